From an optimization exercise on the open Yosys and OpenROAD flow, aimed at a short achievable clock period and few clock cycles; shortcuts taken in it are not production practice.
The RTL was checked by simulation tests, not by an equivalence proof against the original design.
Runs are listed by start time; runs that overlapped did not see each other's results, and the first one shown may already differ from the original design.
Not every run is shown, and edits may drop behaviour that the tests do not exercise.
Power and IR drop assume default switching activity.

[constraint.sdc]
create_clock -name core_clock -period 17.0 [get_ports {clk}]
set_input_delay 3.4000 -clock core_clock [delete_from_list [all_inputs] [get_ports {clk}]]
set_output_delay 3.4000 -clock core_clock [all_outputs]
set_load 0.01 [all_outputs]
[run.sh]
#!/bin/bash
# synth_recipe.tcl (not shown) runs the flow's synth.tcl, then flattens the netlist and writes it again
# the make line also repeats each setting of config.mk as NAME=value (left out here)
make -C /OpenROAD-flow-scripts/flow DESIGN_CONFIG=/design/flow/config.mk WORK_HOME=/design/flow/orfs CLKGATE_MAP_FILE= SYNTH_SCRIPT=/design/flow/synth_recipe.tcl finish
[design.v]
module dff(q, d, wen, clk, rst);
    output         q;  
    input          d;  
    input 	   wen;  
    input          clk;  
    input          rst;  
    reg            state;
    assign q = state;
    always @(posedge clk) begin
      state <= rst ? 1'b0 : (wen ? d : state);
    end
endmodule
module BitCell(clk, rst, D, WriteEnable, ReadEnable1, ReadEnable2, Bitline1, Bitline2);
	input clk;
	input rst;
	input D;
	input WriteEnable;
	input ReadEnable1;
	input ReadEnable2;
	output Bitline1;
	output Bitline2;
	wire q;
	dff flipflop(.q(q), .d(D), .wen(WriteEnable), .clk(clk), .rst(rst));
	assign Bitline1 = ReadEnable1 ? 1'b0 : q;
	assign Bitline2 = ReadEnable2 ? 1'b0 : q;
endmodule
module Register(clk, rst, D, WriteReg, ReadEnable1, ReadEnable2, Bitline1, Bitline2);
	input clk;
	input rst;
	input [15:0] D;
	input WriteReg;
	input ReadEnable1;
	input ReadEnable2;
	output [15:0] Bitline1;
	output [15:0] Bitline2;
	BitCell bitcells[15:0] (.clk(clk), .rst(rst), .D(D), .WriteEnable(WriteReg),
		.ReadEnable1(ReadEnable1), .ReadEnable2(ReadEnable2), .Bitline1(Bitline1), .Bitline2(Bitline2));
endmodule
module Shifter (Shift_Out, Shift_In, Shift_Val, Mode);
	input[15:0] Shift_In;
	input[3:0] Shift_Val;
	input Mode;  
	output[15:0] Shift_Out;
		wire [15:0] shift8 = Shift_In >> 8;
	wire [15:0] bit3 = Shift_Val[3] ? (Mode ? {{8{shift8[7]}}, shift8[7:0]} : (Shift_In << 8)) : Shift_In;
		wire [15:0] shift4 = bit3 >> 4;
	wire [15:0] bit2 = Shift_Val[2] ? (Mode ? {{4{shift4[11]}}, shift4[11:0]} : (bit3 << 4)) : bit3;
		wire [15:0] shift2 = bit2 >> 2;
	wire [15:0] bit1 = Shift_Val[1] ? (Mode ? {{2{shift2[13]}}, shift2[13:0]} : (bit2 << 2)) : bit2;
		wire [15:0] shift1 = bit1 >> 1;
	wire [15:0] bit0 = Shift_Val[0] ? (Mode ? {shift1[14], shift1[14:0]} : (bit1 << 1)) : bit1;
	assign Shift_Out = bit0;
endmodule
module ReadDecoder_4_16(RegId, Wordline);
	input [3:0] RegId;
	output [15:0] Wordline;
	wire [15:0] shiftOut;
	Shifter shifter(.Shift_Out(shiftOut), .Shift_Val(RegId), .Shift_In(16'b1), .Mode(1'b0));
	assign Wordline = ~shiftOut;
endmodule
module WriteDecoder_4_16(RegId, WriteReg, Wordline);
	input [3:0] RegId;
	input WriteReg;
	output [15:0] Wordline;
	wire [15:0] shiftOut;
	Shifter shifter(.Shift_Out(shiftOut), .Shift_Val(RegId), .Shift_In(16'b1), .Mode(1'b0));
	assign Wordline = WriteReg ? shiftOut : 0;
endmodule
module RegisterFile(clk, rst, SrcReg1,  SrcReg2, DstReg, WriteReg, DstData, SrcData1, SrcData2);
	input clk;
	input rst;
	input [3:0] SrcReg1;
	input [3:0] SrcReg2;
	input [3:0] DstReg;
	input WriteReg;
	input [15:0] DstData;
	output [15:0] SrcData1;
	output [15:0] SrcData2;
	wire [15:0] rdecoded1, rdecoded2, wdecoded;
	wire [255:0] rout1, rout2;
	ReadDecoder_4_16 rdecoder1(.RegId(SrcReg1), .Wordline(rdecoded1));
	ReadDecoder_4_16 rdecoder2(.RegId(SrcReg2), .Wordline(rdecoded2));
	WriteDecoder_4_16 wdecoder(.RegId(DstReg), .WriteReg(WriteReg), .Wordline(wdecoded));
	Register registers[15:0] (.clk(clk), .rst(rst), .D(DstData), .WriteReg(wdecoded),
		.ReadEnable1(rdecoded1), .ReadEnable2(rdecoded2), .Bitline1(rout1), .Bitline2(rout2));
	assign SrcData1 = rout1[15:0] | rout1[31:16] | rout1[47:32] | rout1[63:48] |
		rout1[79:64] | rout1[95:80] | rout1[111:96] | rout1[127:112] |
		rout1[143:128] | rout1[159:144] | rout1[175:160] | rout1[191:176] |
		rout1[207:192] | rout1[223:208] | rout1[239:224] | rout1[255:240];
	assign SrcData2 = rout2[15:0] | rout2[31:16] | rout2[47:32] | rout2[63:48] |
		rout2[79:64] | rout2[95:80] | rout2[111:96] | rout2[127:112] |
		rout2[143:128] | rout2[159:144] | rout2[175:160] | rout2[191:176] |
		rout2[207:192] | rout2[223:208] | rout2[239:224] | rout2[255:240];
endmodule
module cla_4bit(
    input [3:0] a,
    input [3:0] b,
    input cin,
    input sub,
    input sat,
    output signed [3:0] sum,
    output cout
);
    wire [3:0] g, p, b_xor_sub;
    wire [4:0] c;
    wire [3:0] result;
    assign b_xor_sub = sub ? ~b : b;
    assign g = a & b_xor_sub;
    assign p = a ^ b_xor_sub;
    assign c[0] = cin | sub;
    assign c[1] = g[0] | (p[0] & c[0]);
    assign c[2] = g[1] | (p[1] & c[1]);
    assign c[3] = g[2] | (p[2] & c[2]);
    assign c[4] = g[3] | (p[3] & c[3]);
    assign result = p ^ c[3:0];
    assign cout = c[4];
    assign  sum = (sat) ? ((result[3]) ?  ((~a[3] & ~b[3]) ? 4'b0111 : result) : ((a[3] & b[3]) ? 4'b1000 : result)) : result;
endmodule
module cla_16bit(
    input [15:0] a,
    input [15:0] b,
    input sub,
    output signed [15:0] sum,
    output cout,
    output N,
    output Z,
    output V
);
    wire [15:0] g, p, b_xor_sub;
    wire [16:0] c;
    wire [15:0] result; 
    assign b_xor_sub = sub ? ~b : b;
    assign g = a & b_xor_sub;
    assign p = a ^ b_xor_sub;
    assign c[0] = sub;
    assign c[1] = g[0] | (p[0] & c[0]);
    assign c[2] = g[1] | (p[1] & c[1]);
    assign c[3] = g[2] | (p[2] & c[2]);
    assign c[4] = g[3] | (p[3] & c[3]);
    assign c[5] = g[4] | (p[4] & c[4]);
    assign c[6] = g[5] | (p[5] & c[5]);
    assign c[7] = g[6] | (p[6] & c[6]);
    assign c[8] = g[7] | (p[7] & c[7]);
    assign c[9] = g[8] | (p[8] & c[8]);
    assign c[10] = g[9] | (p[9] & c[9]);
    assign c[11] = g[10] | (p[10] & c[10]);
    assign c[12] = g[11] | (p[11] & c[11]);
    assign c[13] = g[12] | (p[12] & c[12]);
    assign c[14] = g[13] | (p[13] & c[13]);
    assign c[15] = g[14] | (p[14] & c[14]);
    assign c[16] = g[15] | (p[15] & c[15]);
    assign result = p ^ c[15:0];
    assign cout = c[16];
    assign sum = result[15] ? ((~a[15] & ~b_xor_sub[15]) ? 16'h7FFF : result)
        : ((a[15] & b_xor_sub[15]) ? 16'h8000 : result);
    assign V = result[15] ? (~a[15] & ~b_xor_sub[15]) : (a[15] & b_xor_sub[15]);
    assign N = sum[15];
    assign Z = (sum == 0);
    assign cout = c[16];
endmodule
module RED(
    input [15:0] A,
    input [15:0] B,
    output [15:0] Out
);
wire [8:0] upper, lower;
wire [11:0] upper_ext, lower_ext;
wire [12:0] final_out;
wire u0_cout, l0_cout, f0_cout, f1_cout;
cla_4bit cla_u0(.a(A[11:8]), .b(B[11:8]), .cin(1'b0), .sub(1'b0), .sat(1'b0), .sum(upper[3:0]), .cout(u0_cout));
cla_4bit cla_u1(.a(A[15:12]), .b(B[15:12]), .cin(u0_cout), .sub(1'b0), .sat(1'b0), .sum(upper[7:4]), .cout(upper[8]));
cla_4bit cla_l0(.a(A[3:0]), .b(B[3:0]), .cin(1'b0), .sub(1'b0), .sat(1'b0), .sum(lower[3:0]), .cout(l0_cout));
cla_4bit cla_l1(.a(A[7:4]), .b(B[7:4]), .cin(l0_cout), .sub(1'b0), .sat(1'b0), .sum(lower[7:4]), .cout(lower[8]));
assign upper_ext = {{3{upper[8]}}, upper};
assign lower_ext = {{3{lower[8]}}, lower};
cla_4bit cla_f0(.a(upper_ext[3:0]), .b(lower_ext[3:0]), .cin(1'b0), .sub(1'b0), .sat(1'b0), .sum(final_out[3:0]), .cout(f0_cout));
cla_4bit cla_f1(.a(upper_ext[7:4]), .b(lower_ext[7:4]), .cin(f0_cout), .sub(1'b0), .sat(1'b0), .sum(final_out[7:4]), .cout(f1_cout));
cla_4bit cla_f2(.a(upper_ext[11:8]), .b(lower_ext[11:8]), .cin(f1_cout), .sub(1'b0), .sat(1'b0), .sum(final_out[11:8]), .cout(final_out[12]));
assign Out = {{3{final_out[12]}}, final_out};
endmodule
module PADDSB(
    input [15:0] regT,
    input [15:0] regS,
    output [15:0] regD
);
wire [3:0] first, second, third, fourth;
wire ovfl1, ovfl2, ovfl3, ovfl4;
cla_4bit cla1(.a(regT[15:12]), .b(regS[15:12]), .sum(first), .cin(1'b0), .sub(1'b0), .cout(ovfl1), .sat(1'b1));
cla_4bit cla2(.a(regT[11:8]), .b(regS[11:8]), .sum(second), .cin(1'b0), .sub(1'b0), .cout(ovfl2), .sat(1'b1));
cla_4bit cla3(.a(regT[7:4]), .b(regS[7:4]), .sum(third), .cin(1'b0), .sub(1'b0), .cout(ovfl3), .sat(1'b1));
cla_4bit cla4(.a(regT[3:0]), .b(regS[3:0]), .sum(fourth), .cin(1'b0), .sub(1'b0), .cout(ovfl4), .sat(1'b1));
assign regD = {first, second, third, fourth};
endmodule
module RightRot(
    input [15:0] RR_In, 
    input [3:0] RR_Amt,
    output [15:0] RR_Out
);
wire [15:0] RR_1 = RR_Amt[0] ? {RR_In[0], RR_In[15:1]} : RR_In;
wire [15:0] RR_2 = RR_Amt[1] ? {RR_1[1:0], RR_1[15:2]} : RR_1;
wire [15:0] RR_3 = RR_Amt[2] ? {RR_2[3:0], RR_2[15:4]} : RR_2;
wire [15:0] RR_4 = RR_Amt[3] ? {RR_3[7:0], RR_3[15:8]} : RR_3;
assign RR_Out = RR_4;
endmodule
module Mem_Instr(
    input [15:0] baseReg, 
    input signed [3:0] offset,
    output [15:0] addr_out
);
    wire [15:0] regHold = baseReg & 16'hFFFE;
    wire [15:0] signExtended = ({{12{offset[3]}}, offset} << 1);
    cla_16bit cla(
        .a(regHold), 
        .b(signExtended), 
        .sub(1'b0), 
        .sum(addr_out), 
        .cout(), 
        .N(),
        .Z(),
        .V()
    );
endmodule
module ALU (clk, rst, ALU_Out, ALU_In1, ALU_In2, Opcode, N_Flag, Z_Flag, V_Flag);
    input [15:0] ALU_In1, ALU_In2;
    input [3:0] Opcode;
    input clk, rst;
    output reg [15:0] ALU_Out;
    output N_Flag, Z_Flag, V_Flag;
    wire [15:0] sum;
    wire ovfl;
    wire [15:0] shift_output;
    wire N_In, Z_In, V_In, Z_Out;
    reg Z;
    reg [2:0] NZV_wen;
    wire [15:0] RR_output;
    wire [15:0] Mem_output;
    wire [15:0] pas_output;
    wire [15:0] RED_output;
    RED reduction(.A(ALU_In1),.B(ALU_In2),.Out(RED_output));
    cla_16bit cla(.a(ALU_In1), .b(ALU_In2), .sub(Opcode[0]), .sum(sum), .cout(), .N(N_In), .Z(Z_Out), .V(V_In));
    Shifter shift(.Shift_In(ALU_In1), .Shift_Val(ALU_In2[3:0]), .Shift_Out(shift_output), .Mode(Opcode[0]));
    RightRot rr(.RR_In(ALU_In1), .RR_Amt(ALU_In2[3:0]), .RR_Out(RR_output));
    PADDSB pas(.regT(ALU_In1), .regS(ALU_In2), .regD(pas_output));
    dff N_dff(.q(N_Flag), .d(N_In), .wen(NZV_wen[2]), .clk(clk), .rst(rst));
    dff Z_dff(.q(Z_Flag), .d(Z_In), .wen(NZV_wen[1]), .clk(clk), .rst(rst));
    dff V_dff(.q(V_Flag), .d(V_In), .wen(NZV_wen[0]), .clk(clk), .rst(rst));
    Mem_Instr mem(.baseReg(ALU_In1), .offset(ALU_In2[3:0]), .addr_out(Mem_output));
    assign Z_In = (Opcode[3:1] == 3'b000) ? Z_Out : Z;
    always @* case (Opcode)
        4'b0000: begin  
            ALU_Out = sum;
            NZV_wen = 3'b111;
        end
        4'b0001: begin  
            ALU_Out = sum;
            NZV_wen = 3'b111;
        end
        4'b0010: begin  
            ALU_Out = ALU_In1 ^ ALU_In2;
            NZV_wen = 3'b010;
        end
        4'b0011: begin  
            ALU_Out = RED_output;
            NZV_wen = 3'b000;
        end
        4'b0100: begin  
            ALU_Out = shift_output;
            NZV_wen = 3'b010;
        end
        4'b0101: begin  
            ALU_Out = shift_output;
            NZV_wen = 3'b010;
        end
        4'b0110: begin  
            ALU_Out = RR_output;
            NZV_wen = 3'b010;
        end
        4'b0111: begin  
            ALU_Out = pas_output;
            NZV_wen = 3'b000;
        end
        4'b1000: begin  
            ALU_Out = Mem_output;
            NZV_wen = 3'b000;
        end
        4'b1001: begin  
            ALU_Out = Mem_output;
            NZV_wen = 3'b000;
        end
        4'b1010: begin  
            ALU_Out = ((ALU_In1 & 16'hFF00) | {8'd0, ALU_In2[7:0]});
            NZV_wen = 3'b000;
        end
        4'b1011: begin  
            ALU_Out = ((ALU_In1 & 16'h00FF) | {ALU_In2[7:0], 8'd0});
            NZV_wen = 3'b000;
        end
        4'b1100: begin  
            ALU_Out = 16'h0000;
            NZV_wen = 3'b000;
        end
        4'b1101: begin  
            ALU_Out = 16'h0000;
            NZV_wen = 3'b000;
        end
        4'b1110: begin  
            ALU_Out = 16'h0000;
            NZV_wen = 3'b000;
        end
        4'b1111: begin  
            ALU_Out = 16'h0000;
            NZV_wen = 3'b000;
        end
        default: begin
            ALU_Out = 16'h0000;
            NZV_wen = 3'b000;
        end
    endcase
    always @* Z = (ALU_Out == 16'd0) ? 1'b1 : 1'b0;
endmodule
module Control(Instruction, RegWrite, ALUSrc, 
    MemWrite, MemtoReg, MemRead, Branch, PCStore, LxB, Br, hlt, sw);
    input [3:0] Instruction;
    output RegWrite, MemWrite, MemtoReg, MemRead, Branch, ALUSrc, LxB, PCStore, Br, hlt, sw;  
    assign RegWrite = (~Instruction[3] | 
        (Instruction[3] & ~Instruction[2] & ~Instruction[1] & ~Instruction[0]) | 
        (Instruction[3] & ~Instruction[2] & Instruction[1] & ~Instruction[0]) |
        (Instruction[3] & ~Instruction[2] & Instruction[1] & Instruction[0]) | 
        (Instruction[3] & Instruction[2] & Instruction[1] & ~Instruction[0]));
    assign MemWrite = (Instruction[3] & ~Instruction[2] & ~Instruction[1] & Instruction[0]);
    assign sw = (Instruction[3] & ~Instruction[2] & ~Instruction[1] & Instruction[0]);
    assign MemRead = (Instruction[3] & ~Instruction[2] & ~Instruction[1] & ~Instruction[0]);
    assign MemtoReg = (Instruction[3] & ~Instruction[2] & ~Instruction[1] & ~Instruction[0]);
    assign Branch = (Instruction[3] & Instruction[2] & ~Instruction[1]);
    assign ALUSrc = ((~Instruction[3] & Instruction[2] & ~Instruction[1])|
        (~Instruction[3] & Instruction[2] & Instruction[1] & ~Instruction[0])|
        (Instruction[3]));
    assign LxB = (Instruction[3] & ~Instruction[2] & Instruction[1]);
    assign PCStore = (Instruction[3] & Instruction[2]);
    assign Br = Instruction[0];
    assign hlt = &Instruction;
endmodule
module PC_Updater(clk, rst, AddrSrc, InAddrReg, InAddrImm, branch, cond, Z, N, V, hlt, OutAddr, PCSOut);
	input clk, rst, branch, Z, N, V, AddrSrc, hlt;  
	input [2:0] cond;
	input [15:0] InAddrImm, InAddrReg;
	output [15:0] OutAddr, PCSOut;
	wire [15:0] pcOut, pcPlus2, shiftOut, pcBranchImm, newPc;
	reg isBranching;
	Register pc(.clk(clk), .rst(rst), .D(newPc), .WriteReg(1'b1), .ReadEnable1(1'b0), .ReadEnable2(1'b1), .Bitline1(pcOut), .Bitline2());
	cla_16bit plus2(.a(pcOut), .b(16'd2), .sub(1'b0), .sum(pcPlus2), .cout(), .N(), .Z(), .V());
	cla_16bit branchAdd(.a(pcPlus2), .b(shiftOut), .sub(1'b0), .sum(pcBranchImm), .cout(), .N(), .Z(), .V());
	Shifter ls1(.Shift_Out(shiftOut), .Shift_In(InAddrImm), .Shift_Val(4'd1), .Mode(1'b0));
	assign newPc = hlt ? pcOut : (isBranching ? (AddrSrc ? InAddrReg : pcBranchImm) : pcPlus2);
	assign OutAddr = pcOut;
	assign PCSOut = pcPlus2;
	always @* case(cond)
		3'b000: begin  
			isBranching = ~Z ? branch : 1'b0;
		end
		3'b001: begin  
			isBranching = Z ? branch : 1'b0;
		end
		3'b010: begin  
			isBranching = (Z == 1'b0 && N == 1'b0) ? branch : 1'b0;
		end
		3'b011: begin  
			isBranching = N ? branch : 1'b0;
		end
		3'b100: begin  
			isBranching = (Z | (~Z & ~N)) ? branch : 1'b0;
		end
		3'b101: begin  
			isBranching = (N | Z) ? branch : 1'b0;
		end
		3'b110: begin  
			isBranching = V ? branch : 1'b0;
		end
		3'b111: begin  
			isBranching = branch;
		end
		default: begin
			isBranching = 1'b0;
		end
	endcase
endmodule
module cpu(clk, rst_n, hlt, pc, instr, dmem_addr, dmem_wdata, dmem_re, dmem_we, dmem_rdata);
	input clk, rst_n;
	output hlt;
	output [15:0] pc;
	input [15:0] instr;           
	output [15:0] dmem_addr;      
	output [15:0] dmem_wdata;     
	output dmem_re;               
	output dmem_we;               
	input [15:0] dmem_rdata;      
	wire [15:0] pcAddr, PCSOut, wb, dstData, srcData1, srcData2, signExtImm, ALU_In2, ALU_Out, memOut;
	wire [3:0] srcReg1, srcReg2;
	wire RegWrite, ALUSrc, MemWrite, MemtoReg, MemRead, Branch, PCStore, LxB, Br, N, Z, V, hlt, enable, sw;
	PC_Updater PCU(.clk(clk), .rst(~rst_n), .AddrSrc(Br), .InAddrReg(srcData1), .InAddrImm(signExtImm), .branch(Branch), .cond(instr[11:9]), .Z(Z), .N(N), .V(V), .hlt(hlt), .OutAddr(pcAddr), .PCSOut(PCSOut));
	assign pc = pcAddr;
	assign srcReg1 = LxB ? instr[11:8] : instr[7:4];
	assign dstData = PCStore ? PCSOut : wb;
	assign srcReg2 = sw ? instr[11:8] : instr[3:0];
	RegisterFile registerFile(.clk(clk), .rst(~rst_n), .SrcReg1(srcReg1), .SrcReg2(srcReg2), .DstReg(instr[11:8]), .WriteReg(RegWrite), .DstData(dstData), .SrcData1(srcData1), .SrcData2(srcData2));
	Control control(.Instruction(instr[15:12]), .RegWrite(RegWrite), .ALUSrc(ALUSrc), .MemWrite(MemWrite), .MemtoReg(MemtoReg), .MemRead(MemRead), .Branch(Branch), .PCStore(PCStore), .LxB(LxB), .Br(Br), .hlt(hlt), .sw(sw));
	assign signExtImm = {{7{instr[8]}}, instr[8:0]};
	assign ALU_In2 = ALUSrc ? signExtImm: srcData2;
	ALU alu(.clk(clk), .rst(~rst_n), .ALU_Out(ALU_Out), .ALU_In1(srcData1), .ALU_In2(ALU_In2), .Opcode(instr[15:12]), .N_Flag(N), .Z_Flag(Z), .V_Flag(V));
	assign enable = MemRead | MemWrite;
	assign dmem_addr = ALU_Out;
	assign dmem_wdata = srcData2;
	assign dmem_re = enable & ~MemWrite;
	assign dmem_we = MemWrite & rst_n;
	assign memOut = dmem_rdata;
	assign wb = MemtoReg ? memOut : ALU_Out;
endmodule
[config.mk]
export PLATFORM = sky130hd
export DESIGN_NAME = cpu
export DESIGN_NICKNAME = cpu
export VERILOG_FILES = /design/flow/design.v
export SDC_FILE = /design/flow/constraint.sdc
export NUM_CORES = 4
export LEC_CHECK = 0
export CAP_MARGIN = 20
export CORE_MARGIN = 2
export CORE_UTILIZATION = 40
export PLACE_DENSITY = 0.6
export SETUP_SLACK_MARGIN = 0.3
export SLEW_MARGIN = 20
==> results.py, run 1 <==
metrics = {
    "finish": {
        "areaGrowthSynthToFinish_pct": 18.2,
        "fill_cells": 5610,
        "layout.nets": 3146,
        "final_core_util": 0.478,
        "drive_gt1_frac": 0.168,
        "final_cells": 3778,
    },
    "floorplan": {
        "die_y_um": 242,
        "die_w_um": 242,
        "io_pins": 85,
        "row_count": 87,
        "die_area_mm2": 0.0588,
        "initial_core_util": 0.404,
        "core_mm2": 0.0563,
    },
    "worst_setup_path": {
        "required_ns": 13.60,
        "regToRegEndpoint": "PCU.pc.bitcells[11].flipflop.state",
        "cp-start-kind": "input port",
        "crit_top_cell": "fa_1",
        "critical_path_class": "input port to primary output",
        "worstSetupEndpointType": "primary output",
        "cp_slowest_cell": "fa_1",
        "rrSetupSlack_ns": 6.31,
        "max_stage_delay_ns": 0.51,
        "rr_worst_depth": 42,
        "reg2reg_from": "PCU.pc.bitcells[1].flipflop.state",
        "critical_path_peak_fanout": 8,
        "cp_data_arrival_time_ns": 13.18,
    },
    "job": {
        "maxCapViolations": 0,
    },
    "timing": {
        "worst_pin_slew_ns": 1.21,
        "post-route-min-period_ns": 16.58,
        "hold_ws_ns": 0.497,
        "finalHoldViolations": 0,
        "fmax_mhz": 60.3,
        "finalCritPeriodShare": 0.976,
        "slew_violations": 0,
        "fin_skew_ns": 0.0234,
        "finalSetupViolations": 0,
        "grt_setup_unrepaired": "yes",
        "max_slew_margin": 0.193,
    },
    "cts": {
        "clk_path_buf_depth": 3,
        "clkTransAtPathRegs_ns": 0.06,
        "cts_buffers": 31,
        "h-tree-depth": 1,
        "cts_tree": "done",
        "cts.sinks": 275,
        "clkLatencyLatePin_ns": 0.62,
        "clockRootBuffer": "clkbuf_16",
    },
    "grt": {
        "antenna_found_initial": 2,
        "grt_pass1_wl_um": 189000,
        "grt_pass1_vias": 24873,
        "grt_start_max_net_pins": 98,
        "grt_overflow_total": 0,
        "grt_usage": 0.444,
    },
    "yosys": {
        "synth_cells": 2913,
        "netlist_area_mm2": 0.0227,
        "async_flop_share": 0,
        "syn-num-nets": 3062,
        "synth.area.top_cells": "dfxtp_1 (24%), fa_1 (6.3%), o21ai_0 (5.1%)",
        "synth-warning-count": 3,
        "synth_top_cell_by_area": "dfxtp_1",
        "yosysUniqueCellTypes": 94,
        "synth_seq_cells": 275,
        "synth_top_area_share": 0.242,
        "syn_area_per_cell_um2": 7.81,
        "yosysSeqAreaShare": 0.242,
        "synth_edf_count": 0,
        "ys.flop_type": "dfxtp_1",
    },
    "placed_design": {
        "hpwlAfterDp_um": 102000,
        "gp_congestion": 1.07,
        "portBuffers": 84,
        "place_inst": 3707,
    },
    "power_and_ir_drop": {
        "p_leak_nw": 10.3,
        "ir_worst_vdd_v": 0.0000895,
        "cellPowerDensity_mw_per_mm2": 77.3,
    },
    "hold_path": {
        "holdPathStages": 2,
        "hold_path.class": "flop to flop",
    },
    "route": {
        "drt_wl_total_um": 136000,
        "drc_errors": 0,
        "wl_per_cell_um": 36.1,
        "num_vias": 26795,
        "drtAntennaViolNets": 0,
        "dr.pass1.iters": 7,
        "drtIter0Drc": 4225,
        "drt-vias-per-instance": 7.09,
    },
    "run_status": {
        "status": "timing/DRC/antenna clean",
    },
}
==> flip-flops by register name (all words and copies together), names as in the netlist <==
signal,count
alu.N_dff.state,1
registerFile.registers.bitcells.flipflop.state,256
alu.Z_dff.state,1
alu.V_dff.state,1
PCU.pc.bitcells.flipflop.state,16
==> where the power goes <==
group	switching [mW]	internal [mW]	total [mW]
sequential	0.0260	0.664	0.690
clock	0.300	0.408	0.708
combinational	0.449	0.230	0.680
total	0.775	1.30	2.08
==> metal layers <==
metal  GRT usage  part of all wire
met3       0.132              0.13
met2       0.669              0.42
met1       0.557              0.37
met5           0                 0
met4       0.273             0.080
==> final cells by class <==
cell class              count  area, µm²  share of cell area
well taps                 756        946              0.0352
clock buffers              40        840              0.0312
inverters                  91        347              0.0129
multi-input cells        2248      16000               0.595
diodes                      2       5.00            0.000186
clock inverters            16        199             0.00740
flip-flops and latches    275       5510               0.205
repair buffers            350       3050               0.114
==> per-stage QoR <==
step / setup TNS, ns / total power, mW / setup WS, ns / area, µm²
finish: 0 / 2.08 / 0.416 / 26900
global route: 0 / 2.13 / 0.188 / 26900
CTS: 0 / 2.04 / 0.265 / 26500
detailed placement: -0.564 / 1.34 / -0.427 / 25300
global placement: -0.372 / 1.34 / -0.372 / 25300
floorplan: 0 / 1.04 / 1.08 / 22700
==> logic make-up (layout without fill, tap and decap cells) <==
logic type	count (synthesis)	in the layout	share of synthesized area
buffers and inverters	390	497	0.0765
AND/OR/NAND/NOR	949	949	0.212
AO/OA/AOI/OAI	1000	1000	0.300
adder cells (fa/ha/maj)	115	115	0.0870
XOR/XNOR	19	19	0.00732
multiplexers	165	165	0.0755
flip-flops	275	275	0.242
other	0	2	0
==> how the worst max path moves through the flow <==
| stage | start | end | depth (start not counted) | slack [ns] |
|---|---|---|---|---|
| after floorplan | instr[13] | dmem_addr[15] | 38 | 1.08 |
| after global placement | instr[14] | dmem_addr[6] | 37 | -0.37 |
| after detailed placement | instr[14] | dmem_addr[6] | 37 | -0.43 |
| after CTS | instr[14] | dmem_addr[6] | 38 | 0.26 |
| after global routing | instr[14] | dmem_addr[11] | 35 | 0.19 |
| final | instr[14] | dmem_addr[11] | 35 | 0.42 |
==> timing repair <==
action | CTS | global route
hold buffers | 0 | 0
pin swaps | 6 | 17
setup buffers | 1 | 11
resized for setup | 35 | 67
hold endpoints to repair | 0 | 0
gates cloned | 1 | 0
setup endpoints to repair | 16 | 16
==> placed cells by master (no fill, tap or decap), drive strengths merged, types with 72 or more instances in the layout <==
cell / n
inv: 92
nand3: 126
a22oi: 81
dfxtp: 275
nand2: 232
a21oi: 202
buf: 272
fa: 72
mux2i: 115
nor2: 270
o21ai: 237
a211oi: 85
==> cell usage after synthesis, types with 66 or more instances <==
cell type / number
inv_1: 85
clkbuf_1: 183
o21ai_0: 233
fa_1: 72
a211oi_1: 83
a22oi_1: 79
buf_2: 66
nand2_1: 232
a21oi_1: 202
nand3_1: 126
nor2_1: 270
mux2i_1: 115
dfxtp_1: 275
==> worst max-delay path, delay by kind of cell <==
| kind | cells | cell delay, ns |
|---|---|---|
| and+or+nand+nor | 4 | 0.76 |
| adders and majority gates | 13 | 5.24 |
| buffers and inverters | 9 | 1.63 |
| muxes | 1 | 0.37 |
| AOI/OAI and AO/OA | 8 | 1.76 |
Testbench counts, summed over its fixed seeds: cycles 75,954.
==> run 2, diff against run 1 <==
==> design.v (replaced) <==
module cpu(clk, rst_n, hlt, pc, instr, dmem_addr, dmem_wdata, dmem_re, dmem_we, dmem_rdata);
	input clk, rst_n;
	output hlt;
	output [15:0] pc;
	input [15:0] instr;
	output [15:0] dmem_addr;
	output [15:0] dmem_wdata;
	output dmem_re;
	output dmem_we;
	input [15:0] dmem_rdata;
	reg [15:0] ir;         
	reg        irv;        
	reg [15:0] pci;        
	reg [15:0] seq;        
	reg [15:0] opa, opb;   
	reg        fn, fz, fv;
	reg        hlt_q, we_q, re_q;
	wire [3:0] op = ir[15:12];
	wire [15:0] bx = op[0] ? ~opb : opb;
	wire [15:0] as_r = opa + bx + {15'd0, op[0]};
	wire as_pos = ~opa[15] & ~bx[15] & as_r[15];
	wire as_neg = opa[15] & bx[15] & ~as_r[15];
	wire [15:0] as_sum = as_pos ? 16'h7FFF : (as_neg ? 16'h8000 : as_r);
	wire [8:0] red_u = {1'b0, opa[15:8]} + {1'b0, opb[15:8]};
	wire [8:0] red_l = {1'b0, opa[7:0]} + {1'b0, opb[7:0]};
	wire [12:0] red_s = {1'b0, {3{red_u[8]}}, red_u} + {1'b0, {3{red_l[8]}}, red_l};
	wire [15:0] red_o = {{3{red_s[12]}}, red_s};
	wire [3:0] sh = ir[3:0];
	wire [15:0] sll_o = opa << sh;
	wire [31:0] sra_w = {{16{opa[15]}}, opa} >> sh;
	wire [15:0] sra_o = sra_w[15:0];
	wire [31:0] ror_w = {opa, opa} >> sh;
	wire [15:0] ror_o = ror_w[15:0];
	wire [15:0] pad_o;
	genvar gi;
	generate for (gi = 0; gi < 4; gi = gi + 1) begin : g_pad
		wire [3:0] a4 = opa[4*gi+3:4*gi];
		wire [3:0] b4 = opb[4*gi+3:4*gi];
		wire [3:0] r4 = a4 + b4;
		assign pad_o[4*gi+3:4*gi] = (~a4[3] & ~b4[3] & r4[3]) ? 4'b0111 :
		                            ((a4[3] & b4[3] & ~r4[3]) ? 4'b1000 : r4);
	end endgenerate
	wire [15:0] ma = {opa[15:1], 1'b0};
	wire [15:0] mo = {{11{ir[3]}}, ir[3:0], 1'b0};
	wire [15:0] ma_r = ma + mo;
	wire [15:0] maddr = (~ma[15] & ~mo[15] & ma_r[15]) ? 16'h7FFF :
	                    ((ma[15] & mo[15] & ~ma_r[15]) ? 16'h8000 : ma_r);
	reg [15:0] alu;
	always @* begin
		case (op)
			4'h0, 4'h1: alu = as_sum;
			4'h2: alu = opa ^ opb;
			4'h3: alu = red_o;
			4'h4: alu = sll_o;
			4'h5: alu = sra_o;
			4'h6: alu = ror_o;
			4'h7: alu = pad_o;
			4'hA: alu = {opa[15:8], ir[7:0]};
			4'hB: alu = {ir[7:0], opa[7:0]};
			default: alu = maddr;
		endcase
	end
	wire x_we = irv & (~op[3] | (op == 4'h8) | (op == 4'hA) | (op == 4'hB) | (op == 4'hE));
	wire [3:0] x_rd = ir[11:8];
	wire [15:0] x_wd = (op == 4'h8) ? dmem_rdata : ((op == 4'hE) ? seq : alu);
	reg cond;
	always @* begin
		case (ir[11:9])
			3'b000: cond = ~fz;
			3'b001: cond = fz;
			3'b010: cond = ~fz & ~fn;
			3'b011: cond = fn;
			3'b100: cond = fz | ~fn;
			3'b101: cond = fn | fz;
			3'b110: cond = fv;
			default: cond = 1'b1;
		endcase
	end
	wire [15:0] bo = {{6{ir[8]}}, ir[8:0], 1'b0};
	wire [15:0] bt_r = seq + bo;
	wire [15:0] btgt = (~seq[15] & ~bo[15] & bt_r[15]) ? 16'h7FFF :
	                   ((seq[15] & bo[15] & ~bt_r[15]) ? 16'h8000 : bt_r);
	wire taken = (op[3:1] == 3'b110) & cond;
	wire [15:0] npc = (op == 4'hF) ? pci : (taken ? (op[0] ? opa : btgt) : seq);
	wire [15:0] fpc = irv ? npc : 16'h0000;
	assign pc = fpc;
	assign hlt = hlt_q;
	assign dmem_addr = maddr;
	assign dmem_wdata = opb;
	assign dmem_re = re_q;
	assign dmem_we = we_q & rst_n;
	wire [15:0] rfq [0:15];
	generate for (gi = 0; gi < 16; gi = gi + 1) begin : g_rf
		reg [15:0] q;
		always @(posedge clk)
			if (!rst_n) q <= 16'h0000;
			else if (x_we && x_rd == gi) q <= x_wd;
		assign rfq[gi] = q;
	end endgenerate
	wire [3:0] fop = instr[15:12];
	wire [3:0] fs1 = (fop[3:1] == 3'b101) ? instr[11:8] : instr[7:4];
	wire [3:0] fs2 = (fop == 4'h9) ? instr[11:8] : instr[3:0];
	wire [15:0] opa_n = (x_we && x_rd == fs1) ? x_wd : rfq[fs1];
	wire [15:0] opb_n = (x_we && x_rd == fs2) ? x_wd : rfq[fs2];
	wire [15:0] fpc_r = fpc + 16'd2;
	wire [15:0] fseq = (~fpc[15] & fpc_r[15]) ? 16'h7FFF : fpc_r;
	always @(posedge clk) begin
		ir <= instr;
		pci <= fpc;
		seq <= fseq;
		opa <= opa_n;
		opb <= opb_n;
		re_q <= (fop == 4'h8);
		if (!rst_n) begin
			irv <= 1'b0;
			hlt_q <= 1'b0;
			we_q <= 1'b0;
			fn <= 1'b0;
			fz <= 1'b0;
			fv <= 1'b0;
		end else begin
			irv <= 1'b1;
			hlt_q <= (fop == 4'hF);
			we_q <= (fop == 4'h9);
			if (irv && op[3:1] == 3'b000) begin
				fn <= as_sum[15];
				fz <= (as_sum == 16'h0000);
				fv <= as_pos | as_neg;
			end else if (irv && (op == 4'h2 || op == 4'h4 || op == 4'h5 || op == 4'h6)) begin
				fz <= (alu == 16'h0000);
			end
		end
	end
endmodule
==> results.py, run 2 <==
metrics = {
    "run_status": {
        "status": "timing/DRC/antenna clean",
    },
    "job": {
        "maxCapViolations": 0,
    },
    "floorplan": {
        "core_mm2": 0.0564,
        "die_y_um": 243,
        "initial_core_util": 0.405,
        "row_count": 87,
        "io_pins": 85,
        "die_w_um": 243,
        "die_area_mm2": 0.0590,
    },
    "finish": {
        "final_core_util": 0.458,
        "fill_cells": 5657,
        "drive_gt1_frac": 0.0921,
        "layout_common_cells": "nand2_1 (417), dfxtp_1 (339), nor2_1 (219)",
        "areaGrowthSynthToFinish_pct": 13.1,
        "layout.nets": 3033,
        "final_area_mm2": 0.0258,
        "largest_register_ffs": 256,
        "regMostFlops": "g_rf.q",
        "mostFrequentLayoutCell": "nand2_1",
    },
    "worst_setup_path": {
        "critical_path_class": "flop to primary output",
        "reg2reg_from": "ir[1]",
        "startpoint": "ir[1]",
        "critPathBufInv": 3,
        "max_stage_delay_ns": 0.60,
        "worstSetupEndpointType": "primary output",
        "critical_path.cell_chain": "buf_4 -> inv_2 -> fa_1 -> nand2b_1 -> a21oi_1 -> o2111ai_1 -> a21oi_1 -> o21ai_0 -> a21oi_1 -> or2_2 -> fa_1 -> nor2b_1 -> nor3b_1 -> or2_2 -> clkdlybuf4s50_1",
        "path_delay_family": "simple AND/OR/NAND/NOR gates",
        "cp-start-kind": "flop",
        "cp_data_arrival_time_ns": 5.74,
        "rr_worst_depth": 18,
        "rrSetupSlack_ns": 10.29,
        "regToRegEndpoint": "opb[5]",
        "crit_end": "dmem_addr[12]",
        "crit_cells": 15,
        "crit_top_cell": "a21oi_1",
        "critical_path_peak_fanout": 41,
        "cp_slowest_cell": "nor2b_1",
        "required_ns": 13.60,
    },
    "yosys": {
        "synth_top_area_share": 0.301,
        "synth_cells": 2905,
        "syn_area_per_cell_um2": 7.86,
        "syn-num-nets": 3027,
        "synth-warning-count": 1,
        "yosysSeqAreaShare": 0.301,
        "async_flop_share": 0,
        "synth_seq_cells": 343,
        "synth_edf_count": 0,
        "yosysUniqueCellTypes": 108,
        "netlist_area_mm2": 0.0228,
        "ys.flop_type": "dfxtp_1",
        "synth_top_cells_by_count": "nand2_1 (417), dfxtp_1 (343), nor2_1 (220)",
        "synth.area.top_cells": "dfxtp_1 (30%), nand2_1 (6.9%), a21oi_1 (4.6%)",
        "yosysMostFrequentCell": "nand2_1",
        "synth_top_cell_by_area": "dfxtp_1",
    },
    "timing": {
        "finalSetupViolations": 0,
        "fmax_mhz": 109,
        "finalSetupTns_ns": 0,
        "slew_violations": 0,
        "finalHoldViolations": 0,
        "finalCritPeriodShare": 0.538,
        "fin_skew_ns": 0.0303,
        "max_slew_margin": 0.188,
        "grt_setup_unrepaired": "no",
        "hold_ws_ns": 0.473,
        "post-route-min-period_ns": 9.14,
        "worst_pin_slew_ns": 1.21,
    },
    "placed_design": {
        "gp_congestion": 1.02,
        "placed_area_mm2": 0.0244,
        "hpwlAfterDp_um": 74900,
        "portBuffers": 84,
    },
    "cts": {
        "cts_tree": "done",
        "cts_hold_buf": 0,
        "cts.sinks": 343,
        "cts_resized": 0,
        "clkTransAtPathRegs_ns": 0.06,
        "clockRootBuffer": "clkbuf_16",
        "h-tree-depth": 2,
        "clkLatencyLatePin_ns": 0.60,
        "cts_buffers": 40,
        "clk_path_buf_depth": 3,
        "post_cts_buffers": 0,
    },
    "route": {
        "drtIter0Drc": 3274,
        "num_vias": 25169,
        "wl_per_cell_um": 29.8,
        "dr.pass1.iters": 7,
        "drt-vias-per-instance": 6.81,
        "drtAntennaViolNets": 0,
        "drc_errors": 0,
        "drt_wl_total_um": 110000,
    },
    "grt": {
        "use_met1": 0.453,
        "gr-usage-met2": 0.541,
        "grt_start_max_net_pins": 103,
        "top_usage_layer": "met2",
        "grt_pass1_vias": 23492,
        "antenna_found_initial": 3,
        "grt_overflow_total": 0,
        "grt_usage": 0.359,
        "grt_pass1_wl_um": 159000,
        "use_met3": 0.0912,
    },
    "hold_path": {
        "hold_path.class": "flop to flop",
    },
    "power_and_ir_drop": {
        "p_leak_nw": 9.55,
        "cellPowerDensity_mw_per_mm2": 91.9,
        "total_power_mw": 2.37,
        "ir_worst_vdd_v": 0.0000992,
    },
}
==> run 2: changes by cell type in the layout (fill, tap and decap cells not counted), moves of 33 or more <==
cell and change:
nand2_1 +186, buf_4 -155, dfxtp_1 +64, o21ai_0 -53, mux2i_1 -52, fa_1 -51
a221oi_1 +48, nor2_1 -41, o31ai_1 -39, a22o_1 +36, ha_1 +36, mux2_2 -36
a222oi_1 -33
==> run 2: kinds of logic (layout without fill, tap and decap cells) <==
logic type                 Yosys count  after routing  synth area share
adders and majority gates           89             89            0.0516
xor gates and xnor gates            70             70            0.0269
DFF                                343            343             0.301
other                                0              1                 0
AOI/OAI and AO/OA                  989            989             0.303
and+or+nand+nor                   1058           1058             0.215
muxes                               87             87            0.0515
buffers and inverters              269            305            0.0514
==> run 2: cell type report <==
type | count | area (µm²) | area share
clock buffer | 52 | 1140 | 0.0440
antenna | 1 | 2.50 | 0.0000969
tap | 756 | 946 | 0.0366
sequential | 343 | 6870 | 0.266
clock inverter | 20 | 302 | 0.0117
inverter | 60 | 228 | 0.00882
timing repair buffer | 173 | 1510 | 0.0583
multi-input combinational | 2293 | 14800 | 0.574
==> run 2: report_power, final <==
part           leakage, nW  switching (mW)  internal [mW]
clock                0.709           0.384          0.569
combinational         6.06           0.371          0.190
sequential            2.78          0.0328          0.826
==> run 2: how the worst min path moves through the flow <==
stage | startpoint | end | cells after the start
global route | g_rf[5].q[2] | g_rf[5].q[2] | 2
finish | g_rf[14].q[6] | g_rf[14].q[6] | 2
floorplan | g_rf[13].q[1] | g_rf[13].q[1] | 2
CTS | g_rf[12].q[13] | g_rf[12].q[13] | 2
detailed placement | g_rf[12].q[2] | g_rf[12].q[2] | 2
global placement | g_rf[11].q[2] | g_rf[11].q[2] | 2
==> run 2: routing by layer <==
layer | part of all wire | vias to the layer above
li1 | - | 10890
met1 | 0.38 | 11855
met2 | 0.43 | 1855
met3 | 0.12 | 565
met4 | 0.078 | 4
met5 | 0.00034 | -
==> run 2: tightest hold or removal path, stage by stage, from the launching register on <==
cell	delay (ns)
dfxtp_1	0.32
nand2_1	0.05
a21oi_1	0.05
==> run 2: metrics by stage <==
stage	setup WS, ns	cells
2_1_floorplan	9.16	2905
3_3_place_gp	8.51	3625
3_5_place_dp	8.52	3625
4_1_cts	7.89	3697
5_1_grt	7.53	3697
6_report	7.86	3698
Testbench counts for the RTL of run 2, summed over its fixed seeds: cycles 76,082.
==> run 3, diff against run 2 <==
--- a/design.v
+++ b/design.v
@@ -8,9 +8,10 @@
 	output dmem_re;
 	output dmem_we;
 	input [15:0] dmem_rdata;
+	reg        rst_q;      
+	reg [15:0] pcf;        
 	reg [15:0] ir;         
 	reg        irv;        
-	reg [15:0] pci;        
 	reg [15:0] seq;        
 	reg [15:0] opa, opb;   
 	reg        fn, fz, fv;
@@ -63,28 +64,13 @@
 	wire x_we = irv & (~op[3] | (op == 4'h8) | (op == 4'hA) | (op == 4'hB) | (op == 4'hE));
 	wire [3:0] x_rd = ir[11:8];
 	wire [15:0] x_wd = (op == 4'h8) ? dmem_rdata : ((op == 4'hE) ? seq : alu);
-	reg cond;
-	always @* begin
-		case (ir[11:9])
-			3'b000: cond = ~fz;
-			3'b001: cond = fz;
-			3'b010: cond = ~fz & ~fn;
-			3'b011: cond = fn;
-			3'b100: cond = fz | ~fn;
-			3'b101: cond = fn | fz;
-			3'b110: cond = fv;
-			default: cond = 1'b1;
-		endcase
-	end
-	wire [15:0] bo = {{6{ir[8]}}, ir[8:0], 1'b0};
-	wire [15:0] bt_r = seq + bo;
-	wire [15:0] btgt = (~seq[15] & ~bo[15] & bt_r[15]) ? 16'h7FFF :
-	                   ((seq[15] & bo[15] & ~bt_r[15]) ? 16'h8000 : bt_r);
-	wire taken = (op[3:1] == 3'b110) & cond;
-	wire [15:0] npc = (op == 4'hF) ? pci : (taken ? (op[0] ? opa : btgt) : seq);
-	wire [15:0] fpc = irv ? npc : 16'h0000;
-	assign pc = fpc;
-	assign hlt = hlt_q;
+	wire x_nzv = irv & (op[3:1] == 3'b000);
+	wire x_z = irv & ((op == 4'h2) | (op == 4'h4) | (op == 4'h5) | (op == 4'h6));
+	wire nf = x_nzv ? as_sum[15] : fn;
+	wire nz = x_nzv ? (as_sum == 16'h0000) : (x_z ? (alu == 16'h0000) : fz);
+	wire nv = x_nzv ? (as_pos | as_neg) : fv;
+	assign hlt = hlt_q & rst_q;
+	assign pc = pcf;
 	assign dmem_addr = maddr;
 	assign dmem_wdata = opb;
 	assign dmem_re = re_q;
@@ -93,7 +79,7 @@
 	generate for (gi = 0; gi < 16; gi = gi + 1) begin : g_rf
 		reg [15:0] q;
 		always @(posedge clk)
-			if (!rst_n) q <= 16'h0000;
+			if (!rst_q) q <= 16'h0000;
 			else if (x_we && x_rd == gi) q <= x_wd;
 		assign rfq[gi] = q;
 	end endgenerate
@@ -102,33 +88,47 @@
 	wire [3:0] fs2 = (fop == 4'h9) ? instr[11:8] : instr[3:0];
 	wire [15:0] opa_n = (x_we && x_rd == fs1) ? x_wd : rfq[fs1];
 	wire [15:0] opb_n = (x_we && x_rd == fs2) ? x_wd : rfq[fs2];
-	wire [15:0] fpc_r = fpc + 16'd2;
-	wire [15:0] fseq = (~fpc[15] & fpc_r[15]) ? 16'h7FFF : fpc_r;
+	wire [15:0] fpc_r = pcf + 16'd2;
+	wire [15:0] fseq = (~pcf[15] & fpc_r[15]) ? 16'h7FFF : fpc_r;
+	wire [15:0] fbo = {{6{instr[8]}}, instr[8:0], 1'b0};
+	wire [15:0] fbt_r = fseq + fbo;
+	wire [15:0] fbt = (~fseq[15] & ~fbo[15] & fbt_r[15]) ? 16'h7FFF :
+	                  ((fseq[15] & fbo[15] & ~fbt_r[15]) ? 16'h8000 : fbt_r);
+	reg cond;
+	always @* begin
+		case (instr[11:9])
+			3'b000: cond = ~nz;
+			3'b001: cond = nz;
+			3'b010: cond = ~nz & ~nf;
+			3'b011: cond = nf;
+			3'b100: cond = nz | ~nf;
+			3'b101: cond = nf | nz;
+			3'b110: cond = nv;
+			default: cond = 1'b1;
+		endcase
+	end
+	wire ftaken = (fop[3:1] == 3'b110) & cond;
+	wire [15:0] npc = (fop == 4'hF) ? pcf : (ftaken ? (fop[0] ? opa_n : fbt) : fseq);
 	always @(posedge clk) begin
+		rst_q <= rst_n;
 		ir <= instr;
-		pci <= fpc;
 		seq <= fseq;
 		opa <= opa_n;
 		opb <= opb_n;
 		re_q <= (fop == 4'h8);
-		if (!rst_n) begin
-			irv <= 1'b0;
-			hlt_q <= 1'b0;
-			we_q <= 1'b0;
+		hlt_q <= rst_q & (fop == 4'hF);
+		we_q <= rst_n & rst_q & (fop == 4'h9);
+		irv <= rst_q;
+		if (!rst_q) begin
+			pcf <= 16'h0000;
 			fn <= 1'b0;
 			fz <= 1'b0;
 			fv <= 1'b0;
 		end else begin
-			irv <= 1'b1;
-			hlt_q <= (fop == 4'hF);
-			we_q <= (fop == 4'h9);
-			if (irv && op[3:1] == 3'b000) begin
-				fn <= as_sum[15];
-				fz <= (as_sum == 16'h0000);
-				fv <= as_pos | as_neg;
-			end else if (irv && (op == 4'h2 || op == 4'h4 || op == 4'h5 || op == 4'h6)) begin
-				fz <= (alu == 16'h0000);
-			end
+			pcf <= npc;
+			fn <= nf;
+			fz <= nz;
+			fv <= nv;
 		end
 	end
 endmodule
==> flow/run.sh (new file) <==
#!/bin/bash
set -euo pipefail
export SETUP_SLACK_MARGIN=$(cat flow/margin.txt)
bash standard.sh > standard.log 2>&1
==> flow/margin.txt (new file) <==
10
==> standard.sh (new file) <==
#!/bin/bash
# synth_recipe.tcl (not shown) runs the flow's synth.tcl, then flattens the netlist and writes it again
# the make line also repeats each setting of config.mk as NAME=value (left out here)
make -C /OpenROAD-flow-scripts/flow DESIGN_CONFIG=/design/flow/config.mk WORK_HOME=/design/flow/orfs CLKGATE_MAP_FILE= SYNTH_SCRIPT=/design/flow/synth_recipe.tcl "${@:-finish}"
--- a/config.mk
+++ b/config.mk
@@ -9,5 +9,4 @@
 export CORE_MARGIN = 2
 export CORE_UTILIZATION = 40
 export PLACE_DENSITY = 0.6
-export SETUP_SLACK_MARGIN = 0.3
 export SLEW_MARGIN = 20
removed: run.sh
==> results.py, run 3 <==
metrics = {
    "yosys": {
        "synth_top_cells_by_count": "nand2_1 (592), a21oi_1 (381), dfxtp_1 (344)",
        "yosysMostFrequentCell": "nand2_1",
        "syn_area_per_cell_um2": 7.52,
        "synth-warning-count": 1,
        "synth_top_cell_by_area": "dfxtp_1",
        "ys.flop_type": "dfxtp_1",
        "yosysUniqueCellTypes": 98,
        "async_flop_share": 0,
        "synth_edf_count": 0,
        "synthXorXnorAreaFrac": 0.0324,
        "synth_seq_cells": 344,
        "synth_cells": 3011,
        "synth.area.top_cells": "dfxtp_1 (30%), nand2_1 (9.8%), a21oi_1 (8.4%)",
        "syn-num-nets": 3132,
        "synth_top_area_share": 0.304,
        "yosysSeqAreaShare": 0.304,
        "synth-simple-area-share": 0.219,
        "netlist_area_mm2": 0.0227,
        "synthAdderAreaFrac": 0.0518,
        "synthMuxAreaShare": 0.0561,
        "synth_top_family_by_area": "compound AO/OA/AOI/OAI gates",
        "synth_compound_area_frac": 0.287,
    },
    "route": {
        "met1_length_um": 42500,
        "wl_met2_um": 48900,
        "drtIter0Drc": 3658,
        "wl_per_cell_um": 29.9,
        "drt_wl_total_um": 115000,
        "met3_wirelength_um": 13900,
        "dr.pass1.iters": 7,
        "top_layer_used": "met5",
        "drc_errors": 0,
        "num_vias": 25641,
        "drtAntennaViolNets": 0,
        "drt-vias-per-instance": 6.66,
    },
    "worst_setup_path": {
        "cp_slowest_cell": "fa_2",
        "rrSetupSlack_ns": 10.28,
        "path_delay_family": "compound AO/OA/AOI/OAI gates",
        "crit_cells": 17,
        "rr_worst_depth": 24,
        "critical_path_peak_fanout": 5,
        "critPathBufInv": 5,
        "max_stage_delay_ns": 0.58,
        "cp-start-kind": "flop",
        "critical_path_class": "flop to primary output",
        "cp_data_arrival_time_ns": 3.93,
        "crit_end": "dmem_addr[7]",
        "startpoint": "ir[0]",
        "worstSetupEndpointType": "primary output",
        "reg2reg_from": "opb[9]",
        "regToRegEndpoint": "pcf[3]",
        "required_ns": 13.60,
        "critical_path.cell_chain": "buf_12 -> ha_4 -> inv_2 -> fa_2 -> nor2b_2 -> o31a_1 -> o32ai_4 -> o21a_1 -> o21ai_2 -> a21o_1 -> a21o_1 -> fa_2 -> buf_6 -> nor2b_4 -> o31a_1 -> inv_2 -> buf_6",
    },
    "cts": {
        "clkTransAtPathRegs_ns": 0.06,
        "cts.sinks": 344,
        "h-tree-depth": 2,
        "cts_buffers": 40,
        "cts_hold_buf": 0,
        "clkLatencyLatePin_ns": 0.61,
        "cts_tree": "done",
        "clockRootBuffer": "clkbuf_16",
        "clk_path_buf_depth": 3,
    },
    "floorplan": {
        "core_mm2": 0.0562,
        "die_area_mm2": 0.0586,
        "row_count": 87,
        "die_w_um": 242,
        "io_pins": 85,
        "initial_core_util": 0.403,
        "die_y_um": 242,
    },
    "finish": {
        "areaGrowthSynthToFinish_pct": 18.0,
        "largest_register_ffs": 256,
        "layout.nets": 3184,
        "drive_gt1_frac": 0.120,
        "fill_cells": 5627,
        "mostFrequentLayoutCell": "nand2_1",
        "final_core_util": 0.476,
        "layout_common_cells": "nand2_1 (583), a21oi_1 (372), dfxtp_1 (337)",
        "regMostFlops": "g_rf.q",
    },
    "timing": {
        "max_slew_margin": 0.159,
        "finalSetupTns_ns": 0,
        "post-route-min-period_ns": 7.33,
        "fin_skew_ns": 0.0519,
        "slew_violations": 0,
        "fmax_mhz": 136,
        "finalHoldViolations": 0,
        "grt_setup_unrepaired": "yes",
        "finalSetupViolations": 0,
        "worst_pin_slew_ns": 1.26,
        "finalCritPeriodShare": 0.431,
    },
    "power_and_ir_drop": {
        "total_power_mw": 2.45,
        "ir_worst_vdd_v": 0.0000830,
        "p_leak_nw": 9.96,
        "cellPowerDensity_mw_per_mm2": 91.6,
    },
    "grt": {
        "antenna_found_initial": 2,
        "grt_pass1_wl_um": 165000,
        "grt_start_max_net_pins": 102,
        "grt_pass1_vias": 24124,
        "grt_overflow_total": 0,
        "grt_usage": 0.377,
    },
    "placed_design": {
        "portBuffers": 84,
        "hpwlAfterDp_um": 74700,
        "gp_congestion": 0.997,
    },
    "hold_path": {
        "hold_path.class": "flop to flop",
    },
    "run_status": {
        "status": "timing/DRC/antenna clean",
    },
    "job": {
        "maxCapViolations": 0,
    },
}
run 3: cell type report:
| cell class | count | area, µm² | area share |
|---|---|---|---|
| Multi-Input combinational cell | 2389 | 15000 | 0.562 |
| Sequential cell | 344 | 6900 | 0.258 |
| Timing Repair Buffer | 227 | 2200 | 0.0822 |
| Clock buffer | 52 | 1100 | 0.0410 |
| Tap cell | 756 | 946 | 0.0354 |
| Clock inverter | 19 | 314 | 0.0117 |
| Inverter | 61 | 256 | 0.00959 |
| Antenna cell | 1 | 2.50 | 0.0000936 |
run 3: stage by stage:
| stage | hold WS (ns) | instances | worst slack, ns | instance area [µm²] |
|---|---|---|---|---|
| 3_5_place_dp | 0.463 | 3729 | 8.39 | 24300 |
| 2_1_floorplan | 0.329 | 3011 | 9.96 | 22700 |
| 3_3_place_gp | 0.456 | 3728 | 8.43 | 24300 |
| 4_1_cts | 0.471 | 3835 | 9.66 | 26400 |
| 6_report | 0.474 | 3849 | 9.67 | 26700 |
| 5_1_grt | 0.492 | 3848 | 9.58 | 26700 |
run 3: how the worst min path moves through the flow:
stage,from,end,slack (ns),cells past startpoint
after floorplan,rst_q,irv,0.33,0
after global placement,g_rf[0].q[14],g_rf[0].q[14],0.46,2
after detailed placement,g_rf[7].q[13],g_rf[7].q[13],0.46,2
after CTS,g_rf[7].q[13],g_rf[7].q[13],0.47,2
after global routing,g_rf[7].q[13],g_rf[7].q[13],0.49,2
final,g_rf[7].q[13],g_rf[7].q[13],0.47,2
run 3: cell families (layout without fill, tap and decap cells):
| group | Yosys count | count (layout) |
|---|---|---|
| AND/OR/NAND/NOR | 1137 | 1137 |
| AO/OA/AOI/OAI | 986 | 986 |
| flip-flops | 344 | 344 |
| buffers and inverters | 278 | 359 |
| multiplexers | 96 | 96 |
| adder cells (fa/ha/maj) | 88 | 88 |
| XOR/XNOR | 82 | 82 |
| other | 0 | 1 |
run 3: what timing repair did:
item,4_1_cts,5_1_grt
gates resized for setup,151,50
setup endpoints to repair,49,44
buffers inserted,28,12
pin swaps,22,16
gates cloned,7,0
run 3: report_power, final:
| part | switching, mW | internal, mW | total, mW |
|---|---|---|---|
| registers | 0.0287 | 0.828 | 0.857 |
| clock network | 0.386 | 0.552 | 0.939 |
| logic | 0.427 | 0.226 | 0.653 |
run 3: per-layer routing:
metal / global-route usage / vias to the layer above
met1: 0.457 / 12151
met3: 0.107 / 604
met4: 0.251 / 2
met5: 0 / -
met2: 0.584 / 1833
li1: - / 11051
run 3: worst register-to-register path, cell delays in order (launching register included):
cell and delay (ns):
dfxtp_1 0.65, inv_1 0.14, fa_1 0.48, inv_1 0.07, a21oi_1 0.07, o21bai_1 0.31
nand3_1 0.13, nand2_1 0.09, and2_1 0.14, nor2_1 0.08, ha_1 0.35, o21ai_0 0.25
a2bb2oi_1 0.28, a2111oi_0 0.15, a221o_1 0.36, a211oi_1 0.39, o311ai_0 0.33, nor4_1 0.35
o21a_1 0.21, o2111ai_1 0.14, nor3_2 0.26, nor2_1 0.11, a2111o_2 0.64, and2_4 0.32
a311oi_1 0.30
Testbench counts for the RTL of run 3, summed over its fixed seeds: cycles 76,210.
==> run 4, diff against run 3 <==
==> flow/margin.txt (replaced) <==
11
==> results.py, run 4 <==
metrics = {
    "route": {
        "drt-vias-per-instance": 6.74,
        "num_vias": 26158,
        "drt_wl_total_um": 120000,
        "wl_met2_um": 51400,
        "dr.pass1.iters": 7,
        "met1_length_um": 42100,
        "drtIter0Drc": 4027,
        "met3_wirelength_um": 14300,
        "top_layer_used": "met5",
        "wl_per_cell_um": 30.8,
        "drc_errors": 0,
        "drtAntennaViolNets": 0,
    },
    "grt": {
        "grt_pass1_vias": 24738,
        "grt_usage": 0.394,
        "grt_pass1_wl_um": 171000,
        "grt_start_max_net_pins": 117,
        "grt_overflow_total": 0,
        "antenna_found_initial": 2,
    },
    "yosys": {
        "syn_area_per_cell_um2": 7.52,
        "synth_cells": 3011,
        "async_flop_share": 0,
        "synth_seq_cells": 344,
        "ys.flop_type": "dfxtp_1",
        "synth_edf_count": 0,
        "yosysMostFrequentCell": "nand2_1",
        "netlist_area_mm2": 0.0227,
        "synth.area.top_cells": "dfxtp_1 (30%), nand2_1 (9.8%), a21oi_1 (8.4%)",
        "yosysSeqAreaShare": 0.304,
        "syn-num-nets": 3132,
        "synth_top_cells_by_count": "nand2_1 (592), a21oi_1 (381), dfxtp_1 (344)",
        "synth-warning-count": 1,
        "synth_top_area_share": 0.304,
        "synth_top_cell_by_area": "dfxtp_1",
        "yosysUniqueCellTypes": 98,
    },
    "worst_setup_path": {
        "worstSetupEndpointType": "primary output",
        "regToRegEndpoint": "pcf[1]",
        "cp_data_arrival_time_ns": 3.96,
        "reg2reg_from": "opa[12]",
        "critical_path_peak_fanout": 5,
        "critical_path_class": "flop to primary output",
        "rr_worst_depth": 20,
        "rrSetupSlack_ns": 10.84,
        "cp-start-kind": "flop",
        "required_ns": 13.60,
    },
    "power_and_ir_drop": {
        "power.switching_mw": 0.838,
        "ir_worst_vdd_v": 0.0000739,
        "cellPowerDensity_mw_per_mm2": 86.9,
        "p_seq_frac": 0.364,
        "clockPowerShare": 0.343,
        "total_power_mw": 2.39,
        "pwr-share-comb": 0.293,
        "p_leak_nw": 10.2,
        "swShare": 0.351,
        "power.internal_mw": 1.55,
    },
    "timing": {
        "fmax_mhz": 136,
        "grt_setup_unrepaired": "yes",
        "finalSetupViolations": 0,
        "worst_pin_slew_ns": 1.28,
        "hold_ws_ns": 0.473,
        "fin_skew_ns": 0.0162,
        "post-route-min-period_ns": 7.36,
        "finalCritPeriodShare": 0.433,
        "finalHoldViolations": 0,
        "max_slew_margin": 0.147,
        "finalSetupTns_ns": 0,
        "slew_violations": 0,
    },
    "cts": {
        "h-tree-depth": 2,
        "clk_path_buf_depth": 3,
        "clkLatencyLatePin_ns": 0.58,
        "cts_tree": "done",
        "clockRootBuffer": "clkbuf_16",
        "cts_hold_buf": 0,
        "clkTransAtPathRegs_ns": 0.06,
        "cts.sinks": 344,
        "cts_buffers": 37,
    },
    "floorplan": {
        "row_count": 87,
        "die_y_um": 242,
        "die_w_um": 242,
        "io_pins": 85,
        "initial_core_util": 0.403,
        "die_area_mm2": 0.0586,
        "core_mm2": 0.0562,
    },
    "hold_path": {
        "hold_path.class": "flop to flop",
        "holdPathStages": 2,
        "hold_path_end": "g_rf[7].q[13]",
        "min-delay-start": "g_rf[7].q[13]",
    },
    "placed_design": {
        "hpwlAfterDp_um": 78000,
        "place_inst": 3725,
        "portBuffers": 84,
        "gp_congestion": 1.08,
    },
    "finish": {
        "drive_gt1_frac": 0.156,
        "final_core_util": 0.490,
        "layout.nets": 3221,
        "areaGrowthSynthToFinish_pct": 21.4,
        "mostFrequentLayoutCell": "nand2_1",
        "final_cells": 3883,
        "layout_common_cells": "nand2_1 (576), a21oi_1 (365), dfxtp_1 (327)",
        "regMostFlops": "g_rf.q",
        "largest_register_ffs": 256,
    },
    "job": {
        "maxCapViolations": 0,
    },
    "run_status": {
        "status": "timing/DRC/antenna clean",
    },
}
[run 4: cell counts after synthesis]
Identical to the previous run, type by type.
[run 4: cell type report]
cell class | instances | area, µm²
antenna | 2 | 5.00
clock buffer | 53 | 1110
clock inverter | 11 | 93.8
fill | 5491 | 28700
inverter | 61 | 265
multi-input combinational | 2391 | 15500
sequential | 344 | 6940
tap | 756 | 946
timing repair buffer | 265 | 2590
[run 4: critical path, stage by stage, from the launching register on]
cell     delay [ns]
dfxtp_4        0.35
buf_12         0.13
ha_4           0.16
inv_2          0.05
fa_2           0.21
nor2b_2        0.05
o31a_1         0.28
o32ai_2        0.26
o21a_1         0.19
o21ai_2        0.08
a21o_1         0.16
a21o_1         0.18
fa_2           0.63
buf_6          0.13
nor2b_4        0.05
buf_8          0.14
o31ai_4        0.17
buf_2          0.17
[run 4: power by group through the flow]
stage / logic (mW) / clock network [mW] / registers, mW
after floorplan: 0.374 / 0 / 0.864
after global placement: 0.590 / 0 / 0.884
after detailed placement: 0.594 / 0 / 0.884
after CTS: 0.651 / 0.820 / 0.867
after global routing: 0.725 / 0.854 / 0.870
final: 0.700 / 0.821 / 0.870
[run 4: metal layers]
| layer | up-vias | global-route usage |
|---|---|---|
| li1 | 11141 | - |
| met1 | 12272 | 0.463 |
| met2 | 2019 | 0.607 |
| met3 | 722 | 0.112 |
| met4 | 4 | 0.304 |
| met5 | - | 0 |
[run 4: worst max path at each step]
stage,from,slack [ns],endpoint
2_1_floorplan,rst_n,10.08,dmem_we
3_3_place_gp,ir[0],8.73,dmem_addr[7]
3_5_place_dp,ir[0],8.68,dmem_addr[7]
4_1_cts,ir[0],9.57,dmem_addr[7]
5_1_grt,ir[0],9.53,dmem_addr[4]
6_report,ir[0],9.64,dmem_addr[5]
[run 4: what timing repair did]
action	in CTS	in global routing
resized for setup	255	60
endpoints found under the setup margin	113	56
setup buffers	61	20
hold endpoints to repair	0	0
cloned	9	1
pin swaps	45	41
[run 4: metrics by stage]
step	setup slack [ns]	area, µm²
after floorplan	10.08	23000
after global placement	8.73	24500
after detailed placement	8.68	24500
after CTS	9.57	27100
after global routing	9.53	27500
final	9.64	27500
[run 4: kinds of logic (layout without fill, tap and decap cells)]
kind of cell | after synthesis | after routing | synth area share
fa+ha+maj | 88 | 88 | 0.0518
compound gates | 986 | 987 | 0.287
other cells | 0 | 2 | 0
mux | 96 | 96 | 0.0561
flops | 344 | 344 | 0.304
xor+xnor | 82 | 82 | 0.0324
buf+inv | 278 | 390 | 0.0498
simple gates | 1137 | 1138 | 0.219
==> run 5, diff against run 4 <==
--- a/design.v
+++ b/design.v
@@ -16,6 +16,7 @@
 	reg [15:0] opa, opb;   
 	reg        fn, fz, fv;
 	reg        hlt_q, we_q, re_q;
+	reg [15:0] maddr;      
 	wire [3:0] op = ir[15:12];
 	wire [15:0] bx = op[0] ? ~opb : opb;
 	wire [15:0] as_r = opa + bx + {15'd0, op[0]};
@@ -41,11 +42,6 @@
 		assign pad_o[4*gi+3:4*gi] = (~a4[3] & ~b4[3] & r4[3]) ? 4'b0111 :
 		                            ((a4[3] & b4[3] & ~r4[3]) ? 4'b1000 : r4);
 	end endgenerate
-	wire [15:0] ma = {opa[15:1], 1'b0};
-	wire [15:0] mo = {{11{ir[3]}}, ir[3:0], 1'b0};
-	wire [15:0] ma_r = ma + mo;
-	wire [15:0] maddr = (~ma[15] & ~mo[15] & ma_r[15]) ? 16'h7FFF :
-	                    ((ma[15] & mo[15] & ~ma_r[15]) ? 16'h8000 : ma_r);
 	reg [15:0] alu;
 	always @* begin
 		case (op)
@@ -88,6 +84,11 @@
 	wire [3:0] fs2 = (fop == 4'h9) ? instr[11:8] : instr[3:0];
 	wire [15:0] opa_n = (x_we && x_rd == fs1) ? x_wd : rfq[fs1];
 	wire [15:0] opb_n = (x_we && x_rd == fs2) ? x_wd : rfq[fs2];
+	wire [15:0] ma = {opa_n[15:1], 1'b0};
+	wire [15:0] mo = {{11{instr[3]}}, instr[3:0], 1'b0};
+	wire [15:0] ma_r = ma + mo;
+	wire [15:0] maddr_n = (~ma[15] & ~mo[15] & ma_r[15]) ? 16'h7FFF :
+	                      ((ma[15] & mo[15] & ~ma_r[15]) ? 16'h8000 : ma_r);
 	wire [15:0] fpc_r = pcf + 16'd2;
 	wire [15:0] fseq = (~pcf[15] & fpc_r[15]) ? 16'h7FFF : fpc_r;
 	wire [15:0] fbo = {{6{instr[8]}}, instr[8:0], 1'b0};
@@ -115,6 +116,7 @@
 		seq <= fseq;
 		opa <= opa_n;
 		opb <= opb_n;
+		maddr <= maddr_n;
 		re_q <= (fop == 4'h8);
 		hlt_q <= rst_q & (fop == 4'hF);
 		we_q <= rst_n & rst_q & (fop == 4'h9);
==> flow/margin.txt (replaced) <==
10
==> results.py, run 5 <==
metrics = {
    "run_status": {
        "status": "timing/DRC/antenna clean",
    },
    "placed_design": {
        "hpwlAfterDp_um": 81100,
        "dp_slack_ns": 7.35,
        "portBuffers": 84,
        "gp_congestion": 1.02,
    },
    "timing": {
        "grt_setup_unrepaired": "yes",
        "max_slew_margin": 0.205,
        "post-route-min-period_ns": 7.50,
        "finalCritPeriodShare": 0.441,
        "worst_slack_ns": 9.50,
        "worst_pin_slew_ns": 1.19,
        "fin_skew_ns": 0.0168,
        "fmax_mhz": 133,
        "finalHoldViolations": 0,
        "finalSetupViolations": 0,
        "hold_ws_ns": 0.477,
        "slew_violations": 0,
        "finalSetupTns_ns": 0,
    },
    "cts": {
        "clockRootBuffer": "clkbuf_16",
        "cts_tree": "done",
        "cts.sinks": 360,
        "clk_path_buf_depth": 3,
        "clkLatencyLatePin_ns": 0.59,
        "h-tree-depth": 2,
        "clkTransAtPathRegs_ns": 0.06,
        "cts_hold_buf": 0,
        "cts_buffers": 39,
    },
    "floorplan": {
        "core_mm2": 0.0551,
        "die_area_mm2": 0.0577,
        "initial_core_util": 0.405,
        "die_w_um": 240,
        "die_y_um": 240,
        "row_count": 86,
        "io_pins": 85,
    },
    "finish": {
        "regArea_mm2": 0.00721,
        "fill_cells": 5432,
        "layout.nets": 3104,
        "drive_gt1_frac": 0.134,
        "layout_common_cells": "nand2_1 (497), dfxtp_1 (357), a21oi_1 (307)",
        "final_core_util": 0.484,
        "regMostFlops": "g_rf.q",
        "areaGrowthSynthToFinish_pct": 19.6,
        "multi_input_area_mm2": 0.0147,
        "mostFrequentLayoutCell": "nand2_1",
        "largest_register_ffs": 256,
    },
    "yosys": {
        "synthAdderAreaFrac": 0.0527,
        "yosysUniqueCellTypes": 92,
        "netlist_area_mm2": 0.0223,
        "synth_top_area_share": 0.323,
        "synth_top_family_by_area": "compound AO/OA/AOI/OAI gates",
        "async_flop_share": 0,
        "ys.flop_type": "dfxtp_1",
        "synth_top_cell_by_area": "dfxtp_1",
        "synth.area.top_cells": "dfxtp_1 (32%), nand2_1 (8.5%), a21oi_1 (7.1%)",
        "yosysSeqAreaShare": 0.323,
        "syn-num-nets": 3000,
        "synth_cells": 2879,
        "synth-warning-count": 1,
        "synthXorXnorAreaFrac": 0.0338,
        "synth_top_cells_by_count": "nand2_1 (503), dfxtp_1 (360), a21oi_1 (318)",
        "synthMuxAreaShare": 0.0517,
        "synth-simple-area-share": 0.211,
        "synth_edf_count": 0,
        "synth_seq_cells": 360,
        "yosysMostFrequentCell": "nand2_1",
        "synth_compound_area_frac": 0.284,
        "syn_area_per_cell_um2": 7.75,
    },
    "power_and_ir_drop": {
        "p_leak_nw": 9.94,
        "cellPowerDensity_mw_per_mm2": 91.3,
        "ir_worst_vdd_v": 0.0000696,
    },
    "worst_setup_path": {
        "cp-start-kind": "input port",
        "critical_path_class": "input port to flop",
        "required_ns": 17.51,
        "critical_path_peak_fanout": 8,
        "crit_top_cell": "o21ai_2",
        "max_stage_delay_ns": 0.47,
        "worstSetupEndpointType": "flop",
        "cp_data_arrival_time_ns": 8.01,
        "cp_slowest_cell": "or4_1",
    },
    "grt": {
        "grt_usage": 0.397,
        "grt_overflow_total": 0,
        "grt_start_max_net_pins": 114,
        "grt_pass1_wl_um": 165000,
        "antenna_found_initial": 2,
        "grt_pass1_vias": 23656,
    },
    "hold_path": {
        "hold_path.class": "flop to flop",
    },
    "route": {
        "met3_wirelength_um": 9890,
        "wl_met2_um": 53000,
        "drt_wl_total_um": 116000,
        "drtIter0Drc": 3153,
        "drt-vias-per-instance": 6.61,
        "top_layer_used": "met4",
        "num_vias": 24841,
        "drc_errors": 0,
        "wl_per_cell_um": 31.0,
        "drtAntennaViolNets": 0,
        "met1_length_um": 42500,
        "dr.pass1.iters": 8,
    },
    "job": {
        "maxCapViolations": 0,
    },
}
==> run 5: power breakdown <==
group	switching [mW]	total (mW)	internal, mW
clock	0.378	0.899	0.522
sequential	0.0501	0.927	0.876
combinational	0.392	0.609	0.217
==> run 5: cell type report <==
| cell class | instances | area share |
|---|---|---|
| Inverter | 53 | 0.00765 |
| Timing Repair Buffer | 254 | 0.0858 |
| Sequential cell | 360 | 0.270 |
| Tap cell | 748 | 0.0351 |
| Antenna cell | 1 | 0.0000938 |
| Clock buffer | 51 | 0.0413 |
| Clock inverter | 15 | 0.00849 |
| Multi-Input combinational cell | 2275 | 0.551 |
==> run 5: metrics by stage <==
step / instance area [µm²] / std cells / total power [mW]
6_report: 26700 / 3757 / 2.44
3_3_place_gp: 24300 / 3613 / 1.49
3_5_place_dp: 24300 / 3613 / 1.49
4_1_cts: 26400 / 3742 / 2.41
2_1_floorplan: 22600 / 2879 / 1.25
5_1_grt: 26700 / 3756 / 2.51
==> run 5: final timing paths <==
| check | startpoint | endpoint | slack (ns) | cells after the start |
|---|---|---|---|---|
| worst max-delay path | instr[14] | maddr[5] | 9.50 | 28 |
| worst min-delay path | g_rf[4].q[3] | g_rf[4].q[3] | 0.48 | 2 |
| worst max register to register | opa[0] | maddr[5] | 9.80 | 30 |
| worst min register to register | g_rf[4].q[3] | g_rf[4].q[3] | 0.48 | 2 |
==> run 5: kinds of logic (layout without fill, tap and decap cells) <==
group,after synthesis,in the layout
simple gates,1053,1056
compound gates,952,952
mux,92,92
buf+inv,247,373
xor+xnor,86,86
flops,360,360
fa+ha+maj,89,89
other cells,0,1
==> run 5: critical path, delay by kind of cell <==
kind            cells  cell delay [ns]
compound gates     11             1.57
simple gates        8             1.38
buf+inv             6             0.78
mux                 2             0.57
fa+ha+maj           1             0.25
==> run 5: what timing repair did <==
action / in CTS / in global routing
buffers inserted: 61 / 13
cloned: 2 / 1
endpoints found under the setup margin: 48 / 35
pin swaps: 38 / 12
gates resized for setup: 118 / 40
==> run 5: metal layers <==
metal,up-vias,GRT usage
met2,1630,0.649
met3,580,0.0746
met4,0,0.304
met5,-,0
li1,10791,-
met1,11840,0.459
Testbench counts for the RTL of run 5, summed over its fixed seeds: cycles 76,210.
==> run 6, diff against run 5 <==
--- a/design.v
+++ b/design.v
@@ -84,11 +84,13 @@
 	wire [3:0] fs2 = (fop == 4'h9) ? instr[11:8] : instr[3:0];
 	wire [15:0] opa_n = (x_we && x_rd == fs1) ? x_wd : rfq[fs1];
 	wire [15:0] opb_n = (x_we && x_rd == fs2) ? x_wd : rfq[fs2];
-	wire [15:0] ma = {opa_n[15:1], 1'b0};
-	wire [15:0] mo = {{11{instr[3]}}, instr[3:0], 1'b0};
-	wire [15:0] ma_r = ma + mo;
-	wire [15:0] maddr_n = (~ma[15] & ~mo[15] & ma_r[15]) ? 16'h7FFF :
-	                      ((ma[15] & mo[15] & ~ma_r[15]) ? 16'h8000 : ma_r);
+	wire [15:0] ma_rf = rfq[instr[7:4]];
+	wire [15:0] maddr_rf, maddr_fw;
+	wire [4:0] mo = {instr[3:0], 1'b0};
+	wire mneg = instr[3];
+	madd mrf(.a(ma_rf), .o(mo), .neg(mneg), .s(maddr_rf));
+	madd mfw(.a(x_wd), .o(mo), .neg(mneg), .s(maddr_fw));
+	wire [15:0] maddr_n = (x_we && x_rd == instr[7:4]) ? maddr_fw : maddr_rf;
 	wire [15:0] fpc_r = pcf + 16'd2;
 	wire [15:0] fseq = (~pcf[15] & fpc_r[15]) ? 16'h7FFF : fpc_r;
 	wire [15:0] fbo = {{6{instr[8]}}, instr[8:0], 1'b0};
@@ -134,3 +136,18 @@
 		end
 	end
 endmodule
+module madd(a, o, neg, s);
+	input [15:0] a;
+	input [4:0] o;
+	input neg;
+	output [15:0] s;
+	wire [5:0] lo = {1'b0, a[4:1], 1'b0} + {1'b0, o};
+	wire c = lo[5];
+	wire [10:0] hi = a[15:5];
+	wire [10:0] hi_inc = hi + 11'd1;
+	wire [10:0] hi_dec = hi - 11'd1;
+	wire [10:0] hi_r = neg ? (c ? hi : hi_dec) : (c ? hi_inc : hi);
+	wire pos_ovf = ~neg & c & (hi == 11'h3FF);
+	wire neg_ovf = neg & ~c & (hi == 11'h400);
+	assign s = pos_ovf ? 16'h7FFF : (neg_ovf ? 16'h8000 : {hi_r, lo[4:0]});
+endmodule
==> results.py, run 6 <==
metrics = {
    "route": {
        "drc_errors": 0,
        "num_vias": 28377,
        "drt_wl_total_um": 140000,
        "drtAntennaViolNets": 0,
        "dr.pass1.iters": 7,
        "drtIter0Drc": 4038,
        "wl_per_cell_um": 34.3,
        "drt-vias-per-instance": 6.97,
    },
    "worst_setup_path": {
        "rr_worst_depth": 22,
        "cp_slowest_cell": "and2_4",
        "worstSetupEndpointType": "primary output",
        "cp_data_arrival_time_ns": 3.72,
        "critical_path_class": "input port to primary output",
        "required_ns": 13.60,
        "critical_path_peak_fanout": 2,
        "path_delay_family": "buffers and inverters",
        "crit_cells": 3,
        "reg2reg_from": "opa[0]",
        "rrSetupSlack_ns": 10.30,
        "critPathBufInv": 2,
        "critical_path.cell_chain": "buf_6 -> and2_4 -> buf_6",
        "max_stage_delay_ns": 0.12,
        "regToRegEndpoint": "maddr[2]",
        "crit_top_cell": "buf_6",
        "cp-start-kind": "input port",
    },
    "floorplan": {
        "die_area_mm2": 0.0629,
        "die_y_um": 251,
        "core_mm2": 0.0602,
        "io_pins": 85,
        "row_count": 90,
        "initial_core_util": 0.405,
        "die_w_um": 251,
    },
    "hold_path": {
        "hold_path_end": "g_rf[10].q[0]",
        "hold_path.class": "flop to flop",
        "min-delay-start": "g_rf[10].q[0]",
        "holdPathStages": 2,
    },
    "finish": {
        "regMostFlops": "g_rf.q",
        "areaGrowthSynthToFinish_pct": 16.9,
        "fill_cells": 5904,
        "mostFrequentLayoutCell": "nand2_1",
        "drive_gt1_frac": 0.119,
        "layout_common_cells": "nand2_1 (613), dfxtp_1 (356), a21oi_1 (334)",
        "largest_register_ffs": 256,
        "layout.nets": 3376,
    },
    "grt": {
        "antenna_found_initial": 7,
        "grt_start_max_net_pins": 113,
        "grt_pass1_vias": 26500,
        "grt_usage": 0.425,
        "grt_overflow_total": 0,
        "grt_pass1_wl_um": 195000,
    },
    "cts": {
        "cts_hold_buf": 0,
        "clk_path_buf_depth": 3,
        "cts.sinks": 360,
        "clockRootBuffer": "clkbuf_16",
        "cts_tree": "done",
        "h-tree-depth": 2,
        "clkLatencyLatePin_ns": 0.61,
        "cts_buffers": 43,
        "clkTransAtPathRegs_ns": 0.06,
    },
    "yosys": {
        "yosysSeqAreaShare": 0.296,
        "synth_compound_area_frac": 0.306,
        "ys.flop_type": "dfxtp_1",
        "syn_area_per_cell_um2": 7.58,
        "synth_top_cells_by_count": "nand2_1 (615), dfxtp_1 (360), a21oi_1 (346)",
        "netlist_area_mm2": 0.0244,
        "synth_cells": 3214,
        "synth.area.top_cells": "dfxtp_1 (30%), nand2_1 (9.5%), a21oi_1 (7.1%)",
        "async_flop_share": 0,
        "synth_seq_cells": 360,
        "yosysUniqueCellTypes": 94,
        "synth_edf_count": 0,
        "synthAdderAreaFrac": 0.0489,
        "synth_top_family_by_area": "compound AO/OA/AOI/OAI gates",
        "syn-num-nets": 3334,
        "yosysMostFrequentCell": "nand2_1",
        "synthMuxAreaShare": 0.0450,
        "synthXorXnorAreaFrac": 0.0384,
        "synth_top_area_share": 0.296,
        "synth_top_cell_by_area": "dfxtp_1",
        "synth-warning-count": 1,
        "synth-simple-area-share": 0.218,
    },
    "timing": {
        "max_slew_margin": 0.165,
        "grt_setup_unrepaired": "yes",
        "fmax_mhz": 140,
        "hold_ws_ns": 0.472,
        "worst_pin_slew_ns": 1.25,
        "finalHoldViolations": 0,
        "finalSetupViolations": 0,
        "post-route-min-period_ns": 7.12,
        "finalSetupTns_ns": 0,
        "fin_skew_ns": 0.0344,
        "slew_violations": 0,
        "finalCritPeriodShare": 0.419,
    },
    "power_and_ir_drop": {
        "cellPowerDensity_mw_per_mm2": 89.8,
        "power.internal_mw": 1.69,
        "ir_worst_vdd_v": 0.0000768,
        "p_seq_frac": 0.360,
        "clockPowerShare": 0.396,
        "power.switching_mw": 0.870,
        "swShare": 0.340,
        "pwr-share-comb": 0.244,
        "p_leak_nw": 10.4,
    },
    "placed_design": {
        "portBuffers": 84,
        "gp_congestion": 1.05,
        "hpwlAfterDp_um": 95400,
    },
    "job": {
        "maxCapViolations": 0,
    },
    "run_status": {
        "status": "timing/DRC/antenna clean",
    },
}
[run 6: cell types whose count changed in the layout (fill, tap and decap cells not counted), moves of 16 or more]
cell / previous run / this run
xnor2_1: 31 / 59
nor2_1: 219 / 235
nand4_1: 50 / 77
o21ai_1: 27 / 3
nand2_1: 497 / 613
a22oi_1: 131 / 216
a21oi_1: 307 / 334
a211oi_1: 70 / 49
[run 6: routing by layer]
metal	up-vias	track usage	wire [µm]
met4	8	0.324	13200
met2	2280	0.659	60200
li1	11979	-	-
met5	-	0	64
met1	13361	0.504	49500
met3	749	0.114	16800
[run 6: metrics by stage]
step / cell area, µm² / setup slack, ns / instances / util / total power, mW
floorplan: 24400 / 10.02 / 3214 / - / 1.26
global placement: 26200 / 8.25 / 3949 / 0.434 / 1.51
detailed placement: 26200 / 8.17 / 3949 / 0.434 / 1.51
CTS: 28000 / 9.86 / 4038 / 0.464 / 2.52
global route: 28500 / 9.87 / 4072 / 0.473 / 2.61
finish: 28500 / 9.88 / 4073 / 0.473 / 2.56
[run 6: power by group through the flow]
stage	sequential (mW)	combinational (mW)	clock, mW
2_1_floorplan	0.916	0.346	0
3_3_place_gp	0.936	0.572	0
3_5_place_dp	0.935	0.575	0
4_1_cts	0.917	0.586	1.01
5_1_grt	0.920	0.647	1.04
6_report	0.921	0.623	1.01
[run 6: how the worst max path moves through the flow]
stage	from	to
6_report	rst_n	dmem_we
5_1_grt	rst_n	dmem_we
4_1_cts	rst_n	dmem_we
3_5_place_dp	instr[7]	maddr[1]
3_3_place_gp	instr[7]	maddr[12]
2_1_floorplan	instr[5]	maddr[12]
[run 6: cell type report]
cell class / count / area, µm² / share of cell area
Clock inverter: 25 / 378 / 0.0133
Antenna cell: 1 / 2.50 / 0.0000879
Tap cell: 782 / 978 / 0.0344
Multi-Input combinational cell: 2562 / 16500 / 0.579
Inverter: 60 / 236 / 0.00830
Timing Repair Buffer: 229 / 2030 / 0.0713
Sequential cell: 360 / 7210 / 0.253
Clock buffer: 54 / 1150 / 0.0403
[run 6: timing repair]
item | CTS | global route
endpoints found under the setup margin | 40 | 40
cloned | 2 | 2
pin swaps | 4 | 18
resized for setup | 74 | 57
hold endpoints to repair | 0 | 0
buffers inserted | 8 | 32
[run 6: worst min-delay path: cells and delay by family, from the launching register on]
family | cells | cell delay [ns]
flip-flops | 1 | 0.32
AND/OR/NAND/NOR | 1 | 0.05
AO/OA/AOI/OAI | 1 | 0.05
[run 6: cell families after synthesis]
family | count (synthesis)
AOI/OAI and AO/OA | 1091
muxes | 79
adders and majority gates | 90
DFF | 360
and+or+nand+nor | 1193
xor gates and xnor gates | 107
buffers and inverters | 294
Testbench counts for the RTL of run 6, summed over its fixed seeds: cycles 76,210.
==> run 7, diff against run 6 <==
--- a/design.v
+++ b/design.v
@@ -63,7 +63,9 @@
 	wire x_nzv = irv & (op[3:1] == 3'b000);
 	wire x_z = irv & ((op == 4'h2) | (op == 4'h4) | (op == 4'h5) | (op == 4'h6));
 	wire nf = x_nzv ? as_sum[15] : fn;
-	wire nz = x_nzv ? (as_sum == 16'h0000) : (x_z ? (alu == 16'h0000) : fz);
+	wire [15:0] as_zt = (opa ^ bx) ^ {opa[14:0] | bx[14:0], op[0]};
+	wire as_z = (as_zt == 16'h0000) & ~(opa[15] & bx[15]);
+	wire nz = x_nzv ? as_z : (x_z ? (alu == 16'h0000) : fz);
 	wire nv = x_nzv ? (as_pos | as_neg) : fv;
 	assign hlt = hlt_q & rst_q;
 	assign pc = pcf;
@@ -80,10 +82,11 @@
 		assign rfq[gi] = q;
 	end endgenerate
 	wire [3:0] fop = instr[15:12];
-	wire [3:0] fs1 = (fop[3:1] == 3'b101) ? instr[11:8] : instr[7:4];
-	wire [3:0] fs2 = (fop == 4'h9) ? instr[11:8] : instr[3:0];
-	wire [15:0] opa_n = (x_we && x_rd == fs1) ? x_wd : rfq[fs1];
-	wire [15:0] opb_n = (x_we && x_rd == fs2) ? x_wd : rfq[fs2];
+	wire [15:0] r_d = (x_we && x_rd == instr[11:8]) ? x_wd : rfq[instr[11:8]];
+	wire [15:0] r_s = (x_we && x_rd == instr[7:4]) ? x_wd : rfq[instr[7:4]];
+	wire [15:0] r_t = (x_we && x_rd == instr[3:0]) ? x_wd : rfq[instr[3:0]];
+	wire [15:0] opa_n = (fop[3:1] == 3'b101) ? r_d : r_s;
+	wire [15:0] opb_n = (fop == 4'h9) ? r_d : r_t;
 	wire [15:0] ma_rf = rfq[instr[7:4]];
 	wire [15:0] maddr_rf, maddr_fw;
 	wire [4:0] mo = {instr[3:0], 1'b0};
==> results.py, run 7 <==
metrics = {
    "run_status": {
        "status": "timing/DRC/antenna clean",
    },
    "yosys": {
        "synth_top_cells_by_count": "nand2_1 (518), dfxtp_1 (360), a22oi_1 (260)",
        "async_flop_share": 0,
        "ys.flop_type": "dfxtp_1",
        "synth_cells": 3329,
        "synth-warning-count": 1,
        "yosysMostFrequentCell": "nand2_1",
        "synth_edf_count": 0,
        "yosysUniqueCellTypes": 93,
        "synth.area.top_cells": "dfxtp_1 (27%), a22oi_1 (7.4%), nand2_1 (7.4%)",
        "netlist_area_mm2": 0.0264,
        "yosysSeqAreaShare": 0.274,
        "synth_seq_cells": 360,
        "syn_area_per_cell_um2": 7.92,
        "synth_top_cell_by_area": "dfxtp_1",
        "synth_top_area_share": 0.274,
        "syn-num-nets": 3463,
    },
    "worst_setup_path": {
        "path_delay_family": "buffers and inverters",
        "critical_path_class": "input port to primary output",
        "crit_top_cell": "buf_6",
        "critical_path_peak_fanout": 2,
        "cp-start-kind": "input port",
        "worstSetupEndpointType": "primary output",
        "critical_path.cell_chain": "buf_6 -> and2_4 -> buf_6",
        "critPathBufInv": 2,
        "max_stage_delay_ns": 0.12,
        "required_ns": 13.60,
        "cp_slowest_cell": "and2_4",
        "cp_data_arrival_time_ns": 3.73,
    },
    "power_and_ir_drop": {
        "total_power_mw": 2.61,
        "cellPowerDensity_mw_per_mm2": 85.6,
        "ir_worst_vdd_v": 0.0000685,
        "p_leak_nw": 12.6,
    },
    "cts": {
        "cts_hold_buf": 0,
        "cts_buffers": 44,
        "h-tree-depth": 2,
        "cts.sinks": 360,
        "clkLatencyLatePin_ns": 0.61,
        "clkTransAtPathRegs_ns": 0.06,
        "cts_tree": "done",
        "clockRootBuffer": "clkbuf_16",
        "clk_path_buf_depth": 3,
    },
    "timing": {
        "slew_violations": 0,
        "max_slew_margin": 0.255,
        "fin_skew_ns": 0.0293,
        "finalSetupViolations": 0,
        "hold_ws_ns": 0.505,
        "finalHoldViolations": 0,
        "worst_pin_slew_ns": 1.12,
        "fmax_mhz": 140,
        "post-route-min-period_ns": 7.13,
        "finalSetupTns_ns": 0,
        "finalCritPeriodShare": 0.419,
        "grt_setup_unrepaired": "yes",
    },
    "grt": {
        "antenna_found_initial": 4,
        "grt_pass1_wl_um": 191000,
        "grt_overflow_total": 0,
        "grt_pass1_vias": 27597,
        "grt_usage": 0.383,
        "grt_start_max_net_pins": 98,
    },
    "placed_design": {
        "portBuffers": 84,
        "hpwlAfterDp_um": 90900,
        "gp_congestion": 1.01,
    },
    "floorplan": {
        "core_mm2": 0.0655,
        "initial_core_util": 0.402,
        "die_w_um": 261,
        "die_y_um": 261,
        "die_area_mm2": 0.0679,
        "row_count": 94,
        "io_pins": 85,
    },
    "finish": {
        "layout.nets": 3453,
        "drive_gt1_frac": 0.117,
        "layout_common_cells": "nand2_1 (516), dfxtp_1 (354), a22oi_1 (259)",
        "final_core_util": 0.465,
        "regMostFlops": "g_rf.q",
        "mostFrequentLayoutCell": "nand2_1",
        "fill_cells": 6524,
        "areaGrowthSynthToFinish_pct": 15.7,
        "multi_input_area_mm2": 0.0184,
        "largest_register_ffs": 256,
        "regArea_mm2": 0.00722,
    },
    "route": {
        "drtIter0Drc": 4651,
        "drt-vias-per-instance": 6.94,
        "drt_wl_total_um": 134000,
        "dr.pass1.iters": 10,
        "num_vias": 29294,
        "drtAntennaViolNets": 0,
        "wl_per_cell_um": 31.8,
        "drc_errors": 0,
    },
    "job": {
        "maxCapViolations": 0,
    },
    "hold_path": {
        "hold_path.class": "flop to flop",
    },
}
## run 7: kinds of logic (layout without fill, tap and decap cells)
| logic type | count (synthesis) | after routing | share of synthesized area |
|---|---|---|---|
| AO/OA/AOI/OAI | 1188 | 1188 | 0.335 |
| XOR/XNOR | 119 | 119 | 0.0396 |
| adder cells (fa/ha/maj) | 102 | 102 | 0.0511 |
| buffers and inverters | 360 | 384 | 0.0527 |
| flip-flops | 360 | 360 | 0.274 |
| multiplexers | 82 | 82 | 0.0444 |
| other | 0 | 1 | 0 |
| AND/OR/NAND/NOR | 1118 | 1118 | 0.204 |
## run 7: metrics by stage
stage               area [µm²]  std cells  worst slack, ns
floorplan                26500       3329            10.01
global placement         28500       4114             8.36
detailed placement       28500       4114             8.36
CTS                      30300       4205             9.86
global route             30500       4217             9.86
finish                   30500       4218             9.87
## run 7: timing repair
item / 4_1_cts / 5_1_grt
buffers inserted: 11 / 12
resized for setup: 45 / 32
setup endpoints to repair: 32 / 32
pin swaps: 6 / 8
## run 7: tightest hold or removal path, stage by stage (launching register included)
cell and delay [ns]:
dfxtp_1 0.33, nand2_1 0.06, a21boi_0 0.07
## run 7: path summary, 6_finish.rpt
kind / depth (start not counted) / from / to / slack (ns)
max: 3 / rst_n / dmem_we / 9.87
min: 2 / g_rf[6].q[10] / g_rf[6].q[10] / 0.51
max reg2reg: 24 / ir[12] / maddr[14] / 10.21
min reg2reg: 2 / g_rf[6].q[10] / g_rf[6].q[10] / 0.51
## run 7: power breakdown
part / total (mW) / internal (mW) / switching (mW)
clock: 1.03 / 0.626 / 0.407
sequential: 0.922 / 0.872 / 0.0498
combinational: 0.656 / 0.230 / 0.426
total: 2.61 / 1.73 / 0.883
## run 7: per-layer routing
| layer | part of all wire | up-vias | track usage |
|---|---|---|---|
| met2 | 0.42 | 2245 | 0.582 |
| met1 | 0.37 | 13714 | 0.464 |
| met3 | 0.12 | 801 | 0.106 |
| met5 | 0.00065 | - | 0.00356 |
| li1 | - | 12524 | - |
| met4 | 0.094 | 10 | 0.279 |
## run 7: final cells by class
class / instances / share of cell area
Inverter: 80 / 0.00985
Clock buffer: 60 / 0.0410
Multi-Input combinational cell: 2609 / 0.603
Tap cell: 864 / 0.0355
Timing Repair Buffer: 224 / 0.0632
Antenna cell: 1 / 0.0000821
Sequential cell: 360 / 0.237
Clock inverter: 20 / 0.0106
Testbench counts for the RTL of run 7, summed over its fixed seeds: cycles 76,210.

-- port drivers added, routing unchanged --
The flow's constraints put no driver on any port. The routed layouts listed below were extracted and timed again, unchanged, in two steps. Step 1: set_driving_cell puts a clkbuf_16 on clk and a buf_2 on each other input, an assumption about the parent block. Step 2 also shifts input and output timing later by t, the mid clock arrival at the registers, as if the neighbouring blocks saw the same clock. Slacks: no drivers / after step 1 / after step 2; pairs: no drivers / after step 1.
run | t (ns) | slack for setup (ns) | worst data-port slew with drivers (ns)
run 1 | 0.669 | 0.416 / 0.390 / 0.390 | 0.05
run 2 | 0.640 | 7.860 / 7.802 / 8.442 | 0.07
run 3 | 0.655 | 9.666 / 9.600 / 9.497 | 0.06
run 4 | 0.634 | 9.643 / 9.585 / 9.828 | 0.06
run 5 | 0.636 | 9.496 / 9.509 / 8.873 | 0.08
run 6 | 0.661 | 9.876 / 9.843 / 9.466 | 0.04
run 7 | 0.655 | 9.875 / 9.842 / 9.485 | 0.06
After both steps every run listed still meets setup and hold. The setup slack of run 5, which loses most, moves by +0.013 ns with the drivers and by -0.623 ns with both steps.
